Source: an optimization exercise on an open RTL-to-GDS flow (aim: a short achievable clock period and few clock cycles). Production flows keep margins and buffers that such runs may drop. Only simulation tests tie the RTL to the original design; equivalence was not proved. Order is by start time. A run may have started before the one above it ended, and the first run may already hold edits. Some runs may be left out. An edit can pass the tests and still lose a function that they never use.

[flow/run.sh]
#!/bin/bash
# synth_recipe.tcl (not shown) runs the flow's synth.tcl, then flattens the netlist and writes it again
# the make line also repeats each setting of config.mk as NAME=value (left out here)
make -C /OpenROAD-flow-scripts/flow DESIGN_CONFIG=/design/flow/config.mk WORK_HOME=/design/flow/orfs CLKGATE_MAP_FILE= SYNTH_SCRIPT=/design/flow/synth_recipe.tcl finish
[flow/config.mk]
export PLATFORM = sky130hd
export DESIGN_NAME = PROCESSOR
export DESIGN_NICKNAME = PROCESSOR
export VERILOG_FILES = /design/flow/design.v
export SDC_FILE = /design/flow/constraint.sdc
export NUM_CORES = 4
export LEC_CHECK = 0
export CAP_MARGIN = 20
export CORE_MARGIN = 2
export CORE_UTILIZATION = 40
export PLACE_DENSITY = 0.6
export SLEW_MARGIN = 20
[flow/constraint.sdc]
create_clock -name core_clock -period 7.0 [get_ports {clk}]
set_input_delay 1.4000 -clock core_clock [delete_from_list [all_inputs] [get_ports {clk}]]
set_output_delay 1.4000 -clock core_clock [all_outputs]
set_load 0.01 [all_outputs]
[flow/design.v]
module ALU(
    input  wire        clk,
    input  wire        reset,
    input  wire        req,
    input  wire [4:0]  op,
    input  wire [31:0] lhs,
    input  wire [31:0] rhs,
    output reg  [31:0] res
);
     localparam ADD  = 5'd0;
localparam SUB  = 5'd1;
localparam SLL  = 5'd2;   
localparam SLT  = 5'd3;   
localparam SLTU = 5'd4;   
localparam XOR  = 5'd5;
localparam SRL  = 5'd6;   
localparam SRA  = 5'd7;   
localparam OR   = 5'd8;
localparam AND  = 5'd9;
localparam EQ   = 5'd10;
localparam NEQ  = 5'd11;
localparam LT   = 5'd12;
localparam GE   = 5'd13;
localparam LTU  = 5'd14;
localparam GEU  = 5'd15;
    wire signed [31:0] s_lhs = $signed(lhs);
    wire signed [31:0] s_rhs = $signed(rhs);
    always @(posedge clk) begin
        if (reset) begin
            res <= 32'b0;
        end else if (req) begin
            case (op)
                ADD:     res <= lhs + rhs;
                SUB:     res <= lhs - rhs;
                SLL:     res <= lhs << rhs[4:0];
                SLT:     res <= { 31'b0, s_lhs < s_rhs };
                SLTU:    res <= { 31'b0, lhs < rhs };
                XOR:     res <= lhs ^ rhs;
                SRL:     res <= lhs >> rhs[4:0];
                SRA:     res <= s_lhs >>> rhs[4:0];
                OR:      res <= lhs | rhs;
                AND:     res <= lhs & rhs;
                EQ:      res <= { 31'b0, lhs == rhs };
                NEQ:     res <= { 31'b0, lhs != rhs };
                LT:      res <= { 31'b0, s_lhs < s_rhs };
                GE:      res <= { 31'b0, s_lhs >= s_rhs };
                LTU:     res <= { 31'b0, lhs < rhs };
                GEU:     res <= { 31'b0, lhs >= rhs };
                default: res <= 32'b0;
            endcase
        end
    end
endmodule
module EXEC_STAGE(
    input wire clk,
    input wire reset,
    input wire req,
    input wire [31:0] pc,
    input wire [31:0] rrs1,
    input wire [31:0] rrs2,
    input wire [31:0] imm,
    input wire [4:0]  instr_type,
    input wire [2:0]  funct3,
    input wire [6:0]  funct7,
    output wire [31:0] next_pc,
    output wire [31:0] result,
    output wire [31:0] wr_mem_addr,
    output wire [31:0] rd_mem_addr,
    output wire [31:0] wr_mem_data,
    output wire        rd_mem,
    output wire        wr_mem,
    output wire        wr_regfile
);
localparam R_TYPE = 3'd0;
localparam I_TYPE = 3'd1;
localparam S_TYPE = 3'd2;
localparam B_TYPE = 3'd3;
localparam U_TYPE = 3'd4;
localparam J_TYPE = 3'd5;
localparam R4_TYPE = 3'd6;
localparam LOAD      = 5'b00_000;
localparam STORE     = 5'b01_000;
localparam MADD      = 5'b01_000;
localparam BRANCH    = 5'b11_000;
localparam LOAD_FP   = 5'b00_001;
localparam STORE_FP  = 5'b01_001;
localparam MSUB      = 5'b10_001;
localparam JALR      = 5'b11_001;
localparam NMSUB     = 5'b10_010;
localparam MISC_MEM  = 5'b00_011;
localparam AMO       = 5'b01_011;
localparam NMADD     = 5'b10_011;
localparam JAL       = 5'b11_011;
localparam OP_IMM    = 5'b00_100;
localparam OP        = 5'b01_100;
localparam OP_FP     = 5'b10_100;
localparam SYSTEM    = 5'b11_100;
localparam AUIPC     = 5'b00_101;
localparam LUI       = 5'b01_101;
localparam OP_IMM_32 = 5'b00_110;
localparam OP_32     = 5'b01_110;
localparam FUNCT3_LB = 3'b000;
localparam FUNCT3_LH = 3'b001;
localparam FUNCT3_LW = 3'b010;
localparam FUNCT3_LBU = 3'b100;
localparam FUNCT3_LHU = 3'b101;
localparam FUNCT3_SB = 3'b000;
localparam FUNCT3_SH = 3'b001;
localparam FUNCT3_SW = 3'b010;
localparam FUNCT3_ADD = 3'b000;   
localparam FUNCT3_SLL = 3'b001;
localparam FUNCT3_SLT = 3'b010;
localparam FUNCT3_SLTU = 3'b011;
localparam FUNCT3_XOR = 3'b100;
localparam FUNCT3_SR = 3'b101;   
localparam FUNCT3_OR = 3'b110;
localparam FUNCT3_AND = 3'b111;
localparam FUNCT7_SRLI = 7'b00_00000;
localparam FUNCT7_SRAI = 7'b01_00000;
localparam FUNCT7_ADD = 7'b00_00000;
localparam FUNCT7_SUB = 7'b01_00000;
localparam FUNCT7_SRL = 7'b00_00000;
localparam FUNCT7_SRA = 7'b01_00000;
localparam FUNCT3_EQ = 3'b000;
localparam FUNCT3_NEQ = 3'b001;
localparam FUNCT3_LT = 3'b100;
localparam FUNCT3_GE = 3'b101;
localparam FUNCT3_LTU = 3'b110;
localparam FUNCT3_GEU = 3'b111;
     localparam ADD  = 5'd0;
localparam SUB  = 5'd1;
localparam SLL  = 5'd2;   
localparam SLT  = 5'd3;   
localparam SLTU = 5'd4;   
localparam XOR  = 5'd5;
localparam SRL  = 5'd6;   
localparam SRA  = 5'd7;   
localparam OR   = 5'd8;
localparam AND  = 5'd9;
localparam EQ   = 5'd10;
localparam NEQ  = 5'd11;
localparam LT   = 5'd12;
localparam GE   = 5'd13;
localparam LTU  = 5'd14;
localparam GEU  = 5'd15;
    wire [31:0] arith_lhs, arith_rhs, logic_lhs, logic_rhs;
    wire [4:0]  arith_op, logic_op;
    wire        jump;
    wire [31:0] arith_res, logic_res;
    wire        is_lhs_pc;
    assign is_lhs_pc = (instr_type == BRANCH |
                           instr_type == JAL    |
                           instr_type == AUIPC);
    assign arith_lhs = (is_lhs_pc         ? pc
                        :  instr_type == LUI ? 32'b0 
                        :  rrs1);
    assign arith_rhs = (instr_type == OP ? rrs2 : imm);
    assign arith_op  = (instr_type != OP && instr_type != OP_IMM     ? ADD
                        :  funct3 == FUNCT3_ADD && instr_type == OP_IMM ? ADD
                        :  funct3 == FUNCT3_ADD && funct7 == FUNCT7_ADD ? ADD
                        :  funct3 == FUNCT3_ADD                         ? SUB
                        :  funct3 == FUNCT3_SLL                         ? SLL
                        :  funct3 == FUNCT3_SLT                         ? SLT
                        :  funct3 == FUNCT3_SLTU                        ? SLTU
                        :  funct3 == FUNCT3_XOR                         ? XOR
                        :  funct3 == FUNCT3_SR && funct7 == FUNCT7_SRL  ? SRL
                        :  funct3 == FUNCT3_SR                          ? SRA
                        :  funct3 == FUNCT3_OR                          ? OR
                        :  funct3 == FUNCT3_AND                         ? AND
                        :                                                 5'b0);
    assign logic_lhs = (instr_type == BRANCH ? rrs1 : 32'b0);
    assign logic_rhs = (instr_type == BRANCH ? rrs2 : 32'b0);
    assign logic_op  = (funct3 == FUNCT3_EQ  ? EQ
                        :  funct3 == FUNCT3_NEQ ? NEQ
                        :  funct3 == FUNCT3_LT  ? LT
                        :  funct3 == FUNCT3_GE  ? GE
                        :  funct3 == FUNCT3_LTU ? LTU
                        :  funct3 == FUNCT3_GEU ? GEU
                        :                         5'b0);
    assign jump = (instr_type == BRANCH |
                      instr_type == JAL    |
                      instr_type == JALR);
    ALU arith_alu(
        .clk(clk),
        .reset(reset),
        .req(req),
        .lhs(arith_lhs),
        .rhs(arith_rhs),
        .op(arith_op),
        .res(arith_res)
    );
    ALU logic_alu(
        .clk(clk),
        .reset(reset),
        .req(req),
        .lhs(logic_lhs),
        .rhs(logic_rhs),
        .op(logic_op),
        .res(logic_res)
    );
    assign next_pc    = (~jump                ? pc + 4
                         :  instr_type != BRANCH ? arith_res
                         :  logic_res            ? arith_res
                         :  pc + 4);
    assign result = (jump ? pc + 4 : arith_res);
    assign wr_mem_data = rrs2;
    assign wr_mem      = (instr_type == STORE);
    assign rd_mem      = (instr_type == LOAD);
    assign wr_mem_addr = (wr_mem ? arith_res : 32'b0);
    assign rd_mem_addr = (rd_mem ? arith_res : 32'b0);
    assign wr_regfile  = (instr_type != STORE && instr_type != BRANCH);
endmodule
module EXTEND_IMM(
    input wire [31:0] instr,
    input wire [2:0] instr_format,
    output wire [31:0] imm
);
localparam R_TYPE = 3'd0;
localparam I_TYPE = 3'd1;
localparam S_TYPE = 3'd2;
localparam B_TYPE = 3'd3;
localparam U_TYPE = 3'd4;
localparam J_TYPE = 3'd5;
localparam R4_TYPE = 3'd6;
localparam LOAD      = 5'b00_000;
localparam STORE     = 5'b01_000;
localparam MADD      = 5'b01_000;
localparam BRANCH    = 5'b11_000;
localparam LOAD_FP   = 5'b00_001;
localparam STORE_FP  = 5'b01_001;
localparam MSUB      = 5'b10_001;
localparam JALR      = 5'b11_001;
localparam NMSUB     = 5'b10_010;
localparam MISC_MEM  = 5'b00_011;
localparam AMO       = 5'b01_011;
localparam NMADD     = 5'b10_011;
localparam JAL       = 5'b11_011;
localparam OP_IMM    = 5'b00_100;
localparam OP        = 5'b01_100;
localparam OP_FP     = 5'b10_100;
localparam SYSTEM    = 5'b11_100;
localparam AUIPC     = 5'b00_101;
localparam LUI       = 5'b01_101;
localparam OP_IMM_32 = 5'b00_110;
localparam OP_32     = 5'b01_110;
    wire [11:0] imm12 = (instr_format == I_TYPE ? instr[31:20] :
                            instr_format == S_TYPE ? { instr[31:25], instr[11:7] } : 12'b0);
    wire [12:0] imm13 = (instr_format == B_TYPE ? { instr[31], instr[7], instr[30:25], instr[11:8], 1'b0 } : 13'b0);
    wire [19:0] imm20 = (instr_format == J_TYPE ? { instr[31], instr[19:12], instr[20], instr[30:21], 1'b0 } : 20'b0);
    assign imm = (instr_format == R_TYPE ? 32'd0 :
                     instr_format == I_TYPE ? { {20{imm12[11]}}, imm12[11:0] } :
                     instr_format == S_TYPE ? { {20{imm12[11]}}, imm12[11:0] } :
                     instr_format == B_TYPE ? { {19{imm13[12]}}, imm13[12:0] } :
                     instr_format == U_TYPE ? { instr[31:12], 12'd0 } :
                     instr_format == J_TYPE ? { {12{imm20[19]}}, imm20[19:0] } :
                                              32'd0);
endmodule
module INSTR_DECODER(
    input  wire clk,
    input  wire reset,
    input  wire req,
    input  wire [31:0] instr,
    output wire [4:0] rs1, rs2, rd,
    output wire [31:0] imm,
    output wire [2:0] funct3,
    output wire [6:0] funct7,
    output wire [4:0] instr_type
);
    assign funct7 = instr[31:25];
    assign rs2    = instr[24:20];
    assign rs1    = instr[19:15];
    assign funct3 = instr[14:12];
    assign rd     = instr[11:7];
    wire [4:0] opcode = instr[6:2];
    wire [2:0] instr_format;
    INSTR_TYPE itype(
        .opcode(opcode),
        .instr_format(instr_format),
        .instr_type(instr_type)
    );
    EXTEND_IMM extend_imm(
        .instr(instr), 
        .instr_format(instr_format), 
        .imm(imm)
    );
endmodule
module INSTR_FETCH(
    input wire        clk, 
    input wire        reset,
    input wire [31:0] pc,
    input  wire        req,
    output reg         fin,
    output reg  [31:0] instr,
    input  wire        dram_rd_fin,
    output reg         dram_rd_req,
    input  wire [31:0] dram_rd_data,
    output reg  [31:0] dram_rd_addr
);
    localparam IDLE = 2'd0;
    localparam REQ  = 2'd1;
    localparam FIN  = 2'd2;
    reg [1:0] state;
    always @(posedge clk) begin
        if (reset) begin
            state        <= IDLE;
            dram_rd_req  <= 1'b0;
            dram_rd_addr <= 32'b0;
            fin          <= 1'b0;
        end else begin
            case (state)
                IDLE: begin
                    if (req) begin
                        state        <= REQ;
                        dram_rd_req  <= 1'b1;
                    end else begin
                        state        <= IDLE;
                        dram_rd_req  <= 1'b0;
                    end
                    dram_rd_addr <= pc;
                end
                REQ: begin
                    if (dram_rd_fin) begin
                        state        <= FIN;
                        dram_rd_req <= 1'b0;
                        instr        <= dram_rd_data;
                        fin          <= 1'b1;
                    end else begin
                        state        <= REQ;
                    end
                end
                FIN: begin
                    state            <= IDLE;
                    fin              <= 1'b0;
                end
                default: begin
                    state            <= state;
                end
            endcase
        end
    end
endmodule
module INSTR_TYPE(
    input  wire [4:0] opcode,
    output wire [2:0] instr_format,
    output wire [4:0] instr_type
);
localparam R_TYPE = 3'd0;
localparam I_TYPE = 3'd1;
localparam S_TYPE = 3'd2;
localparam B_TYPE = 3'd3;
localparam U_TYPE = 3'd4;
localparam J_TYPE = 3'd5;
localparam R4_TYPE = 3'd6;
localparam LOAD      = 5'b00_000;
localparam STORE     = 5'b01_000;
localparam MADD      = 5'b01_000;
localparam BRANCH    = 5'b11_000;
localparam LOAD_FP   = 5'b00_001;
localparam STORE_FP  = 5'b01_001;
localparam MSUB      = 5'b10_001;
localparam JALR      = 5'b11_001;
localparam NMSUB     = 5'b10_010;
localparam MISC_MEM  = 5'b00_011;
localparam AMO       = 5'b01_011;
localparam NMADD     = 5'b10_011;
localparam JAL       = 5'b11_011;
localparam OP_IMM    = 5'b00_100;
localparam OP        = 5'b01_100;
localparam OP_FP     = 5'b10_100;
localparam SYSTEM    = 5'b11_100;
localparam AUIPC     = 5'b00_101;
localparam LUI       = 5'b01_101;
localparam OP_IMM_32 = 5'b00_110;
localparam OP_32     = 5'b01_110;
    assign { instr_format, instr_type } = opcode == 5'b00_000 ? { I_TYPE, LOAD }
                                           : opcode == 5'b01_000 ? { S_TYPE, STORE }
                                           : opcode == 5'b10_000 ? { R4_TYPE, MADD }
                                           : opcode[2:0] == 3'b000 ? { B_TYPE, BRANCH }
                                           : opcode == 5'b11_001 ? { I_TYPE, JALR }
                                           : opcode[2:0] == 3'b001 ? { I_TYPE, JALR }    
                                           : opcode == 5'b10_010 ? { I_TYPE, NMSUB }
                                           : opcode[2:0] == 3'b010 ? { I_TYPE, NMSUB }   
                                           : opcode == 5'b11_011 ? { J_TYPE, JAL }
                                           : opcode[2:0] == 3'b011 ? { J_TYPE, JAL }     
                                           : opcode == 5'b00_100 ? { I_TYPE, OP_IMM }
                                           : opcode == 5'b01_100 ? { R_TYPE, OP }
                                           : opcode[2:0] == 3'b100 ? { R_TYPE, OP }      
                                           : opcode == 5'b00_101 ? { U_TYPE, AUIPC }
                                           : opcode == 5'b01_101 ? { U_TYPE, LUI }
                                           : opcode[2:0] == 3'b101 ? { U_TYPE, LUI }     
                                           : opcode == 5'b00_110 ? { I_TYPE, OP_IMM_32 }
                                           : opcode == 5'b01_110 ? { R_TYPE, OP_32 }
                                           : opcode[2:0] == 3'b110 ? { R_TYPE, OP_32 }   
                                           :                       8'b0;
endmodule
module MEM_STAGE(
    input wire clk,
    input wire reset,
    input  wire mem_wr_req,
    input  wire mem_rd_req,
    output reg  mem_wr_fin,
    output reg  mem_rd_fin,
    input wire [31:0] mem_wr_addr,
    input wire [31:0] mem_wr_data,
    input wire [31:0] mem_rd_addr,
    output reg [31:0] mem_rd_data,
    input  wire [31:0] sdram_rd_data,
    output wire [31:0] sdram_rd_addr,
    output reg         sdram_rd_req,
    input  wire        sdram_rd_fin,
    output wire [31:0] sdram_wr_data,
    output wire [31:0] sdram_wr_addr,
    output reg         sdram_wr_req,
    input  wire        sdram_wr_fin
);
    localparam IDLE   = 3'd0;
    localparam WR_REQ = 3'd1;
    localparam RD_REQ = 3'd2;
    localparam FIN    = 3'd3;
    reg [2:0] state;
    always @(posedge clk) begin
        if (reset) begin
            state        <= IDLE;
            mem_wr_fin   <= 1'b0;
            mem_rd_fin   <= 1'b0;
            mem_rd_data  <= 32'b0;
            sdram_wr_req <= 1'b0;
            sdram_rd_req <= 1'b0;
        end else begin
            case (state)
                IDLE: begin
                    mem_wr_fin        <= 1'b0;
                    mem_rd_fin        <= 1'b0;
                    if (mem_wr_req) begin
                        state         <= WR_REQ;
                        sdram_wr_req  <= 1'b1;
                    end else if (mem_rd_req) begin
                        state         <= RD_REQ;
                        sdram_rd_req  <= 1'b1;
                    end else begin
                        state         <= IDLE;
                    end
                end
                WR_REQ: begin
                    if (sdram_wr_fin) begin
                        state         <= FIN;
                        mem_wr_fin    <= 1'b1;
                        sdram_wr_req  <= 1'b0;
                    end else begin
                        state         <= WR_REQ;
                    end
                end
                RD_REQ: begin
                    if (sdram_rd_fin) begin
                        state         <= FIN;
                        mem_rd_fin    <= 1'b1;
                        sdram_rd_req  <= 1'b0;
                        mem_rd_data   <= sdram_rd_data;
                    end else begin
                        state         <= RD_REQ;
                    end
                end
                FIN: begin
                    state             <= IDLE;
                end
                default: begin
                    state             <= state;
                end
            endcase
        end
    end
    assign sdram_wr_addr = mem_wr_addr;
    assign sdram_wr_data = mem_wr_data;
    assign sdram_rd_addr = mem_rd_addr;
endmodule
module REGFILE(
    input  wire        clk, 
    input  wire        reset,
    input  wire        wr_req,
    input  wire [31:0] wr_data,
    input  wire [4:0]  rs1, 
    input  wire [4:0]  rs2,
    input  wire [4:0]  rd,
    output wire [31:0] rrs1, 
    output wire [31:0] rrs2,
    output wire [31:0] a10
);
    reg [31:0] x[0:31];
    always @(posedge clk) begin
        if (reset) begin
            x[0] <= 0;
            x[1] <= 0;   
            x[2] <= 32'hff00;   
            x[8] <= 32'hff00;   
        end else begin
            if (wr_req && rd != 0) x[rd] <= wr_data;
        end
    end
    assign rrs1 = x[rs1];
    assign rrs2 = x[rs2];
    assign a10  = x[10];
endmodule
`default_nettype none
module PROCESSOR(
    input wire clk,
    input wire reset,
    input  wire [31:0] entry_addr,
    output wire        dram_wr_req,
    input  wire        dram_wr_fin,
    output wire [31:0] dram_wr_addr,
    output wire [31:0] dram_wr_data,
    output wire        dram_rd_req,
    input  wire        dram_rd_fin,
    output wire [31:0] dram_rd_addr,
    input  wire [31:0] dram_rd_data,
    output reg  [31:0] display_data,
    output reg         display,
    output wire        halted
);
    localparam IDLE    = 4'd0;
    localparam IF      = 4'd1;
    localparam ID      = 4'd2;
    localparam EX      = 4'd3;
    localparam MEM     = 4'd4;
    localparam WB      = 4'd5;
    localparam INVALID = 4'd15;
    reg [3:0]  state;
    reg [31:0] PC;
    reg [31:0] NEXT_PC;
    reg [31:0] IF_ID_instr;
    reg [31:0] ID_EX_rrs1;
    reg [31:0] ID_EX_rrs2;
    reg [31:0] ID_EX_imm;
    reg [4:0]  ID_EX_instr_type;
    reg [2:0]  ID_EX_funct3;
    reg [6:0]  ID_EX_funct7;
    reg [4:0]  ID_WB_rd;
    reg        EX_MEM_wr_req;
    reg [31:0] EX_MEM_wr_addr;
    reg [31:0] EX_MEM_wr_data;
    reg        EX_MEM_rd_req;
    reg [31:0] EX_MEM_rd_addr;
    reg        EX_WB_wr_regfile;
    reg        EX_WB_load;
    reg [31:0] EX_WB_data;
    reg [31:0] MEM_WB_data;
    reg        WB_ID_wr_regfile;
    reg [4:0]  WB_ID_rd;
    reg [31:0] WB_ID_wr_data;
    wire [31:0] IF_dram_rd_addr;
    wire        IF_dram_rd_req;
    wire [31:0] IF_instr;
    reg         IF_req;
    wire        IF_fin;
    INSTR_FETCH if_inst(
        .clk(clk),
        .reset(reset),
        .pc(PC),
        .req(IF_req),
        .fin(IF_fin),
        .instr(IF_instr),
        .dram_rd_req(IF_dram_rd_req),
        .dram_rd_fin(dram_rd_fin),
        .dram_rd_addr(IF_dram_rd_addr),
        .dram_rd_data(dram_rd_data)
    );
    wire [2:0]  ID_funct3;
    wire [6:0]  ID_funct7;
    wire [4:0]  ID_instr_type;
    wire [4:0]  ID_rs1;
    wire [4:0]  ID_rs2;
    wire [4:0]  ID_rd;
    wire [31:0] ID_imm;
    wire [31:0] ID_rrs1;
    wire [31:0] ID_rrs2;
    wire [31:0] ID_a10;
    INSTR_DECODER id_inst(
        .clk(clk),
        .reset(reset),
        .instr(IF_ID_instr),
        .rs1(ID_rs1),
        .rs2(ID_rs2),
        .rd(ID_rd),
        .imm(ID_imm),
        .funct3(ID_funct3),
        .funct7(ID_funct7),
        .instr_type(ID_instr_type)
    );
    REGFILE regfile(
        .clk(clk),
        .reset(reset),
        .wr_req(WB_ID_wr_regfile),
        .wr_data(WB_ID_wr_data),
        .rs1(ID_rs1),
        .rs2(ID_rs2),
        .rd(WB_ID_rd),
        .rrs1(ID_rrs1),
        .rrs2(ID_rrs2),
        .a10(ID_a10)
    );
    reg         EX_req;
    wire [31:0] EX_next_pc;
    wire [31:0] EX_result;
    wire        EX_mem_wr_req;
    wire [31:0] EX_mem_wr_addr;
    wire [31:0] EX_mem_wr_data;
    wire        EX_mem_rd_req;
    wire [31:0] EX_mem_rd_addr;
    wire        EX_wr_regfile;
    EXEC_STAGE exec(
        .clk(clk),
        .reset(reset),
        .req(EX_req),
        .pc(PC),
        .rrs1(ID_EX_rrs1),
        .rrs2(ID_EX_rrs2),
        .imm(ID_EX_imm),
        .instr_type(ID_EX_instr_type),
        .funct3(ID_EX_funct3),
        .funct7(ID_EX_funct7),
        .next_pc(EX_next_pc),
        .result(EX_result),
        .wr_mem(EX_mem_wr_req),
        .wr_mem_addr(EX_mem_wr_addr),
        .wr_mem_data(EX_mem_wr_data),
        .rd_mem(EX_mem_rd_req),
        .rd_mem_addr(EX_mem_rd_addr),
        .wr_regfile(EX_wr_regfile)
    );
    wire        MEM_wr_fin;
    wire        MEM_rd_fin;
    wire [31:0] MEM_rd_data;
    wire        MEM_fin;
    wire        MEM_dram_wr_req;
    wire [31:0] MEM_dram_wr_addr;
    wire [31:0] MEM_dram_wr_data;
    wire        MEM_dram_rd_req;
    wire [31:0] MEM_dram_rd_addr;
    MEM_STAGE mem(
        .clk(clk),
        .reset(reset),
        .mem_wr_req(EX_MEM_wr_req),
        .mem_wr_fin(MEM_wr_fin),
        .mem_wr_addr(EX_MEM_wr_addr),
        .mem_wr_data(EX_MEM_wr_data),
        .mem_rd_req(EX_MEM_rd_req),
        .mem_rd_fin(MEM_rd_fin),
        .mem_rd_addr(EX_MEM_rd_addr),
        .mem_rd_data(MEM_rd_data),
        .sdram_wr_req(MEM_dram_wr_req),
        .sdram_wr_fin(dram_wr_fin),
        .sdram_wr_addr(MEM_dram_wr_addr),
        .sdram_wr_data(MEM_dram_wr_data),
        .sdram_rd_req(MEM_dram_rd_req),
        .sdram_rd_fin(dram_rd_fin),
        .sdram_rd_addr(MEM_dram_rd_addr),
        .sdram_rd_data(dram_rd_data)
    );
    assign MEM_fin = MEM_wr_fin | MEM_rd_fin;
    wire        WB_wr_regfile;
    wire [4:0]  WB_rd;
    wire [31:0] WB_wr_data;
    assign WB_rd         = (state == WB    ? ID_WB_rd         : 5'b0);
    assign WB_wr_regfile = (state == WB    ? EX_WB_wr_regfile : 1'b0);
    assign WB_wr_data    = (state != WB    ? 32'b0            :
                               ~WB_wr_regfile ? 32'b0            :
                               EX_WB_load     ? MEM_WB_data      : EX_WB_data);
    assign dram_rd_req  = IF_dram_rd_req | MEM_dram_rd_req;
    assign dram_rd_addr = (IF_dram_rd_req ? IF_dram_rd_addr : MEM_dram_rd_addr);
    assign dram_wr_req  = MEM_dram_wr_req;
    assign dram_wr_addr = MEM_dram_wr_addr;
    assign dram_wr_data = MEM_dram_wr_data;
    assign halted = (PC == 32'b0);
    reg init_pc;
    reg mem_init;
    reg [1:0] idle_wait;
    localparam DISPLAY_ADDR = 32'd65864;
    always @(posedge clk) begin
        if (reset) begin
            idle_wait <= 2'b0;
            init_pc          <= 1'b0;
            PC               <= entry_addr;
            state            <= IDLE;
            IF_ID_instr      <= 32'b0;
            ID_EX_rrs1       <= 32'b0;
            ID_EX_rrs2       <= 32'b0;
            ID_EX_imm        <= 32'b0;
            ID_EX_instr_type <= 5'b0;
            ID_EX_funct3     <= 3'b0;
            ID_EX_funct7     <= 7'b0;
            ID_WB_rd         <= 5'b0;
            EX_MEM_wr_req    <= 1'b0;
            EX_MEM_wr_addr   <= 32'b0;
            EX_MEM_wr_data   <= 32'b0;
            EX_MEM_rd_req    <= 1'b0;
            EX_MEM_rd_addr   <= 32'b0;
            EX_WB_wr_regfile <= 1'b0;
            EX_WB_load       <= 1'b0;
            EX_WB_data       <= 32'b0;
            MEM_WB_data      <= 32'b0;
            WB_ID_wr_regfile <= 1'b0;
            WB_ID_rd         <= 5'b0;
            WB_ID_wr_data    <= 32'b0;
            IF_req           <= 1'b0;
            EX_req           <= 1'b0;
            mem_init         <= 1'b0;
            NEXT_PC          <= 32'b0;
            display <= 1'b0;
            display_data <= 32'b0;
        end else if (PC == 32'b0) begin
            state            <= IDLE;
            IF_ID_instr      <= 32'b0;
            ID_EX_rrs1       <= 32'b0;
            ID_EX_rrs2       <= 32'b0;
            ID_EX_imm        <= 32'b0;
            ID_EX_instr_type <= 5'b0;
            ID_EX_funct3     <= 3'b0;
            ID_EX_funct7     <= 7'b0;
            ID_WB_rd         <= 5'b0;
            EX_MEM_wr_req    <= 1'b0;
            EX_MEM_wr_addr   <= 32'b0;
            EX_MEM_wr_data   <= 32'b0;
            EX_MEM_rd_req    <= 1'b0;
            EX_MEM_rd_addr   <= 32'b0;
            EX_WB_wr_regfile <= 1'b0;
            EX_WB_load       <= 1'b0;
            EX_WB_data       <= 32'b0;
            MEM_WB_data      <= 32'b0;
            WB_ID_wr_regfile <= 1'b0;
            WB_ID_rd         <= 5'b0;
            WB_ID_wr_data    <= 32'b0;
        end else begin
            case (state)
                IDLE: begin
                    if (idle_wait == 2'b11) begin
                        state            <= IF;
                        IF_req           <= 1'b1;
                    end else begin
                        if (idle_wait == 2'b0) begin
                            if (~init_pc) begin
                                init_pc      <= 1'b1;
                            end else begin
                                PC           <= NEXT_PC;
                            end
                            WB_ID_wr_regfile <= 1'b0;
                        end
                        idle_wait <= idle_wait + 2'b1;
                    end
                end
                IF: begin
                    if (IF_fin) begin
                        IF_req      <= 1'b0;
                        IF_ID_instr <= IF_instr;
                        state       <= ID;
                    end else begin
                        state       <= IF;
                    end
                end
                ID: begin
                    state            <= EX;
                    EX_req           <= 1'b1;
                    ID_EX_rrs1       <= ID_rrs1;
                    ID_EX_rrs2       <= ID_rrs2;
                    ID_EX_imm        <= ID_imm;
                    ID_EX_instr_type <= ID_instr_type;
                    ID_EX_funct3     <= ID_funct3;
                    ID_EX_funct7     <= ID_funct7;
                    ID_WB_rd         <= ID_rd;
                end
                EX: if (EX_req) begin
                    EX_req               <= 1'b0;
                end else begin
                    if (EX_mem_wr_req | EX_mem_rd_req) begin
                        state            <= MEM;
                        mem_init         <= 1'b1;
                        EX_MEM_wr_req    <= EX_mem_wr_req;
                        EX_MEM_wr_addr   <= EX_mem_wr_addr;
                        EX_MEM_wr_data   <= EX_mem_wr_data;
                        EX_MEM_rd_req    <= EX_mem_rd_req;
                        EX_MEM_rd_addr   <= EX_mem_rd_addr;
                    end else begin
                        state            <= WB;
                    end
                    EX_WB_wr_regfile     <= EX_wr_regfile;
                    EX_WB_load           <= EX_mem_rd_req;
                    EX_WB_data           <= EX_result;
                    NEXT_PC              <= EX_next_pc;
                    EX_req               <= 1'b0;
                    if (PC == DISPLAY_ADDR) begin
                        display_data <= ID_a10;
                        display <= 1'b1;
                    end
                end
                MEM: begin
                    if (mem_init) begin
                        mem_init     <= 1'b0;
                    end else if (MEM_fin) begin
                        state         <= WB;
                        EX_MEM_wr_req <= 1'b0;
                        EX_MEM_rd_req <= 1'b0;
                        MEM_WB_data   <= MEM_rd_data;
                    end else begin
                        state         <= MEM;
                    end
                end
                WB: begin
                    idle_wait <= 2'b0;
                    state            <= IDLE;
                    WB_ID_wr_regfile <= WB_wr_regfile;
                    WB_ID_rd         <= WB_rd;
                    WB_ID_wr_data    <= WB_wr_data;
                end
                default: begin
                    state            <= INVALID;
                end
            endcase
        end
    end
endmodule
localparam ADD  = 5'd0;
localparam SUB  = 5'd1;
localparam SLL  = 5'd2;   
localparam SLT  = 5'd3;   
localparam SLTU = 5'd4;   
localparam XOR  = 5'd5;
localparam SRL  = 5'd6;   
localparam SRA  = 5'd7;   
localparam OR   = 5'd8;
localparam AND  = 5'd9;
localparam EQ   = 5'd10;
localparam NEQ  = 5'd11;
localparam LT   = 5'd12;
localparam GE   = 5'd13;
localparam LTU  = 5'd14;
localparam GEU  = 5'd15;
localparam FUNCT3_LB = 3'b000;
localparam FUNCT3_LH = 3'b001;
localparam FUNCT3_LW = 3'b010;
localparam FUNCT3_LBU = 3'b100;
localparam FUNCT3_LHU = 3'b101;
localparam FUNCT3_SB = 3'b000;
localparam FUNCT3_SH = 3'b001;
localparam FUNCT3_SW = 3'b010;
localparam FUNCT3_ADD = 3'b000;   
localparam FUNCT3_SLL = 3'b001;
localparam FUNCT3_SLT = 3'b010;
localparam FUNCT3_SLTU = 3'b011;
localparam FUNCT3_XOR = 3'b100;
localparam FUNCT3_SR = 3'b101;   
localparam FUNCT3_OR = 3'b110;
localparam FUNCT3_AND = 3'b111;
localparam FUNCT7_SRLI = 7'b00_00000;
localparam FUNCT7_SRAI = 7'b01_00000;
localparam FUNCT7_ADD = 7'b00_00000;
localparam FUNCT7_SUB = 7'b01_00000;
localparam FUNCT7_SRL = 7'b00_00000;
localparam FUNCT7_SRA = 7'b01_00000;
localparam FUNCT3_EQ = 3'b000;
localparam FUNCT3_NEQ = 3'b001;
localparam FUNCT3_LT = 3'b100;
localparam FUNCT3_GE = 3'b101;
localparam FUNCT3_LTU = 3'b110;
localparam FUNCT3_GEU = 3'b111;
localparam R_TYPE = 3'd0;
localparam I_TYPE = 3'd1;
localparam S_TYPE = 3'd2;
localparam B_TYPE = 3'd3;
localparam U_TYPE = 3'd4;
localparam J_TYPE = 3'd5;
localparam R4_TYPE = 3'd6;
localparam LOAD      = 5'b00_000;
localparam STORE     = 5'b01_000;
localparam MADD      = 5'b01_000;
localparam BRANCH    = 5'b11_000;
localparam LOAD_FP   = 5'b00_001;
localparam STORE_FP  = 5'b01_001;
localparam MSUB      = 5'b10_001;
localparam JALR      = 5'b11_001;
localparam NMSUB     = 5'b10_010;
localparam MISC_MEM  = 5'b00_011;
localparam AMO       = 5'b01_011;
localparam NMADD     = 5'b10_011;
localparam JAL       = 5'b11_011;
localparam OP_IMM    = 5'b00_100;
localparam OP        = 5'b01_100;
localparam OP_FP     = 5'b10_100;
localparam SYSTEM    = 5'b11_100;
localparam AUIPC     = 5'b00_101;
localparam LUI       = 5'b01_101;
localparam OP_IMM_32 = 5'b00_110;
localparam OP_32     = 5'b01_110;
==> results.sh, run 1 <==
export IMPL_fillCellCount=18920
export IMPL_wl_per_cell_um=31.51
export IMPL_skew_ns=0.07972
export IMPL_hold_class="register to register"
export IMPL_post_route_period_util_pct=90.51
export IMPL_fp_dieW_um=462.8
export IMPL_ctsHoldBuffers=0
export IMPL_core_um2=209400
export IMPL_insertion_delay_ns=0.86
export IMPL_slew_headroom_pct=22.72
export IMPL_vias=60150
export IMPL_vias_per_cell=6.166
export IMPL_grt_pass1_vias=57940
export IMPL_rows=168
export IMPL_tns_ns=0
export IMPL_cp_max_fo=16
export IMPL_die_area_um2=214200
export IMPL_cts_repair_resized=0
export IMPL_grt_pass1_wl_um=433700
export IMPL_status="timing/DRC/antenna clean"
export IMPL_ys_seq_area_share_pct=52.07
export IMPL_final_nets=7057
export IMPL_firstDrtPassIters=8
export IMPL_slowest_stage="o21ai_0"
export IMPL_synth_edf_count=1086
export IMPL_drtIter0Drc=7552
export IMPL_ys_flop_type="edfxtp_1"
export IMPL_grt_util_all_layers_pct=27.95
export IMPL_antenna_found_initial=13
export IMPL_cp_arrival_ns=7.05
export IMPL_grt_max_degree=154
export IMPL_cts_made_buffers=177
export IMPL_h_tree_depth=4
export IMPL_avgSynthCellArea_um2=12.49
export IMPL_cts_tree="done"
export IMPL_yosys_area_top_type="edfxtp_1"
export IMPL_dp_hpwl_um=206800
export IMPL_wl_um=307400
export IMPL_clock_sinks=1647
export IMPL_finalSetupViolations=0
export IMPL_syn_area_um2=84200
export IMPL_ios=200
export IMPL_final_antenna_net_count=0
export IMPL_drcViolationCount=0
export IMPL_stdcell_area_um2=95410
export IMPL_routabilityCongestion=1.046
export IMPL_finalHoldViolCount=0
export IMPL_cts_root_buf="clkbuf_16"
export IMPL_synthTopCellsByArea="edfxtp_1, mux4_2, dfxtp_1"
export IMPL_crit_buf_inv=2
export IMPL_synth_top_area_share_pct=38.73
export IMPL_cp_top_family="compound AO/OA/AOI/OAI gates"
export IMPL_cts_buffer_depth=3
export IMPL_drv_slew=0
export IMPL_rsz0062_at_grt="false"
export IMPL_ys_types=100
export IMPL_grt_ovfl_total=0
export IMPL_fmax_mhz=157.8
export IMPL_period_minus_slack_ns=6.336
export IMPL_regArea_um2=43880
export IMPL_netlist_instances=6741
export IMPL_synth_most_common_cell="edfxtp_1"
export IMPL_drive_gt1_share_pct=19.39
export IMPL_die_y_um=462.8
export IMPL_worstMarginPinSlew_ns=1.145
export IMPL_max_stage_delay_ns=0.79
export IMPL_clk_pin_slew_ns=0.06
export IMPL_io_buffers=199
export IMPL_crit_type="register to register"
export IMPL_async_flop_share_pct=0
export IMPL_multi_input_area_um2=37900
export IMPL_area_growth_pct=13.31
export IMPL_worstSetupEndpointType="register"
export IMPL_post_cts_buffers=0
export IMPL_start_util_pct=40.22
export IMPL_start_kind="register"
export IMPL_path_cells="xor2_2 > o22ai_1 > buf_4 > a21oi_1 > inv_1 > ha_1 > nand2_1 > nor4_1 > nor3b_1 > o41ai_1 > o21ai_0 > a211oi_1 > o41ai_1 > xor2_1 > nand2_1 > a31oi_1"
export IMPL_dp_slack_ns=0.8916
export IMPL_drv_cap=0
export IMPL_synthTopCellsByCount="edfxtp_1, nand2_1, nor2_1, mux4_2, dfxtp_1"
export IMPL_worstPathRequired_ns=7.71
export IMPL_placed_cell_area_um2=89460
export IMPL_ys_seq_elements=1647
export IMPL_yosysWarnings=5
export IMPL_layout_setup_ws_ns=0.6642
==> registers in the layout, indices dropped and copies added, names as in the netlist, 32 cells and up <==
name and flops:
mem.mem_rd_data 32, ID_EX_rrs1 32, NEXT_PC 32, EX_MEM_wr_data 32, EX_WB_data 32, PC 32, if_inst.dram_rd_addr 32, MEM_WB_data 32
regfile.x 1024, ID_EX_imm 32, exec.logic_alu.res 32, ID_EX_rrs2 32, WB_ID_wr_data 32, display_data 32, exec.arith_alu.res 32, EX_MEM_rd_addr 32
EX_MEM_wr_addr 32
==> metrics by stage <==
step                hold WS (ns)  std cells  util (%)
floorplan                 0.4254       6772         -
global placement          0.4396       9420     42.72
detailed placement        0.4440       9421     42.73
CTS                       0.4516       9747     45.56
global route              0.4652       9749     45.57
finish                    0.4515       9755     45.57
==> worst register-to-register path, cell delays in order (launching register included) <==
cell and delay [ns]:
dfxtp_1 0.60, xor2_2 0.75, o22ai_1 0.14, buf_4 0.25
a21oi_1 0.60, inv_1 0.20, ha_1 0.44, nand2_1 0.11
nor4_1 0.60, nor3b_1 0.44, o41ai_1 0.19, o21ai_0 0.79
a211oi_1 0.22, o41ai_1 0.44, xor2_1 0.18, nand2_1 0.08
a31oi_1 0.17
==> cells in the final DEF, fill, tap and decap left out, types with 27 or more instances in the layout <==
cell                n
nor3_1             55
mux2_2            150
xnor2_1            46
edfxtp_1         1086
nor4_1             32
conb_1             32
mux2i_1           255
clkbuf_1           34
o21bai_1           27
clkdlybuf4s50_1   198
a21oi_1           535
nand2_1           687
mux4_2            644
and2_1             29
clkbuf_16         183
dfxtp_1           549
a22oi_1            36
inv_1             223
nand3_1           126
ha_1              188
nor2_1            647
a211oi_1          172
nor2_4             29
o21ai_0           136
o211ai_1           53
clkinv_2           32
and3_1             61
buf_4             146
==> worst paths after layout <==
path | from | endpoint | slack [ns] | cells past startpoint
hold / removal | EX_MEM_wr_addr[16]$_SDFFE_PP0P_ | EX_MEM_wr_addr[16]$_SDFFE_PP0P_ | 0.45 | 2
setup / recovery | ID_EX_instr_type[1]$_SDFFE_PP0P_ | exec.arith_alu.res[31]$_SDFFE_PP0P_ | 0.66 | 16
hold reg to reg | EX_MEM_wr_addr[16]$_SDFFE_PP0P_ | EX_MEM_wr_addr[16]$_SDFFE_PP0P_ | 0.45 | 2
setup reg to reg | ID_EX_instr_type[1]$_SDFFE_PP0P_ | exec.arith_alu.res[31]$_SDFFE_PP0P_ | 0.66 | 16
==> routing by layer <==
layer  vias to the layer above  track usage [%]  part of all wire (%)
met2                      3004            45.06                    47
met3                       618            4.744                   8.1
met4                        12            13.42                   5.5
met5                         -                0                 0.033
met1                     30830            36.70                    39
li1                      25680                -                     -
==> cells by family after synthesis <==
logic type / after synthesis / synth area share [%]
other: 1 / 0.004454
XOR/XNOR: 72 / 0.7578
AND/OR/NAND/NOR: 1808 / 9.211
adder cells (fa/ha/maj): 193 / 2.904
multiplexers: 1056 / 22.39
buffers and inverters: 746 / 3.502
AO/OA/AOI/OAI: 1218 / 9.162
flip-flops: 1647 / 52.07
==> area by class of cell <==
cell class / instances / area share, %
well taps: 2805 / 3.678
multi-input cells: 4379 / 39.72
clock buffers: 235 / 5.151
inverters: 235 / 0.9245
flip-flops and latches: 1647 / 45.99
repair buffers: 356 / 3.472
diodes: 7 / 0.01836
clock inverters: 91 / 1.045
Testbench counts, summed over its fixed seeds: cycles 1,838,540.
Power of run 1 is not shown: the default activity estimate is doubtful for this run.
==> run 2: changes to the inputs <==
==> flow/design.v (replaced) <==
`default_nettype none
module PROCESSOR(
    input wire clk,
    input wire reset,
    input  wire [31:0] entry_addr,
    output wire        dram_wr_req,
    input  wire        dram_wr_fin,
    output wire [31:0] dram_wr_addr,
    output wire [31:0] dram_wr_data,
    output wire        dram_rd_req,
    input  wire        dram_rd_fin,
    output wire [31:0] dram_rd_addr,
    input  wire [31:0] dram_rd_data,
    output reg  [31:0] display_data,
    output reg         display,
    output wire        halted
);
    localparam [31:0] DISPLAY_ADDR = 32'h00010148;
    localparam ICW  = 7;                  
    localparam ICN  = 1 << ICW;
    localparam ICTW = 16 - ICW - 2;       
    localparam DCW  = 5;
    localparam DCN  = 1 << DCW;
    localparam DCTW = 16 - DCW - 2;
    localparam [15:0] PFW = 16'd32;
    localparam SBW  = 2;
    localparam SBN  = 1 << SBW;
    reg [31:0] pcF;
    reg        vD;
    reg [31:0] irD, pcD;
    reg        ptD;
    reg        vE;
    reg [31:0] pcE, immE, tgtE, linkE, aE, bE;
    reg        fwdMaE, fwdWaE, fwdMbE, fwdWbE;
    reg [4:0]  rdE;
    reg        wrE, ldE, stE, brE, jalE, jalrE, ptE, dispE;
    reg [2:0]  f3E;        
    reg [2:0]  bf3E;       
    reg        subE, sraE, useImmE;
    reg [1:0]  rselE;      
    reg        vM;
    reg [31:0] resM, sdM, ddataM;
    reg [4:0]  rdM;
    reg        wrM, ldM, stM, dhitM, dispM;
    reg        vW;
    reg [31:0] resW;
    reg [4:0]  rdW;
    reg        wrW, dispW;
    reg        halted_r;
    reg        rd_req_r, rd_is_ld;
    reg [31:0] rd_addr_r;
    reg        wr_req_r;
    reg [31:0] wr_addr_r, wr_data_r;
    reg        fill_v;
    reg [31:0] fill_addr, fill_data;
    reg        ld_done;
    reg [31:0] ld_data;
    reg [31:0] FP;
    reg [31:0] sb_addr [0:SBN-1];
    reg [31:0] sb_data [0:SBN-1];
    reg [SBW-1:0] sb_head, sb_tail;
    reg [SBW:0]   sb_cnt;
    reg [31:0]     ic_data [0:ICN-1];
    reg [ICTW-1:0] ic_tag  [0:ICN-1];
    reg [14:0]     ic_pt   [0:ICN-1];    
    reg [ICN-1:0]  ic_v;
    reg [31:0]     dc_data [0:DCN-1];
    reg [DCTW-1:0] dc_tag  [0:DCN-1];
    reg [DCN-1:0]  dc_v;
    reg [31:0] rf [1:31];
    wire [ICW-1:0] fidx    = pcF[ICW+1:2];
    wire           f_stop  = (pcF == 32'b0);
    wire           f_hit   = ic_v[fidx] && (ic_tag[fidx] == pcF[15:ICW+2]) && (pcF[31:16] == 16'h0001);
    wire [31:0]    f_inst  = ic_data[fidx];
    wire [14:0]    f_pt    = ic_pt[fidx];
    wire [31:0]    f_pc4   = pcF + 32'd4;
    wire [31:0]    f_npc   = f_pt[14] ? {pcF[31:16], f_pt[13:0], 2'b00} : f_pc4;
    wire [4:0] opD  = irD[6:2];
    wire [4:0] rs1D = irD[19:15];
    wire [4:0] rs2D = irD[24:20];
    wire [4:0] rdD  = irD[11:7];
    wire [2:0] f3D  = irD[14:12];
    wire isLUI   = (opD == 5'b01101);
    wire isAUIPC = (opD == 5'b00101);
    wire isJAL   = (opD == 5'b11011);
    wire isJALR  = (opD == 5'b11001);
    wire isBR    = (opD == 5'b11000);
    wire isLD    = (opD == 5'b00000);
    wire isST    = (opD == 5'b01000);
    wire isOPI   = (opD == 5'b00100);
    wire isOP    = (opD == 5'b01100);
    wire [31:0] immI = {{20{irD[31]}}, irD[31:20]};
    wire [31:0] immS = {{20{irD[31]}}, irD[31:25], irD[11:7]};
    wire [31:0] immB = {{20{irD[31]}}, irD[7], irD[30:25], irD[11:8], 1'b0};
    wire [31:0] immU = {irD[31:12], 12'b0};
    wire [31:0] immJ = {{12{irD[31]}}, irD[19:12], irD[20], irD[30:21], 1'b0};
    wire [31:0] immD = isST ? immS :
                       isBR ? immB :
                       (isLUI | isAUIPC) ? immU :
                       isJAL ? immJ : immI;
    wire wrD      = (isLUI | isAUIPC | isJAL | isJALR | isLD | isOPI | isOP) && (rdD != 5'd0);
    wire usesRs1D = isJALR | isBR | isLD | isST | isOPI | isOP;
    wire usesRs2D = isBR | isST | isOP;
    wire [31:0] rf1 = (rs1D == 5'd0) ? 32'b0 : rf[rs1D];
    wire [31:0] rf2 = (rs2D == 5'd0) ? 32'b0 : rf[rs2D];
    wire        byW1 = vW && wrW && (rdW == rs1D);
    wire        byW2 = vW && wrW && (rdW == rs2D);
    wire [31:0] rv1D = byW1 ? resW : rf1;
    wire [31:0] rv2D = byW2 ? resW : rf2;
    wire fMa = vE && wrE && (rdE == rs1D);
    wire fMb = vE && wrE && (rdE == rs2D);
    wire fWa = vM && wrM && (rdM == rs1D);
    wire fWb = vM && wrM && (rdM == rs2D);
    wire ldUse = vE && ldE && wrE &&
                 ((usesRs1D && rdE == rs1D) || (usesRs2D && rdE == rs2D));
    wire [31:0] A  = fwdMaE ? resM : fwdWaE ? resW : aE;
    wire [31:0] Bv = fwdMbE ? resM : fwdWbE ? resW : bE;
    wire [31:0] B2 = useImmE ? immE : Bv;
    wire [31:0] addrE = A + immE;
    wire [31:0] sumE  = subE ? (A - B2) : (A + B2);
    wire        eqE   = (A == B2);
    wire        ltuE  = (A < B2);
    wire        ltE   = ($signed(A) < $signed(B2));
    wire [31:0] sllE  = A << B2[4:0];
    wire [31:0] srE   = $signed({sraE & A[31], A}) >>> B2[4:0];
    reg  [31:0] aluE;
    always @(*) begin
        case (f3E)
            3'd0: aluE = sumE;
            3'd1: aluE = sllE;
            3'd2: aluE = {31'b0, ltE};
            3'd3: aluE = {31'b0, ltuE};
            3'd4: aluE = A ^ B2;
            3'd5: aluE = srE;
            3'd6: aluE = A | B2;
            default: aluE = A & B2;
        endcase
    end
    wire [31:0] resE = (rselE == 2'd0) ? aluE :
                       (rselE == 2'd1) ? immE :
                       (rselE == 2'd2) ? tgtE : linkE;
    reg takenE;
    always @(*) begin
        case (bf3E)
            3'd0: takenE = eqE;
            3'd1: takenE = !eqE;
            3'd4: takenE = ltE;
            3'd5: takenE = !ltE;
            3'd6: takenE = ltuE;
            default: takenE = !ltuE;
        endcase
    end
    wire stallM = vM && ((ldM && !dhitM && !ld_done) || (stM && sb_cnt == SBN));
    wire advM   = !stallM;
    wire mispE    = (brE && (takenE != ptE)) || (jalE && !ptE) || jalrE;
    wire redirect = vE && advM && mispE;
    wire [31:0] redirPC = jalrE ? addrE : (brE && !takenE) ? linkE : tgtE;
    wire [DCW-1:0] didxE  = addrE[DCW+1:2];
    wire [DCW-1:0] didxM  = resM[DCW+1:2];
    wire           stWr   = vM && stM && advM;
    wire           dhitE  = dc_v[didxE] && (dc_tag[didxE] == addrE[15:DCW+2]) &&
                            (addrE[31:16] == 16'h0001) && !(stWr && didxM == didxE);
    wire [31:0]    ddataE = dc_data[didxE];
    wire advD    = vD && advM && !ldUse;     
    wire acceptD = !vD || advD;              
    wire rd_done  = rd_req_r && dram_rd_fin;
    wire wr_done  = wr_req_r && dram_wr_fin;
    wire bus_free = (!rd_req_r && !wr_req_r) || rd_done || wr_done;
    wire ld_wait  = vM && ldM && !dhitM && !ld_done && !(rd_req_r && rd_is_ld);
    wire sb_empty = (sb_cnt == 0);
    wire [ICW-1:0] pidx       = FP[ICW+1:2];
    wire           fp_present = ic_v[pidx] && (ic_tag[pidx] == FP[15:ICW+2]) && (FP[31:16] == 16'h0001);
    wire [15:0]    fdiff      = FP[17:2] - pcF[17:2];
    wire           win_ok     = !fdiff[15] && (fdiff < PFW) && !f_stop && !halted_r;
    wire           f_miss     = !f_hit && !f_stop;
    wire           if_demand  = f_miss && (FP == pcF);
    wire           if_want    = win_ok && !fp_present;
    wire           fp_skip    = win_ok && fp_present;
    wire           fp_reset   = (f_miss && (FP != pcF) &&
                                 !(rd_req_r && !rd_is_ld && rd_addr_r == pcF) &&
                                 !(fill_v && fill_addr == pcF)) ||
                                (fdiff[15] && !f_stop);
    wire sel_ld = ld_wait && sb_empty;
    wire sel_st = !sel_ld && !sb_empty && (ld_wait || !if_demand);
    wire sel_if = !sel_ld && !sel_st && if_want && !fp_reset;
    wire issue_ld = bus_free && sel_ld;
    wire issue_st = bus_free && sel_st;
    wire issue_if = bus_free && sel_if;
    assign dram_rd_req  = rd_req_r;
    assign dram_rd_addr = rd_addr_r;
    assign dram_wr_req  = wr_req_r;
    assign dram_wr_addr = wr_addr_r;
    assign dram_wr_data = wr_data_r;
    assign halted       = halted_r;
    wire [6:0]  fopc   = fill_data[6:0];
    wire        f_isJ  = (fopc == 7'b1101111);
    wire        f_isB  = (fopc == 7'b1100011);
    wire [31:0] f_immB = {{20{fill_data[31]}}, fill_data[7], fill_data[30:25], fill_data[11:8], 1'b0};
    wire [31:0] f_immJ = {{12{fill_data[31]}}, fill_data[19:12], fill_data[20], fill_data[30:21], 1'b0};
    wire [31:0] f_imm  = f_isJ ? f_immJ : f_immB;
    wire [16:0] f_lo   = {1'b0, fill_addr[15:0]} + {1'b0, f_imm[15:0]};
    wire        f_same = f_lo[16] ? (f_imm[31:16] == 16'hffff) : (f_imm[31:16] == 16'h0000);
    wire        f_ptk  = (f_isJ || (f_isB && fill_data[31])) && f_same;
    wire        f_reg  = (fill_addr[31:16] == 16'h0001);
    integer k;
    always @(posedge clk) begin
        if (fill_v) begin
            ic_data[fill_addr[ICW+1:2]] <= fill_data;
            ic_tag [fill_addr[ICW+1:2]] <= fill_addr[15:ICW+2];
            ic_pt  [fill_addr[ICW+1:2]] <= {f_ptk, f_lo[15:2]};
        end
    end
    wire dc_we   = vM && advM && (stM || (ldM && !dhitM)) && (resM[31:16] == 16'h0001);
    wire [31:0] dc_wd = stM ? sdM : ld_data;
    always @(posedge clk) begin
        if (dc_we) begin
            dc_data[didxM] <= dc_wd;
            dc_tag [didxM] <= resM[15:DCW+2];
        end
    end
    always @(posedge clk) begin
        if (reset) begin
            ic_v <= {ICN{1'b0}};
            dc_v <= {DCN{1'b0}};
        end else begin
            if (fill_v) ic_v[fill_addr[ICW+1:2]] <= f_reg;
            if (dc_we) dc_v[didxM] <= 1'b1;
        end
    end
    always @(posedge clk) begin
        if (stWr) begin
            sb_addr[sb_tail] <= resM;
            sb_data[sb_tail] <= sdM;
        end
    end
    always @(posedge clk) begin
        if (reset) begin
            rf[1] <= 32'b0;
            rf[2] <= 32'h0000ff00;
            rf[8] <= 32'h0000ff00;
        end else if (vW && wrW) begin
            rf[rdW] <= resW;
        end
    end
    always @(posedge clk) begin
        if (reset) begin
            pcF      <= entry_addr;
            vD       <= 1'b0;
            vE       <= 1'b0;
            vM       <= 1'b0;
            vW       <= 1'b0;
            halted_r <= 1'b0;
            display  <= 1'b0;
            display_data <= 32'b0;
        end else begin
            if (redirect) begin
                pcF <= redirPC;
                vD  <= 1'b0;
            end else if (acceptD) begin
                vD <= f_hit;
                if (f_hit) pcF <= f_npc;
            end
            if (advM) begin
                vE <= advD && !redirect;
            end
            if (advM) vM <= vE;
            vW <= vM && advM;
            if (vW && dispW) begin
                display      <= 1'b1;
                display_data <= rf[10];
            end
            if (f_stop && !vD && !vE && !vM && !vW && sb_empty &&
                !rd_req_r && !wr_req_r)
                halted_r <= 1'b1;
        end
    end
    always @(posedge clk) begin
        if (acceptD) begin
            irD <= f_inst;
            pcD <= pcF;
            ptD <= f_pt[14];
        end
        if (advM) begin
            pcE     <= pcD;
            immE    <= immD;
            tgtE    <= pcD + immD;
            linkE   <= pcD + 32'd4;
            aE      <= rv1D;
            bE      <= rv2D;
            fwdMaE  <= fMa;
            fwdWaE  <= fWa && !fMa;
            fwdMbE  <= fMb;
            fwdWbE  <= fWb && !fMb;
            rdE     <= rdD;
            wrE     <= wrD;
            ldE     <= isLD;
            stE     <= isST;
            brE     <= isBR;
            jalE    <= isJAL;
            jalrE   <= isJALR;
            ptE     <= ptD;
            dispE   <= (pcD == DISPLAY_ADDR);
            f3E     <= (isOP | isOPI) ? f3D : 3'd0;
            bf3E    <= f3D;
            subE    <= isOP && f3D == 3'd0 && irD[30];
            sraE    <= (isOP | isOPI) && f3D == 3'd5 && irD[30];
            useImmE <= !(isOP | isBR);
            rselE   <= isLUI ? 2'd1 : isAUIPC ? 2'd2 : (isJAL | isJALR) ? 2'd3 : 2'd0;
        end else begin
            aE     <= A;
            bE     <= Bv;
            fwdMaE <= 1'b0;
            fwdWaE <= 1'b0;
            fwdMbE <= 1'b0;
            fwdWbE <= 1'b0;
        end
        if (advM) begin
            resM   <= (ldE || stE) ? addrE : resE;
            sdM    <= Bv;
            ddataM <= ddataE;
            dhitM  <= dhitE;
            rdM    <= rdE;
            wrM    <= wrE;
            ldM    <= ldE;
            stM    <= stE;
            dispM  <= dispE;
        end
        resW  <= ldM ? (dhitM ? ddataM : ld_data) : resM;
        rdW   <= rdM;
        wrW   <= wrM;
        dispW <= dispM;
    end
    always @(posedge clk) begin
        if (reset) begin
            rd_req_r <= 1'b0;
            rd_is_ld <= 1'b0;
            wr_req_r <= 1'b0;
            fill_v   <= 1'b0;
            ld_done  <= 1'b0;
            sb_head  <= {SBW{1'b0}};
            sb_tail  <= {SBW{1'b0}};
            sb_cnt   <= {(SBW+1){1'b0}};
            FP       <= entry_addr;
        end else begin
            if (issue_ld || issue_if) begin
                rd_req_r  <= 1'b1;
                rd_is_ld  <= issue_ld;
                rd_addr_r <= issue_ld ? resM : FP;
            end else if (rd_done) begin
                rd_req_r  <= 1'b0;
            end
            if (issue_st) begin
                wr_req_r  <= 1'b1;
                wr_addr_r <= sb_addr[sb_head];
                wr_data_r <= sb_data[sb_head];
            end else if (wr_done) begin
                wr_req_r  <= 1'b0;
            end
            fill_v <= rd_done && !rd_is_ld;
            if (rd_done && !rd_is_ld) begin
                fill_addr <= rd_addr_r;
                fill_data <= dram_rd_data;
            end
            if (rd_done && rd_is_ld) begin
                ld_done <= 1'b1;
                ld_data <= dram_rd_data;
            end else if (advM) begin
                ld_done <= 1'b0;
            end
            if (stWr)     sb_tail <= sb_tail + 1'b1;
            if (issue_st) sb_head <= sb_head + 1'b1;
            sb_cnt <= sb_cnt + (stWr ? 1'b1 : 1'b0) - (issue_st ? 1'b1 : 1'b0);
            if (fp_reset)
                FP <= pcF;
            else if (issue_if || fp_skip)
                FP <= FP + 32'd4;
        end
    end
endmodule
==> results.sh, run 2 <==
export IMPL_layout_commonest_cell="edfxtp_1"
export IMPL_synth_edf_count=9697
export IMPL_final_nets=22260
export IMPL_firstDrtPassIters=9
export IMPL_crit_type="register to register"
export IMPL_yosysWarnings=1
export IMPL_cp_arrival_ns=7.61
export IMPL_netlist_instances=20990
export IMPL_die_area_um2=1056000
export IMPL_routabilityCongestion=0.9842
export IMPL_grt_pass1_vias=226900
export IMPL_clock_sinks=10090
export IMPL_wl_um=1431000
export IMPL_post_cts_buffers=0
export IMPL_final_antenna_net_count=0
export IMPL_worstMarginPinSlew_ns=1.321
export IMPL_hold_class="register to register"
export IMPL_skew_ns=0.09034
export IMPL_r2r_slack_ns=0.25
export IMPL_area_growth_pct=14.59
export IMPL_drtIter0Drc=35050
export IMPL_start_util_pct=40.06
export IMPL_fillCellCount=87530
export IMPL_status="timing/DRC/antenna clean"
export IMPL_tns_ns=0
export IMPL_start_kind="register"
export IMPL_synth_mux_area_share_pct=19.89
export IMPL_ctsHoldBuffers=0
export IMPL_cts_root_buf="clkbuf_16"
export IMPL_ys_types=98
export IMPL_layoutNonFillerInstCount=36920
export IMPL_vias=231900
export IMPL_synth_compound_area_share_pct=3.046
export IMPL_h_tree_depth=7
export IMPL_syn_area_um2=419100
export IMPL_die_y_um=1028
export IMPL_synth_top_family_by_area="multiplexers"
export IMPL_synthTopCellsByCount="edfxtp_1, mux4_2, nand2_1, clkbuf_1, nor2_1"
export IMPL_drive_gt1_share_pct=28.22
export IMPL_insertion_delay_ns=1.13
export IMPL_cts_made_buffers=1094
export IMPL_grt_pass1_wl_um=1937000
export IMPL_slew_headroom_pct=11.96
export IMPL_vias_per_cell=6.281
export IMPL_post_route_period_util_pct=96.43
export IMPL_synth_fa_ha_area_share_pct=0.6376
export IMPL_clk_pin_slew_ns=0.06
export IMPL_cts_repair_resized=0
export IMPL_yosys_area_top_type="edfxtp_1"
export IMPL_core_um2=1046000
export IMPL_period_minus_slack_ns=6.750
export IMPL_cts_buffer_depth=5
export IMPL_cts_tree="done"
export IMPL_wl_per_cell_um=38.75
export IMPL_dp_cells=34870
export IMPL_async_flop_share_pct=0
export IMPL_synth_simple_area_share_pct=2.892
export IMPL_fp_dieW_um=1028
export IMPL_rows=376
export IMPL_grt_util_all_layers_pct=26.57
export IMPL_ys_seq_area_share_pct=71.36
export IMPL_finalHoldViolCount=0
export IMPL_cp_max_fo=17
export IMPL_synthTopCellsByArea="edfxtp_1, mux4_2, dfxtp_1"
export IMPL_fmax_mhz=148.1
export IMPL_drv_slew=0
export IMPL_grt_ovfl_total=0
export IMPL_worstSetupEndpointType="register"
export IMPL_ys_seq_elements=10090
export IMPL_io_buffers=199
export IMPL_ys_flop_type="edfxtp_1"
export IMPL_ios=200
export IMPL_largest_reg_flops=3840
export IMPL_dp_hpwl_um=863500
export IMPL_avgSynthCellArea_um2=19.97
export IMPL_worstPathRequired_ns=7.86
export IMPL_synth_most_common_cell="edfxtp_1"
export IMPL_synthXorXnorAreaFrac_pct=0.7460
export IMPL_drv_cap=0
export IMPL_synth_top_area_share_pct=69.47
export IMPL_drcViolationCount=0
export IMPL_grt_max_degree=143
export IMPL_finalSetupViolations=0
export IMPL_rsz0062_at_grt="false"
export IMPL_final_cell_mix="edfxtp_1, mux4_2, clkbuf_16"
export IMPL_antenna_found_initial=83
[run 2: cell types whose count changed after synthesis, sizes merged, moves of 259 or more]
cell,delta
edfxtp,+8611
mux4,+2710
buf,+259
clkbuf,+534
nand2,+363
mux2i,+268
[run 2: routing by layer]
metal / wire, um / global-route usage (%) / up-vias / share of wire, %
met1: 545700 / 35.59 / 125800 / 38
met4: 77470 / 11.99 / 24 / 5.4
li1: - / - / 89710 / -
met2: 659200 / 41.41 / 13800 / 46
met5: 152 / 0 / - / 0.011
met3: 148200 / 6.535 / 2530 / 10
[run 2: kinds of logic after synthesis]
kind of cell,after synthesis
AND/OR/NAND/NOR,2720
AO/OA/AOI/OAI,1955
multiplexers,4108
XOR/XNOR,357
flip-flops,10090
adder cells (fa/ha/maj),210
buffers and inverters,1543
[run 2: final timing paths]
kind	from	endpoint	cells past startpoint
min reg2reg	dispM$_DFFE_PN_	dispW$_DFF_P_	0
max	useImmE$_DFFE_PN_	resM[27]$_DFFE_PN_	17
max reg2reg	useImmE$_DFFE_PN_	resM[27]$_DFFE_PN_	17
min	dispM$_DFFE_PN_	dispW$_DFF_P_	0
[run 2: stage by stage]
step,utilization [%],worst slack [ns],hold slack [ns],cell area (um^2)
after floorplan,-,0.01482,0.3233,419300
after global placement,42.55,0.3215,0.3439,445200
after detailed placement,42.58,0.5701,0.3380,445500
after CTS,45.86,0.5161,0.3480,479900
after global routing,45.88,0.2280,0.3547,480000
final,45.90,0.2499,0.3464,480300
[run 2: critical path: stages, from the launching register on]
cell      delay, ns
edfxtp_1       1.08
buf_4          0.35
o21a_1         0.27
ha_1           0.38
or3b_2         0.55
nor4_1         0.94
a221o_1        0.38
a221o_1        0.26
a211oi_1       0.16
buf_4          0.17
o21bai_1       0.31
a41o_1         0.29
a41oi_1        0.14
buf_4          0.17
xor2_1         0.15
a221oi_1       0.63
buf_4          0.22
a211oi_1       0.04
[run 2: area by class of cell]
type / count / area, um^2 / area share [%]
clock inverter: 535 / 5155 / 1.073
tap: 13990 / 17500 / 3.643
antenna: 113 / 282.8 / 0.05887
sequential: 10090 / 299100 / 62.28
inverter: 239 / 927.1 / 0.1930
timing repair buffer: 1204 / 11900 / 2.477
clock buffer: 1403 / 29240 / 6.089
multi-input combinational: 9350 / 116100 / 24.18
Testbench counts for the RTL of run 2, summed over its fixed seeds: cycles 195,709.
Power of run 2 is not shown: the default activity estimate is doubtful for this run.
==> run 3: changes to the inputs <==
==> flow/design.v (replaced) <==
module KS_ADD #(parameter W = 32) (
    input  wire [W-1:0] a,
    input  wire [W-1:0] b,
    input  wire         cin,
    output wire [W-1:0] s,
    output wire         cout
);
    localparam L = (W <= 2) ? 1 : (W <= 4) ? 2 : (W <= 8) ? 3 : (W <= 16) ? 4 : (W <= 32) ? 5 : 6;
    wire [W-1:0] g [0:L];
    wire [W-1:0] p [0:L];
    assign g[0] = (a & b) | ({{(W-1){1'b0}}, cin} & (a ^ b));
    assign p[0] = a ^ b;
    genvar i, j;
    generate
        for (i = 0; i < L; i = i + 1) begin : lvl
            for (j = 0; j < W; j = j + 1) begin : bit_
                if (j >= (1 << i)) begin : comb
                    assign g[i+1][j] = g[i][j] | (p[i][j] & g[i][j-(1<<i)]);
                    assign p[i+1][j] = p[i][j] & p[i][j-(1<<i)];
                end else begin : pass
                    assign g[i+1][j] = g[i][j];
                    assign p[i+1][j] = p[i][j];
                end
            end
        end
    endgenerate
    assign s    = p[0] ^ {g[L][W-2:0], cin};
    assign cout = g[L][W-1];
endmodule
module CMP_TREE (
    input  wire [30:0] a,
    input  wire [30:0] b,
    output wire        lt,
    output wire        eq
);
    wire [31:0] l0 = {1'b0, ~a & b};
    wire [31:0] e0 = {1'b1, ~(a ^ b)};
    wire [15:0] l1, e1;
    wire [7:0]  l2, e2;
    wire [3:0]  l3, e3;
    wire [1:0]  l4, e4;
    genvar i;
    generate
        for (i = 0; i < 16; i = i + 1) begin : s1
            assign l1[i] = l0[2*i+1] | (e0[2*i+1] & l0[2*i]);
            assign e1[i] = e0[2*i+1] & e0[2*i];
        end
        for (i = 0; i < 8; i = i + 1) begin : s2
            assign l2[i] = l1[2*i+1] | (e1[2*i+1] & l1[2*i]);
            assign e2[i] = e1[2*i+1] & e1[2*i];
        end
        for (i = 0; i < 4; i = i + 1) begin : s3
            assign l3[i] = l2[2*i+1] | (e2[2*i+1] & l2[2*i]);
            assign e3[i] = e2[2*i+1] & e2[2*i];
        end
        for (i = 0; i < 2; i = i + 1) begin : s4
            assign l4[i] = l3[2*i+1] | (e3[2*i+1] & l3[2*i]);
            assign e4[i] = e3[2*i+1] & e3[2*i];
        end
    endgenerate
    assign lt = l4[1] | (e4[1] & l4[0]);
    assign eq = e4[1] & e4[0];
endmodule
module PREDEC (
    input  wire [31:0] w,
    input  wire [31:0] a,
    output wire        ptk,
    output wire [13:0] tgt,
    output wire        call,
    output wire        ret
);
    wire [6:0]  opc  = w[6:0];
    wire        isJ  = (opc == 7'b1101111);
    wire        isB  = (opc == 7'b1100011);
    wire [31:0] immB = {{20{w[31]}}, w[7], w[30:25], w[11:8], 1'b0};
    wire [31:0] immJ = {{12{w[31]}}, w[19:12], w[20], w[30:21], 1'b0};
    wire [13:0] loJ, loB;
    wire        cJ, cB;
    KS_ADD #(14) add_pj (.a(a[15:2]), .b(immJ[15:2]), .cin(1'b0), .s(loJ), .cout(cJ));
    KS_ADD #(14) add_pb (.a(a[15:2]), .b(immB[15:2]), .cin(1'b0), .s(loB), .cout(cB));
    wire        sameJ = cJ ? (&immJ[20:16]) : !(|immJ[20:16]);
    assign ptk  = isJ ? sameJ : (isB && w[31] && cB);
    assign tgt  = isJ ? loJ : loB;
    assign call = isJ && (w[11:7] == 5'd1 || w[11:7] == 5'd5);
    assign ret  = (opc == 7'b1100111) && (w[11:7] == 5'd0) &&
                  (w[19:15] == 5'd1 || w[19:15] == 5'd5);
endmodule
`default_nettype none
module PROCESSOR(
    input wire clk,
    input wire reset,
    input  wire [31:0] entry_addr,
    output wire        dram_wr_req,
    input  wire        dram_wr_fin,
    output wire [31:0] dram_wr_addr,
    output wire [31:0] dram_wr_data,
    output wire        dram_rd_req,
    input  wire        dram_rd_fin,
    output wire [31:0] dram_rd_addr,
    input  wire [31:0] dram_rd_data,
    output reg  [31:0] display_data,
    output reg         display,
    output wire        halted
);
    localparam [31:0] DISPLAY_ADDR = 32'h00010148;
    localparam ICW  = 6;                  
    localparam ICN  = 1 << ICW;
    localparam ICTW = 16 - ICW - 2;       
    localparam DCW  = 5;
    localparam DCN  = 1 << DCW;
    localparam DCTW = 16 - DCW - 2;
    localparam [15:0] PFW = 16'd40;
    localparam SBN  = 4;
    localparam SBW  = 2;
    integer k;
    reg [31:0] pcF;
    reg        vD;
    reg [31:0] irD, pcD, npD;
    reg        seqD;       
    reg        vE;
    reg [31:0] pcE, immE, tgtE, linkE, aE, bE, sdE, chkE;
    reg [4:0]  rdE;
    reg        wrE, ldE, stE, brE, jalE, jalrE, dispE;
    reg        seqOkE;
    reg [31:0] npE;
    reg [7:0]  dloE;       
    reg        dokE;       
    reg [2:0]  f3E;        
    reg [2:0]  bf3E;       
    reg        subE, sraE;
    reg [1:0]  rselE;      
    reg        vM;
    reg [31:0] resM, sdM, ddataM;
    reg [4:0]  rdM;
    reg        wrM, ldM, stM, dhitM, dispM;
    reg        vW;
    reg [31:0] resW;
    reg [4:0]  rdW;
    reg        wrW, dispW;
    reg        halted_r;
    reg        rd_req_r;
    reg [1:0]  rd_kind;       
    reg [31:0] rd_addr_r;
    reg        wr_req_r;
    reg [31:0] wr_addr_r, wr_data_r;
    reg        fill_v;
    reg [31:0] fill_addr, fill_data;
    reg        ld_done;
    reg [31:0] ld_data;
    reg [31:0] FP;            
    reg        q_v, q_dem;    
    reg [31:0] q_addr;
    reg [31:0]    sb_addr [0:SBN-1];
    reg [31:0]    sb_data [0:SBN-1];
    reg [SBW-1:0] sb_head, sb_tail;
    reg [SBN-1:0] sb_vld;
    reg [31:0]     ic_data [0:ICN-1];
    reg [ICTW-1:0] ic_tag  [0:ICN-1];
    reg [14:0]     ic_pt   [0:ICN-1];    
    reg [1:0]      ic_k    [0:ICN-1];    
    reg [ICN-1:0]  ic_v;
    reg [31:0]     ras;
    reg            upd_v, upd_tk;
    reg [15:0]     upd_hi, upd_pchi;
    reg            upd2_v, upd2_pt;
    reg [ICW-1:0]  upd2_idx;
    reg [13:0]     upd2_tgt;
    reg [ICW-1:0]  upd_idx;
    reg [13:0]     upd_tgt;
    reg [ICTW-1:0] upd_tag;
    reg [31:0]     dc_data [0:DCN-1];
    reg [DCTW-1:0] dc_tag  [0:DCN-1];
    reg [DCN-1:0]  dc_v;
    reg [31:0] rf [1:31];
    wire        f_ptk, f_call, f_ret, i_ptk, i_call, i_ret;
    wire [13:0] f_tgt, i_tgt;
    PREDEC pd_fill (.w(fill_data), .a(fill_addr), .ptk(f_ptk), .tgt(f_tgt), .call(f_call), .ret(f_ret));
    PREDEC pd_bus  (.w(dram_rd_data), .a(rd_addr_r), .ptk(i_ptk), .tgt(i_tgt), .call(i_call), .ret(i_ret));
    wire [ICW-1:0] fidx    = pcF[ICW+1:2];
    wire           f_stop  = (pcF == 32'b0);
    wire           f_chit  = ic_v[fidx] && (ic_tag[fidx] == pcF[15:ICW+2]) && (pcF[31:16] == 16'h0001);
    wire           f_byp   = fill_v && (fill_addr[31:2] == pcF[31:2]);
    wire           i_byp   = rd_req_r && (rd_kind == 2'd0) && dram_rd_fin && (rd_addr_r[31:2] == pcF[31:2]);
    wire           f_hit   = f_chit || f_byp || i_byp;
    wire [31:0]    f_inst  = f_chit ? ic_data[fidx] : f_byp ? fill_data : dram_rd_data;
    wire [14:0]    f_pt    = f_chit ? ic_pt[fidx] : f_byp ? {f_ptk, f_tgt} : {i_ptk, i_tgt};
    wire [1:0]     f_k     = f_chit ? ic_k[fidx] : f_byp ? {f_call, f_ret} : {i_call, i_ret};
    wire [31:0]    f_pc4   = {pcF[31:2] + 30'd1, 2'b00};
    wire           f_seq   = !f_k[0] && !f_pt[14];
    wire [31:0]    f_npc   = f_k[0] ? ras : f_pt[14] ? {pcF[31:16], f_pt[13:0], 2'b00} : f_pc4;
    wire           f_miss  = !f_hit && !f_stop;
    wire [4:0] opD  = irD[6:2];
    wire [4:0] rs1D = irD[19:15];
    wire [4:0] rs2D = irD[24:20];
    wire [4:0] rdD  = irD[11:7];
    wire [2:0] f3D  = irD[14:12];
    wire isLUI   = (opD == 5'b01101);
    wire isAUIPC = (opD == 5'b00101);
    wire isJAL   = (opD == 5'b11011);
    wire isJALR  = (opD == 5'b11001);
    wire isBR    = (opD == 5'b11000);
    wire isLD    = (opD == 5'b00000);
    wire isST    = (opD == 5'b01000);
    wire isOPI   = (opD == 5'b00100);
    wire isOP    = (opD == 5'b01100);
    wire [31:0] immI = {{20{irD[31]}}, irD[31:20]};
    wire [31:0] immS = {{20{irD[31]}}, irD[31:25], irD[11:7]};
    wire [31:0] immB = {{20{irD[31]}}, irD[7], irD[30:25], irD[11:8], 1'b0};
    wire [31:0] immU = {irD[31:12], 12'b0};
    wire [31:0] immJ = {{12{irD[31]}}, irD[19:12], irD[20], irD[30:21], 1'b0};
    wire [31:0] immD = isST ? immS :
                       isBR ? immB :
                       (isLUI | isAUIPC) ? immU :
                       isJAL ? immJ : immI;
    wire wrD      = (isLUI | isAUIPC | isJAL | isJALR | isLD | isOPI | isOP) && (rdD != 5'd0);
    wire usesRs1D = isJALR | isBR | isLD | isST | isOPI | isOP;
    wire usesRs2D = isBR | isST | isOP;
    wire [31:0] tgtD, pc4D, chkD;
    KS_ADD #(32) add_tgt (.a(pcD), .b(immD), .cin(1'b0), .s(tgtD), .cout());
    KS_ADD #(32) add_chk (.a(npD), .b(~immD), .cin(1'b1), .s(chkD), .cout());
    assign pc4D = {pcD[31:2] + 30'd1, 2'b00};
    wire [31:0] rf1 = (rs1D == 5'd0) ? 32'b0 : rf[rs1D];
    wire [31:0] rf2 = (rs2D == 5'd0) ? 32'b0 : rf[rs2D];
    wire        ld_now = rd_req_r && (rd_kind == 2'd1) && dram_rd_fin;
    wire [31:0] ldv    = ld_done ? ld_data : dram_rd_data;
    wire [31:0] resMf  = ldM ? (dhitM ? ddataM : ldv) : resM;
    wire [31:0] resE;
    wire fE1 = vE && wrE && (rdE == rs1D);
    wire fE2 = vE && wrE && (rdE == rs2D);
    wire fM1 = vM && wrM && (rdM == rs1D);
    wire fM2 = vM && wrM && (rdM == rs2D);
    wire fW1 = vW && wrW && (rdW == rs1D);
    wire fW2 = vW && wrW && (rdW == rs2D);
    wire [31:0] rv1e = fM1 ? resMf : fW1 ? resW : rf1;
    wire [31:0] rv2e = fM2 ? resMf : fW2 ? resW : rf2;
    wire [31:0] rv1D = fE1 ? resE : rv1e;
    wire [31:0] rv2D = fE2 ? resE : rv2e;
    wire        useImmD = !(isOP | isBR);
    wire ldUse = vE && ldE && wrE &&
                 ((usesRs1D && rdE == rs1D) || (usesRs2D && rdE == rs2D));
    wire [31:0] A  = aE;
    wire [31:0] B2 = bE;
    wire [31:0] sumE, addrE;
    KS_ADD #(32) add_alu (.a(A), .b(subE ? ~B2 : B2), .cin(subE), .s(sumE), .cout());
    KS_ADD #(32) add_adr (.a(A), .b(immE), .cin(1'b0), .s(addrE), .cout());
    wire        lt31, eq31;
    CMP_TREE cmp (.a(A[30:0]), .b(B2[30:0]), .lt(lt31), .eq(eq31));
    wire        msbEq = (A[31] == B2[31]);
    wire        eqE   = eq31 && msbEq;
    wire        ltuE  = (!A[31] && B2[31]) || (msbEq && lt31);
    wire        ltE   = (A[31] && !B2[31]) || (msbEq && lt31);
    wire [31:0] sllE  = A << B2[4:0];
    wire [31:0] srE   = $signed({sraE & A[31], A}) >>> B2[4:0];
    reg  [31:0] aluE;
    always @(*) begin
        case (f3E)
            3'd0: aluE = sumE;
            3'd1: aluE = sllE;
            3'd2: aluE = {31'b0, ltE};
            3'd3: aluE = {31'b0, ltuE};
            3'd4: aluE = A ^ B2;
            3'd5: aluE = srE;
            3'd6: aluE = A | B2;
            default: aluE = A & B2;
        endcase
    end
    assign resE = (rselE == 2'd0) ? aluE :
                  (rselE == 2'd1) ? immE :
                  (rselE == 2'd2) ? tgtE : linkE;
    reg takenE;
    always @(*) begin
        case (bf3E)
            3'd0: takenE = eqE;
            3'd1: takenE = !eqE;
            3'd4: takenE = ltE;
            3'd5: takenE = !ltE;
            3'd6: takenE = ltuE;
            default: takenE = !ltuE;
        endcase
    end
    wire sb_full  = &sb_vld;
    wire sb_empty = ~|sb_vld;
    wire stallM = vM && ((ldM && !dhitM && !ld_done && !ld_now) || (stM && sb_full));
    wire advM   = !stallM;
    wire tgtOkE   = (npE == tgtE);
    wire mispE    = brE   ? (takenE ? !tgtOkE : !seqOkE) :
                    jalE  ? !tgtOkE :
                    jalrE ? (A != chkE) : !seqOkE;
    wire redirect = vE && advM && mispE;
    wire [31:0] redirPC = jalrE ? addrE : ((brE && takenE) || jalE) ? tgtE : linkE;
    wire [DCW-1:0]   didxE  = dloE[DCW+1:2];
    wire [7:0]       dlo    = dloE;
    wire [24:0]      dT     = {16'h0001, dc_tag[didxE]};
    wire [24:0]      dR     = A[31:7] ^ immE[31:7] ^ dT;
    wire [23:0]      dG     = (A[30:7] & immE[30:7]) | ((A[30:7] ^ immE[30:7]) & dR[23:0]);
    wire             dmatch = (dR[0] == dlo[7]) && (dR[24:1] == dG);
    wire [DCW-1:0]   didxM  = resM[DCW+1:2];
    wire             stWr   = vM && stM && advM;
    wire             dhitE  = dc_v[didxE] && dmatch && dokE && !(stWr && didxM == didxE);
    wire [31:0]      ddataE = dc_data[didxE];
    wire advD    = vD && advM && !ldUse;     
    wire acceptD = !vD || advD;              
    wire rd_done  = rd_req_r && dram_rd_fin;
    wire wr_done  = wr_req_r && dram_wr_fin;
    wire bus_free = (!rd_req_r && !wr_req_r) || rd_done || wr_done;
    wire ld_infl  = rd_req_r && (rd_kind == 2'd1);
    wire ld_wait  = vM && ldM && !dhitM && !ld_done && !ld_infl;
    reg  sb_conf;
    always @(*) begin
        sb_conf = wr_req_r && (wr_addr_r[31:2] == resM[31:2]);
        for (k = 0; k < SBN; k = k + 1)
            if (sb_vld[k] && sb_addr[k][31:2] == resM[31:2]) sb_conf = 1'b1;
    end
    wire ld_early = vE && ldE && advM && sb_empty && !(vM && stM);
    wire if_ok    = !f_stop && !halted_r;
    wire sel_ld = ld_wait && !sb_conf;
    wire sel_st = !sel_ld && !sb_empty && (ld_wait || !(q_v && q_dem && if_ok));
    wire sel_le = !sel_ld && !sel_st && ld_early;
    wire sel_if = !sel_ld && !sel_st && !ld_early && q_v && if_ok;
    wire issue_ld = bus_free && sel_ld;
    wire issue_st = bus_free && sel_st;
    wire issue_le = bus_free && sel_le;
    wire issue_if = bus_free && sel_if;
    wire [ICW-1:0] pidx       = FP[ICW+1:2];
    wire           fp_present = ic_v[pidx] && (ic_tag[pidx] == FP[15:ICW+2]) && (FP[31:16] == 16'h0001);
    wire [15:0]    fdiff      = FP[17:2] - pcF[17:2];
    wire           win_ok     = !fdiff[15] && (fdiff < PFW) && if_ok;
    wire           f_dem      = f_miss &&
                                !(q_v && q_addr[31:2] == pcF[31:2]) &&
                                !(rd_req_r && rd_kind == 2'd0 && rd_addr_r[31:2] == pcF[31:2]);
    wire           fp_behind  = fdiff[15] && if_ok;
    wire           q_free     = !q_v || issue_if;
    assign dram_rd_req  = rd_req_r;
    assign dram_rd_addr = rd_addr_r;
    assign dram_wr_req  = wr_req_r;
    assign dram_wr_addr = wr_addr_r;
    assign dram_wr_data = wr_data_r;
    assign halted       = halted_r;
    wire        f_reg  = (fill_addr[31:16] == 16'h0001);
    always @(posedge clk) begin
        if (upd2_v)
            ic_pt[upd2_idx] <= {upd2_pt, upd2_tgt};
        if (fill_v) begin
            ic_k   [fill_addr[ICW+1:2]] <= {f_call, f_ret};
            ic_data[fill_addr[ICW+1:2]] <= fill_data;
            ic_tag [fill_addr[ICW+1:2]] <= fill_addr[15:ICW+2];
            ic_pt  [fill_addr[ICW+1:2]] <= {f_ptk, f_tgt};
        end
    end
    wire dc_we   = vM && advM && (stM || (ldM && !dhitM)) && (resM[31:16] == 16'h0001);
    wire [31:0] dc_wd = stM ? sdM : ldv;
    always @(posedge clk) begin
        if (dc_we) begin
            dc_data[didxM] <= dc_wd;
            dc_tag [didxM] <= resM[15:DCW+2];
        end
    end
    always @(posedge clk) begin
        if (reset) begin
            ic_v <= {ICN{1'b0}};
            dc_v <= {DCN{1'b0}};
        end else begin
            if (fill_v) ic_v[fill_addr[ICW+1:2]] <= f_reg;
            if (dc_we) dc_v[didxM] <= 1'b1;
        end
    end
    always @(posedge clk) begin
        if (stWr) begin
            sb_addr[sb_tail] <= resM;
            sb_data[sb_tail] <= sdM;
        end
    end
    always @(posedge clk) begin
        if (reset) begin
            rf[1] <= 32'b0;
            rf[2] <= 32'h0000ff00;
            rf[8] <= 32'h0000ff00;
        end else if (vW && wrW) begin
            rf[rdW] <= resW;
        end
    end
    always @(posedge clk) begin
        if (reset) begin
            pcF      <= entry_addr;
            vD       <= 1'b0;
            vE       <= 1'b0;
            vM       <= 1'b0;
            vW       <= 1'b0;
            halted_r <= 1'b0;
            upd_v    <= 1'b0;
            upd2_v   <= 1'b0;
            display  <= 1'b0;
            display_data <= 32'b0;
        end else begin
            if (redirect) begin
                pcF <= redirPC;
                vD  <= 1'b0;
            end else if (acceptD) begin
                vD <= f_hit;
                if (f_hit) pcF <= f_npc;
            end
            upd_v   <= redirect;
            upd_idx <= pcE[ICW+1:2];
            upd_tag <= pcE[15:ICW+2];
            upd_tk   <= jalE || jalrE || (brE && takenE);
            upd2_v   <= upd_v && (ic_tag[upd_idx] == upd_tag);
            upd2_idx <= upd_idx;
            upd2_pt  <= upd_tk && (upd_hi == upd_pchi);
            upd2_tgt <= upd_tgt;
            upd_hi   <= redirPC[31:16];
            upd_pchi <= pcE[31:16];
            upd_tgt <= redirPC[15:2];
            if (advM) vE <= advD && !redirect;
            if (advM) vM <= vE;
            vW <= vM && advM;
            if (vW && dispW) begin
                display      <= 1'b1;
                display_data <= rf[10];
            end
            if (f_stop && !vD && !vE && !vM && !vW && sb_empty &&
                !rd_req_r && !wr_req_r)
                halted_r <= 1'b1;
        end
    end
    always @(posedge clk) begin
        if (acceptD) begin
            irD  <= f_inst;
            pcD  <= pcF;
            npD  <= f_npc;
            seqD <= f_seq;
            if (f_hit && f_k[1]) ras <= f_pc4;
        end
        if (advM) begin
            pcE     <= pcD;
            immE    <= immD;
            tgtE    <= tgtD;
            linkE   <= pc4D;
            aE      <= rv1D;
            bE      <= useImmD ? immD : rv2D;
            sdE     <= rv2D;
            chkE    <= chkD;
            seqOkE  <= seqD;
            npE     <= npD;
            dloE    <= {1'b0, rv1e[6:0]} + {1'b0, immD[6:0]};
            dokE    <= !fE1;
            rdE     <= rdD;
            wrE     <= wrD;
            ldE     <= isLD;
            stE     <= isST;
            brE     <= isBR;
            jalE    <= isJAL;
            jalrE   <= isJALR;
            dispE   <= (pcD == DISPLAY_ADDR);
            f3E     <= (isOP | isOPI) ? f3D : 3'd0;
            bf3E    <= f3D;
            subE    <= isOP && f3D == 3'd0 && irD[30];
            sraE    <= (isOP | isOPI) && f3D == 3'd5 && irD[30];
            rselE   <= isLUI ? 2'd1 : isAUIPC ? 2'd2 : (isJAL | isJALR) ? 2'd3 : 2'd0;
        end
        if (advM) begin
            resM   <= (ldE || stE) ? addrE : resE;
            sdM    <= sdE;
            ddataM <= ddataE;
            dhitM  <= dhitE;
            rdM    <= rdE;
            wrM    <= wrE;
            ldM    <= ldE;
            stM    <= stE;
            dispM  <= dispE;
        end
        resW  <= resMf;
        rdW   <= rdM;
        wrW   <= wrM;
        dispW <= dispM;
    end
    always @(posedge clk) begin
        if (reset) begin
            rd_req_r <= 1'b0;
            rd_kind  <= 2'd0;
            wr_req_r <= 1'b0;
            fill_v   <= 1'b0;
            ld_done  <= 1'b0;
            sb_head  <= {SBW{1'b0}};
            sb_tail  <= {SBW{1'b0}};
            sb_vld   <= {SBN{1'b0}};
            FP       <= entry_addr;
            q_v      <= 1'b0;
            q_dem    <= 1'b0;
        end else begin
            if (advM && ld_infl && !rd_done)
                rd_kind   <= 2'd2;
            if (issue_ld || issue_if || issue_le) begin
                rd_req_r  <= 1'b1;
                rd_kind   <= (issue_ld || issue_le) ? 2'd1 : 2'd0;
                rd_addr_r <= issue_le ? addrE : issue_ld ? resM : q_addr;
            end else if (rd_done) begin
                rd_req_r  <= 1'b0;
            end
            if (issue_st) begin
                wr_req_r  <= 1'b1;
                wr_addr_r <= sb_addr[sb_head];
                wr_data_r <= sb_data[sb_head];
            end else if (wr_done) begin
                wr_req_r  <= 1'b0;
            end
            fill_v <= rd_done && rd_kind == 2'd0;
            if (rd_done && rd_kind == 2'd0) begin
                fill_addr <= rd_addr_r;
                fill_data <= dram_rd_data;
            end
            if (advM) begin
                ld_done <= 1'b0;
            end else if (rd_done && rd_kind == 2'd1) begin
                ld_done <= 1'b1;
                ld_data <= dram_rd_data;
            end
            if (stWr)     sb_tail <= sb_tail + 1'b1;
            if (issue_st) sb_head <= sb_head + 1'b1;
            for (k = 0; k < SBN; k = k + 1) begin
                if (issue_st && sb_head == k) sb_vld[k] <= 1'b0;
                if (stWr && sb_tail == k)     sb_vld[k] <= 1'b1;
            end
            if (issue_if) q_v <= 1'b0;
            if (f_dem) begin
                q_v    <= 1'b1;
                q_dem  <= 1'b1;
                q_addr <= pcF;
                FP     <= f_pc4;
            end else if (fp_behind) begin
                FP     <= pcF;
            end else if (win_ok && q_free) begin
                if (!fp_present) begin
                    q_v    <= 1'b1;
                    q_dem  <= 1'b0;
                    q_addr <= FP;
                end
                FP <= {FP[31:2] + 30'd1, 2'b00};
            end
        end
    end
endmodule
--- a/flow/config.mk
+++ b/flow/config.mk
@@ -6,7 +6,9 @@
 export NUM_CORES = 4
 export LEC_CHECK = 0
+export ABC_CLOCK_PERIOD_IN_PS = 2500
 export CAP_MARGIN = 20
 export CORE_MARGIN = 2
-export CORE_UTILIZATION = 40
-export PLACE_DENSITY = 0.6
+export CORE_UTILIZATION = 45
+export PLACE_DENSITY = 0.65
+export SETUP_SLACK_MARGIN = 3.5
 export SLEW_MARGIN = 20
==> results.sh, run 3 <==
export IMPL_finalHoldViolCount=0
export IMPL_io_buffers=199
export IMPL_period_minus_slack_ns=4.940
export IMPL_vias=205900
export IMPL_synthTopCellsByArea="edfxtp_1, mux4_2, nand2_1"
export IMPL_synth_top_area_share_pct=63.67
export IMPL_worstMarginPinSlew_ns=1.363
export IMPL_antenna_found_initial=89
export IMPL_worstSetupEndpointType="register"
export IMPL_insertion_delay_ns=1.21
export IMPL_cts_root_buf="clkbuf_16"
export IMPL_grt_max_degree=126
export IMPL_slew_headroom_pct=8.475
export IMPL_wl_per_cell_um=37.56
export IMPL_final_cell_mix="edfxtp_1, mux4_2, nand2_1"
export IMPL_final_antenna_net_count=0
export IMPL_drcViolationCount=0
export IMPL_hold_class="register to register"
export IMPL_hold_depth=0
export IMPL_r2r_end="pcF[11]$_DFFE_PP_"
export IMPL_r2r_slack_ns=2.06
export IMPL_ys_seq_area_share_pct=65.44
export IMPL_core_um2=722600
export IMPL_async_flop_share_pct=0
export IMPL_ios=200
export IMPL_start_kind="register"
export IMPL_grt_pass1_vias=195100
export IMPL_clk_pin_slew_ns=0.07
export IMPL_fp_dieW_um=855.9
export IMPL_start_util_pct=45.19
export IMPL_rr_startpoint="pcF[16]$_DFFE_PP_"
export IMPL_fmax_mhz=202.4
export IMPL_area_growth_pct=18.53
export IMPL_yosys_area_top_type="edfxtp_1"
export IMPL_die_area_um2=732500
export IMPL_cts_tree="done"
export IMPL_crit_type="register to register"
export IMPL_die_y_um=855.9
export IMPL_grt_ovfl_total=0
export IMPL_synth_most_common_cell="edfxtp_1"
export IMPL_final_nets=21250
export IMPL_dp_hpwl_um=709700
export IMPL_skew_ns=0.08547
export IMPL_avgSynthCellArea_um2=16.67
export IMPL_wl_um=1169000
export IMPL_rows=312
export IMPL_cts_buffer_depth=4
export IMPL_firstDrtPassIters=9
export IMPL_syn_area_um2=326600
export IMPL_holdPathEnd="dispW$_DFF_P_"
export IMPL_hold_start="dispM$_DFFE_PN_"
export IMPL_yosysWarnings=3
export IMPL_grt_pass1_wl_um=1585000
export IMPL_fillCellCount=56200
export IMPL_clock_sinks=7212
export IMPL_synthTopCellsByCount="edfxtp_1, mux4_2, nand2_1, o21ai_0, clkbuf_1"
export IMPL_cp_max_fo=13
export IMPL_ctsHoldBuffers=0
export IMPL_h_tree_depth=6
export IMPL_finalSetupViolations=0
export IMPL_ys_seq_elements=7212
export IMPL_worstPathRequired_ns=7.92
export IMPL_tns_ns=0
export IMPL_drv_cap=0
export IMPL_routabilityCongestion=0.9904
export IMPL_drive_gt1_share_pct=31.78
export IMPL_cts_made_buffers=736
export IMPL_rsz0062_at_grt="true"
export IMPL_drtIter0Drc=34810
export IMPL_vias_per_cell=6.617
export IMPL_post_route_period_util_pct=70.58
export IMPL_r2r_worst_path_cells=15
export IMPL_grt_util_all_layers_pct=30.80
export IMPL_ys_types=95
export IMPL_largest_reg_flops=1920
export IMPL_cp_arrival_ns=5.86
export IMPL_layout_commonest_cell="edfxtp_1"
export IMPL_ys_flop_type="edfxtp_1"
export IMPL_synth_edf_count=6924
export IMPL_drv_slew=0
export IMPL_netlist_instances=19590
export IMPL_status="timing/DRC/antenna clean"
## run 3: cell types whose count changed after synthesis, sizes merged, moves of 109 or more
cell and delta:
a21oi +188, mux4 -818, xor2 +109, xnor2 +205, nand2 +780, a22oi -152, edfxtp -2773, clkbuf +121
ha +116, o21ai +1019
## run 3: timing repair
item	CTS	global route
gates resized for setup	1632	625
pin swaps	321	295
setup buffers	641	214
gates cloned	71	17
endpoints found under the setup margin	5254	2175
## run 3: worst max-delay path, stage by stage, from the launching register on
cell	delay (ns)
edfxtp_1	0.96
inv_1	0.28
or3_1	0.48
or4_4	0.57
or4b_1	0.58
a221oi_4	0.31
and3_4	0.24
buf_12	0.13
buf_12	0.10
buf_4	0.10
buf_4	0.10
buf_4	0.11
mux2i_4	0.37
a21oi_2	0.13
o22ai_2	0.16
nor2_1	0.06
## run 3: metal layers
layer | global-route usage (%) | vias up | routed length, um
li1 | - | 80900 | -
met2 | 45.63 | 15200 | 513200
met5 | 0 | - | 352
met1 | 41.48 | 106900 | 416600
met3 | 8.856 | 2888 | 158800
met4 | 16.49 | 43 | 79760
## run 3: cell families after synthesis
group	count (synthesis)	share of synthesized area (%)
DFF	7212	65.44
AOI/OAI and AO/OA	2890	5.085
buffers and inverters	1754	2.126
muxes	3177	19.55
xor gates and xnor gates	671	1.800
adders and majority gates	337	1.330
and+or+nand+nor	3548	4.675
## run 3: layout make-up
cell class	count	area [um^2]	area share, %
diodes	68	170.2	0.04396
clock buffers	947	19580	5.058
clock inverters	415	4352	1.124
inverters	318	1544	0.3989
multi-input cells	10640	114200	29.50
flip-flops and latches	7212	213800	55.23
well taps	9577	11980	3.096
repair buffers	1942	21460	5.543
## run 3: worst max path at each step
stage                      start                 to  slack (ns)  depth (start not counted)
2_1_floorplan           register   irD[2]$_DFFE_PN_        2.61                         12
3_3_place_gp    dram_rd_data[25]  pcF[31]$_DFFE_PP_        0.62                         15
3_5_place_dp    dram_rd_data[25]  pcF[29]$_DFFE_PP_        0.59                         14
4_1_cts                 register   pcF[8]$_DFFE_PP_        2.20                         18
5_1_grt                 register   pcF[8]$_DFFE_PP_        2.09                         18
6_report       pcF[16]$_DFFE_PP_  pcF[11]$_DFFE_PP_        2.06                         15
## run 3: stage by stage
step / area [um^2] / worst slack [ns] / util [%] / cells / hold slack [ns]
2_1_floorplan: 327800 / 2.613 / - / 19590 / 0.3233
3_3_place_gp: 343800 / 0.6156 / 47.58 / 28740 / 0.3452
3_5_place_dp: 343900 / 0.5908 / 47.60 / 28740 / 0.3454
4_1_cts: 381900 / 2.201 / 52.86 / 30820 / 0.3593
5_1_grt: 387000 / 2.087 / 53.55 / 31070 / 0.3687
6_report: 387100 / 2.060 / 53.57 / 31120 / 0.3588
Testbench counts for the RTL of run 3, summed over its fixed seeds: cycles 172,005.
Power of run 3 is not shown: the default activity estimate is doubtful for this run.
==> run 4: changes to the inputs <==
--- a/flow/config.mk
+++ b/flow/config.mk
@@ -9,6 +9,6 @@
 export CAP_MARGIN = 20
 export CORE_MARGIN = 2
-export CORE_UTILIZATION = 45
-export PLACE_DENSITY = 0.65
+export CORE_UTILIZATION = 35
+export PLACE_DENSITY = 0.55
 export SETUP_SLACK_MARGIN = 3.5
 export SLEW_MARGIN = 20
==> results.sh, run 4 <==
export IMPL_async_flop_share_pct=0
export IMPL_wl_per_cell_um=36.44
export IMPL_die_y_um=969.9
export IMPL_firstDrtPassIters=8
export IMPL_drv_cap=0
export IMPL_drcViolationCount=0
export IMPL_antenna_found_initial=109
export IMPL_grt_max_degree=125
export IMPL_layoutNonFillerInstCount=34010
export IMPL_synth_most_common_cell="edfxtp_1"
export IMPL_yosys_area_top_type="edfxtp_1"
export IMPL_clk_pin_slew_ns=0.07
export IMPL_ios=200
export IMPL_grt_pass1_vias=196400
export IMPL_slew_headroom_pct=8.763
export IMPL_worstPathRequired_ns=7.98
export IMPL_synth_top_area_share_pct=63.67
export IMPL_status="timing/DRC/antenna clean"
export IMPL_final_nets=21490
export IMPL_crit_type="register to register"
export IMPL_ys_flop_type="edfxtp_1"
export IMPL_hold_class="register to register"
export IMPL_die_area_um2=940700
export IMPL_tns_ns=0
export IMPL_max_stage_delay_ns=0.50
export IMPL_cts_made_buffers=781
export IMPL_start_kind="register"
export IMPL_drtIter0Drc=29900
export IMPL_syn_area_um2=326600
export IMPL_ys_seq_elements=7212
export IMPL_fp_dieW_um=969.9
export IMPL_dp_hpwl_um=754300
export IMPL_grt_pass1_wl_um=1665000
export IMPL_layout_setup_ws_ns=2.233
export IMPL_ys_seq_area_share_pct=65.44
export IMPL_dp_slack_ns=0.9510
export IMPL_grt_util_all_layers_pct=25.46
export IMPL_area_growth_pct=20.69
export IMPL_core_um2=929700
export IMPL_yosysWarnings=3
export IMPL_drive_gt1_share_pct=32.92
export IMPL_io_buffers=199
export IMPL_wl_met1_um=477700
export IMPL_largest_reg_flops=1920
export IMPL_post_route_period_util_pct=68.11
export IMPL_vias=204500
export IMPL_cp_max_fo=6
export IMPL_grt_ovfl_total=0
export IMPL_dp_cells=31470
export IMPL_worstMarginPinSlew_ns=1.330
export IMPL_cts_root_buf="clkbuf_16"
export IMPL_start_util_pct=35.12
export IMPL_clock_sinks=7212
export IMPL_cp_top_family="compound AO/OA/AOI/OAI gates"
export IMPL_skew_ns=0.1051
export IMPL_slowest_stage="mux4_2"
export IMPL_routed_top_layer="met5"
export IMPL_final_cell_mix="edfxtp_1, mux4_2, nand2_1"
export IMPL_synthTopCellsByArea="edfxtp_1, mux4_2, nand2_1"
export IMPL_worstSetupEndpointType="register"
export IMPL_dr_wl_met3_um=132600
export IMPL_layout_commonest_cell="edfxtp_1"
export IMPL_cp_arrival_ns=5.75
export IMPL_crit_buf_inv=7
export IMPL_dr_wl_met2_um=559600
export IMPL_routabilityCongestion=0.9668
export IMPL_ys_types=95
export IMPL_synthTopCellsByCount="edfxtp_1, mux4_2, nand2_1, o21ai_0, clkbuf_1"
export IMPL_synth_edf_count=6924
export IMPL_period_minus_slack_ns=4.767
export IMPL_vias_per_cell=6.013
export IMPL_finish_utilization_pct=42.39
export IMPL_crit_top_cell="buf_12"
export IMPL_fmax_mhz=209.8
export IMPL_rsz0062_at_grt="true"
export IMPL_rows=354
export IMPL_wl_um=1239000
export IMPL_final_antenna_net_count=0
export IMPL_finalSetupViolations=0
export IMPL_avgSynthCellArea_um2=16.67
export IMPL_finalHoldViolCount=0
export IMPL_insertion_delay_ns=1.18
export IMPL_h_tree_depth=6
export IMPL_cts_tree="done"
export IMPL_path_cells="buf_12 > buf_6 > mux4_2 > a22o_1 > a221o_1 > or4_1 > a221o_2 > buf_6 > a221oi_4 > and3_4 > mux2i_4 > buf_12 > buf_12 > buf_12 > buf_8 > nor2_4 > a311oi_2 > a221o_1"
export IMPL_netlist_instances=19590
export IMPL_drv_slew=0
export IMPL_fillCellCount=81670
export IMPL_cts_buffer_depth=5
## run 4: final timing paths
kind / start / to / slack [ns] / depth (start not counted)
hold reg to reg: dispM$_DFFE_PN_ / dispW$_DFF_P_ / 0.34 / 0
setup reg to reg: register / pcF[29]$_DFFE_PP_ / 2.23 / 18
setup / recovery: register / pcF[29]$_DFFE_PP_ / 2.23 / 18
hold / removal: dispM$_DFFE_PN_ / dispW$_DFF_P_ / 0.34 / 0
## run 4: cells by family (layout without fill, tap and decap cells)
logic type / after synthesis / count (layout) / share of synthesized area, %
buf+inv: 1754 / 3829 / 2.126
mux: 3177 / 3177 / 19.55
xor+xnor: 671 / 671 / 1.800
flops: 7212 / 7212 / 65.44
simple gates: 3548 / 3557 / 4.675
fa+ha+maj: 337 / 337 / 1.330
other cells: 0 / 50 / 0
compound gates: 2890 / 2891 / 5.085
## run 4: layer usage
| metal | up-vias | GRT usage (%) |
|---|---|---|
| met5 | - | 0 |
| met2 | 12190 | 39.24 |
| met3 | 2425 | 6.218 |
| met1 | 108500 | 34.40 |
| li1 | 81310 | - |
| met4 | 32 | 11.36 |
## run 4: cell type report
| class | instances | area, um^2 | area share (%) |
|---|---|---|---|
| well taps | 12280 | 15370 | 3.899 |
| clock inverters | 393 | 3641 | 0.9238 |
| flip-flops and latches | 7212 | 213800 | 54.24 |
| inverters | 318 | 1543 | 0.3914 |
| repair buffers | 2141 | 24530 | 6.225 |
| multi-input cells | 10630 | 114500 | 29.04 |
| clock buffers | 977 | 20670 | 5.245 |
| diodes | 50 | 125.1 | 0.03175 |
## run 4: what timing repair did
action,CTS,global route
endpoints found under the setup margin,5283,1867
pin swaps,395,339
hold buffers,0,0
cloned,96,20
gates resized for setup,1963,726
setup buffers,749,243
## run 4: worst reg2reg max path, cell delays in order (launching register included)
cell and delay (ns):
dfxtp_4 0.39, buf_12 0.15, buf_6 0.12, mux4_2 0.50, a22o_1 0.28, a221o_1 0.28
or4_1 0.41, a221o_2 0.45, buf_6 0.16, a221oi_4 0.26, and3_4 0.32, mux2i_4 0.28
buf_12 0.14, buf_12 0.11, buf_12 0.14, buf_8 0.16, nor2_4 0.04, a311oi_2 0.24
a221o_1 0.14
## run 4: per-stage QoR
step | hold slack [ns] | instance area, um^2
after global routing | 0.3487 | 394100
final | 0.3403 | 394100
after CTS | 0.3416 | 388500
after floorplan | 0.3233 | 327800
after global placement | 0.3303 | 347200
after detailed placement | 0.3313 | 347400
Power of run 4 is not shown: the default activity estimate is doubtful for this run.

[port drivers added, routing unchanged]
The flow's constraints put no driver on any port. The routed layouts listed below were extracted and timed again, unchanged, in two steps. Step 1 assumes that a clkbuf_16 drives the clock port and a buf_2 every other input. Step 2 times the ports against the registers' clock, not the clock port: input delays grow and output delays shrink by t, the midpoint of the rising clock arrivals with the driver on. Three values: ideal ports, drivers, drivers and shift; two values: the first two.
| run | t (ns) | setup WS [ns] | worst data-port slew with drivers (ns) |
|---|---|---|---|
| run 1 | 0.902 | 0.664 / 0.664 / 0.664 | 0.19 |
| run 2 | 1.242 | 0.250 / 0.250 / 0.250 | 0.48 |
| run 3 | 1.319 | 2.060 / 2.060 / 1.103 | 0.34 |
| run 4 | 1.276 | 2.233 / 2.233 / 1.004 | 0.41 |
After both steps setup and hold are still met in every run listed. The setup slack of run 4, which loses most, moves by 0.000 ns with the drivers and by -1.229 ns with both steps.
